From an optimization exercise on the open Yosys and OpenROAD flow, aimed at small area, a short achievable clock period and few clock cycles per item; shortcuts taken in it are not production practice.
RTL that was checked went through simulation tests only; none was proved equivalent to the original.
Runs are listed by start time; runs that overlapped did not see each other's results, and the first one shown may already differ from the original design.
The series may have gaps, and a smaller design here may also do less where the tests do not look.
For runs 2 to 12, only the layout was checked, not whether the RTL still works.
Power figures rest on the tool's default switching activity, not on a simulated workload.

## config.mk

```make
export PLATFORM = sky130hd
export DESIGN_NAME = v_tile
export DESIGN_NICKNAME = v_tile
export VERILOG_FILES = /design/flow/design.v
export SDC_FILE = /design/flow/constraint.sdc
export NUM_CORES = 4
export LEC_CHECK = 0
export CAP_MARGIN = 20
export CORE_MARGIN = 2
export CORE_UTILIZATION = 40
export SLEW_MARGIN = 20
```

## constraint.sdc

```tcl
create_clock -name core_clock -period 4.5 [get_ports {clk}]
set_input_delay 0.9000 -clock core_clock [delete_from_list [all_inputs] [get_ports {clk}]]
set_output_delay 0.9000 -clock core_clock [all_outputs]
set_load 0.01 [all_outputs]
```

## design.v

```verilog
module regfile #(
    parameter width = 16, 
    parameter num_regs = 16, 
    parameter num_inputs = 4,
    parameter total_inputs = num_inputs + num_inputs)(
    input wire clk,
    input wire reset,
    input wire ren,
    output reg [(total_inputs+1)*width-1:0] r_data,
    output reg r_data_vld,
    input wire wen1,
    input wire [num_inputs*width-1:0] w_data1,
    output reg wr_ack1,
    input wire wen2,
    input wire [num_inputs*width-1:0] w_data2,
    output reg wr_ack2,
    input wire wen3,
    input wire [width-1:0] w_data3,
    output reg wr_ack3
);
    reg [width-1:0] registers [0:num_regs-1];
    always @(*) begin
        if (ren) begin
            for (int i = 0; i <= total_inputs; i += 1 ) begin
                r_data[i*width +: width] = registers[i];  
            end
            r_data_vld = 1'b1;
        end else begin
            for (int i = 0; i <= total_inputs; i += 1) begin
                r_data[i*width +: width] = {width{1'b0}};  
            end
            r_data_vld = 1'b0;
        end
    end
    always @(posedge clk) begin
        wr_ack1 <= 1'b0;
        wr_ack2 <= 1'b0;
        wr_ack3 <= 1'b0;
        if (reset) begin
            for (int i = 0; i < num_regs; i = i + 1) begin
                registers[i] <= {width{1'b0}};
            end
        end else if (!ren) begin
            if (wen1) begin
                for (int i = 0; i < num_inputs; i += 1) begin
                    registers[i] <= w_data1[i*width +: width]; 
                end
                wr_ack1 <= 1'b1;
            end
            if (wen2) begin
                for (int i = 0; i < num_inputs; i += 1) begin
                    registers[i + num_inputs] <= w_data2[i*width +: width]; 
                end
                wr_ack2 <= 1'b1;
            end
            if (wen3) begin
                registers[total_inputs] <= w_data3;
                wr_ack3 <= 1'b1;
            end
        end
    end
endmodule
`timescale 1ns/1ps
module mem #(
    parameter width = 16,
    parameter num_regs = 16,
    parameter num_inputs = 4,
    parameter total_inputs = num_inputs + num_inputs
) (
    input wire clk,
    input wire reset,
    input wire on_off,  
    input wire write_en1,  
    output reg write_rdy1,
    input wire [num_inputs*width-1:0] w_data_in1,
    output wire write_ack1,
    input wire write_en2,  
    output reg write_rdy2,
    input wire [num_inputs*width-1:0] w_data_in2,
    output wire write_ack2,
    input wire write_en3,  
    output reg write_rdy3,
    input wire [width-1:0] w_data_in3,
    output wire write_ack3,
    output wire [width-1:0] config_in,
    output wire [total_inputs*width-1:0] adder_inputs,
    output wire on_off_vector_fu,  
    output wire r_data_vld
);
    reg write_reg_en1, write_reg_en2, write_reg_en3;
    wire [(total_inputs+1)*width-1:0] r_data_out;
    wire read_reg_en, writing;
    wire write_ack_wire1, write_ack_wire2, write_ack_wire3;
    always @(posedge clk) begin
        if (reset) begin
            write_reg_en1 <= 0;
            write_reg_en2 <= 0;
            write_reg_en3 <= 0;
            write_rdy1 <= 1'b1;
            write_rdy2 <= 1'b1;
            write_rdy3 <= 1'b1;
        end else begin
            write_reg_en1 <= 0;
            write_reg_en2 <= 0;
            write_reg_en3 <= 0;
            if (!on_off) begin
                write_rdy1 <= (!write_en1) ? 1'b1 : 1'b0;
                write_rdy2 <= (!write_en2) ? 1'b1 : 1'b0;
                write_rdy3 <= (!write_en3) ? 1'b1 : 1'b0;
                if (write_en1 && !write_ack1) 
                    write_reg_en1 <= 1;
                if (write_en2 && !write_ack2) 
                    write_reg_en2 <= 1;
                if (write_en3 && !write_ack3) 
                    write_reg_en3 <= 1;
            end else begin
                write_rdy1 <= 1'b0;
                write_rdy2 <= 1'b0;
                write_rdy3 <= 1'b0;
            end
        end
    end
    assign writing = (write_en1 || write_en2 || write_en3);
    assign write_ack1 = write_ack_wire1;
    assign write_ack2 = write_ack_wire2;
    assign write_ack3 = write_ack_wire3;
    assign on_off_vector_fu = on_off && !writing;
    assign read_reg_en = on_off_vector_fu;
    assign config_in = r_data_out[total_inputs*width +: width];
    genvar i;
    generate
        for (i = 0; i < total_inputs; i = i + 1) begin
            assign adder_inputs[i*width +: width] = r_data_out[i*width +: width];
        end
    endgenerate
    regfile #(
        .width(width),
        .num_regs(num_regs),
        .num_inputs(num_inputs)
    ) regfile1 (
        .clk(clk),
        .reset(reset),
        .ren(read_reg_en),
        .r_data(r_data_out),
        .r_data_vld(r_data_vld),
        .wen1(write_reg_en1),
        .w_data1(w_data_in1),
        .wr_ack1(write_ack_wire1),
        .wen2(write_reg_en2),
        .w_data2(w_data_in2),
        .wr_ack2(write_ack_wire2),
        .wen3(write_reg_en3),
        .w_data3(w_data_in3),
        .wr_ack3(write_ack_wire3)
    );
endmodule
module half_adder #(parameter width = 16) (
    input wire clk,
    input wire reset,
    input wire [width-1:0] a,
    input wire [width-1:0] b,
    output reg [width-1:0] c,
    output reg carry_out,
    output reg ack,
    input wire on_off
);
    always @(posedge clk) begin
        if (reset || !on_off) begin
            c <= {width{1'b0}};
            carry_out <= 1'b0;
            ack <= 1'b0;
        end else begin
            {carry_out, c} = a + b;
            ack <= 1'b1;
        end
    end
endmodule
module full_adder #(parameter width = 16) (
    input wire clk,
    input wire reset,
    input wire [width-1:0] a,
    input wire [width-1:0] b,
    input wire carry_in,
    output reg [width-1:0] c,
    output reg carry_out,
    output reg ack,
    input wire carry_listen,
    input wire on_off
);
    always @(posedge clk) begin
        if (reset || !on_off) begin
            c <= {width{1'b0}};
            carry_out <= 1'b0;
            ack <= 1'b0;
        end else begin
            if (carry_listen) begin
                {carry_out, c} = a + b + carry_in;
                ack <= 1'b1;
            end else begin
                {carry_out, c} = a + b;
                ack <= 1'b1;
            end
        end
    end
endmodule
`timescale 1ns/1ps
module adder_fu #(
    parameter width = 16,
    parameter num_inputs = 4,
    parameter total_inputs = num_inputs + num_inputs
) (
    input wire clk,
    input wire reset,
    input wire [total_inputs*width-1:0] inputs,
    input wire on_off,
    input wire [15:0] config_in,
    output wire [num_inputs*width-1:0] outputs,
    output wire [3:0] dest_info,
    output wire ack
);
    wire carry1, carry2, carry3, carry4;
    wire ack1, ack2, ack3, ack4;
    reg a1_on_off, a2_on_off, a3_on_off, a4_on_off;
    wire [1:0] adder_config;
    assign adder_config = config_in[1:0];
    assign dest_info = config_in[5:2];
    always @(posedge clk) begin
        if (reset) begin
            a1_on_off <= 1'b0;
            a2_on_off <= 1'b0;
            a3_on_off <= 1'b0;
            a4_on_off <= 1'b0;
        end else if (on_off) begin
            case (adder_config)
                2'd0: begin  
                    a1_on_off <= 1'b1;
                    a2_on_off <= 1'b1;
                    a3_on_off <= 1'b1;
                    a4_on_off <= 1'b1;
                end
                2'd1: begin  
                    a1_on_off <= 1'b1;
                    a2_on_off <= a1_on_off;
                    a3_on_off <= 1'b1;
                    a4_on_off <= a3_on_off;
                end
                2'd3: begin  
                    a1_on_off <= 1'b1;
                    a2_on_off <= a1_on_off;
                    a3_on_off <= a2_on_off;
                    a4_on_off <= a3_on_off;
                end
                default: begin
                    a1_on_off <= 1'b0;
                    a2_on_off <= 1'b0;
                    a3_on_off <= 1'b0;
                    a4_on_off <= 1'b0;
                end
            endcase
        end else begin
                a1_on_off <= 1'b0;
                a2_on_off <= 1'b0;
                a3_on_off <= 1'b0;
                a4_on_off <= 1'b0;
        end
    end
    assign ack = ack4;
    half_adder #( .width(width) ) adder1 (
        .clk(clk),
        .reset(reset),
        .a(inputs[0*width +: width]),
        .b(inputs[4*width +: width]),
        .c(outputs[0*width +: width]),
        .carry_out(carry1),
        .ack(ack1),
        .on_off(a1_on_off)
    );
    full_adder #( .width(width) ) adder2 (
        .clk(clk),
        .reset(reset),
        .a(inputs[1*width +: width]),
        .b(inputs[5*width +: width]),
        .c(outputs[1*width +: width]),
        .carry_in(carry1),
        .carry_out(carry2),
        .carry_listen(config_in[0]),
        .on_off(a2_on_off),
        .ack(ack2)
    );
    full_adder #( .width(width) ) adder3 (
        .clk(clk),    
        .reset(reset),
        .a(inputs[2*width +: width]),
        .b(inputs[6*width +: width]),
        .c(outputs[2*width +: width]),
        .carry_in(carry2),
        .carry_out(carry3),
        .carry_listen(config_in[1]),
        .on_off(a3_on_off),
        .ack(ack3)
    );
    full_adder #( .width(width) ) adder4 (
        .clk(clk),
        .reset(reset),
        .a(inputs[3*width +: width]),
        .b(inputs[7*width +: width]),
        .c(outputs[3*width +: width]),
        .carry_in(carry3),
        .carry_out(carry4),
        .carry_listen(config_in[0]),
        .on_off(a4_on_off),
        .ack(ack4)
    );
endmodule
`timescale 1ns/1ps
module v_tile #(
    parameter width = 16,  
    parameter num_inputs = 4,  
    parameter num_regs = 16,  
    parameter total_inputs = num_inputs + num_inputs  
) (
    input wire clk,
    input wire reset,
    input wire on_off,  
    input wire write_en1,  
    output wire write_rdy1,
    input wire [num_inputs*width-1:0] w_data_in1,  
    output wire write_ack1,
    input wire write_en2,  
    output wire write_rdy2,
    input wire [num_inputs*width-1:0] w_data_in2,  
    output wire write_ack2,
    input wire write_en3,  
    output wire write_rdy3,
    input wire [width-1:0] w_data_in3,
    output wire write_ack3,
    output wire [num_inputs*width-1:0] adder_outputs,  
    output wire [3:0] dest_info,
    output wire adder_ack
);
    wire [total_inputs*width-1:0] adder_inputs;
    wire on_off_vector_fu;
    wire [15:0] config_in;
    mem #(
        .width(width),
        .num_regs(num_regs),
        .num_inputs(num_inputs)
    ) mem_inst (
        .clk(clk),
        .reset(reset),
        .on_off(on_off),
        .write_en1(write_en1),
        .write_rdy1(write_rdy1),
        .w_data_in1(w_data_in1),
        .write_ack1(write_ack1),
        .write_en2(write_en2),
        .write_rdy2(write_rdy2),
        .w_data_in2(w_data_in2),
        .write_ack2(write_ack2),
        .write_en3(write_en3),
        .write_rdy3(write_rdy3),
        .w_data_in3(w_data_in3),
        .write_ack3(write_ack3),
        .config_in(config_in),
        .adder_inputs(adder_inputs),
        .on_off_vector_fu(on_off_vector_fu)
    );
    adder_fu #(
        .width(width),
        .num_inputs(num_inputs)
    ) adder_fu_inst (
        .clk(clk),
        .reset(reset),
        .inputs(adder_inputs),  
        .on_off(on_off_vector_fu),  
        .config_in(config_in),
        .outputs(adder_outputs),
        .dest_info(dest_info),
        .ack(adder_ack)
    );
endmodule
```

## run.sh

```bash
#!/bin/bash
# synth_recipe.tcl (not shown) runs the flow's synth.tcl, then flattens the netlist and writes it again
# the make line also repeats each setting of config.mk as NAME=value (left out here)
make -C /OpenROAD-flow-scripts/flow DESIGN_CONFIG=/design/flow/config.mk WORK_HOME=/design/flow/orfs CLKGATE_MAP_FILE= SYNTH_SCRIPT=/design/flow/synth_recipe.tcl finish
```

==> results of run 1 <==
## what timing repair did
item	CTS	global route
hold buffers	0	0
resized for setup	0	2
setup endpoints to repair	0	2
## path summary, 6_finish.rpt
check	start	endpoint	slack, ns	depth (start not counted)
worst max-delay path	write_en2	adder_fu_inst.adder4.c[15]$_SDFF_PN0_	0.24	15
worst max register to register	mem_inst.regfile1.registers[2][0]$_SDFFE_PP0P_	adder_fu_inst.adder3.carry_out$_SDFF_PP0_	1.12	12
worst min register to register	mem_inst.regfile1.wr_ack2$_SDFF_PP0_	mem_inst.write_reg_en2$_SDFF_PP0_	0.44	1
worst min-delay path	mem_inst.regfile1.wr_ack2$_SDFF_PP0_	mem_inst.write_reg_en2$_SDFF_PP0_	0.44	1
## synthesized netlist by cell type (all sizes together) (4+ instances only)
cell type	n	area, sq um
a31oi	9	71.3
and3	8	50.1
a21oi	186	935
clkbuf	69	259
nor2b	11	68.8
a21o	25	188
nor3b	5	42.5
and2	140	876
xnor2	31	272
o21bai	5	37.5
nor3	34	175
xor2	32	280
a2111oi	5	45.0
inv	23	86.3
a211o	5	43.8
or3	8	50.1
fa	4	80.1
a211oi	14	115
nor4b	7	82.6
o21ai	34	174
dfxtp	215	4300
nand4	9	62.6
a21boi	4	30.0
o211ai	10	75.1
o21a	14	105
nor2	88	330
ha	69	863
buf	5	23.8
nand2b	8	50.1
nand3	33	175
nand2	316	1190
nor4	7	56.3
## area by class of cell
class / instances / area share
inverter: 23 / 0.00531
sequential: 215 / 0.265
timing repair buffer: 379 / 0.211
tap: 384 / 0.0296
clock inverter: 12 / 0.0167
antenna: 1 / 0.000154
clock buffer: 32 / 0.0421
multi-input combinational: 1171 / 0.430
## metrics by stage
| stage | utilization | instances |
|---|---|---|
| after floorplan | - | 1483 |
| after global placement | 0.532 | 2172 |
| after detailed placement | 0.532 | 2172 |
| after CTS | 0.566 | 2216 |
| after global routing | 0.566 | 2217 |
| final | 0.566 | 2217 |
## sequential cells by signal, indices dropped and copies added, names as in the netlist, 16 cells and up
name and count:
adder_fu_inst.adder1.c 16, adder_fu_inst.adder2.c 16, adder_fu_inst.adder3.c 16, adder_fu_inst.adder4.c 16, mem_inst.regfile1.registers 134
## metal layers
layer	routed length, microns	vias up	share of wire
li1	-	5745	-
met1	15000	5216	0.45
met2	15600	231	0.47
met3	1690	45	0.051
met4	751	0	0.023
met5	0	-	0
## cell families after synthesis
logic type,count (synthesis),synth area share
adders and majority gates,73,0.0810
AOI/OAI and AO/OA,347,0.184
muxes,2,0.00193
DFF,215,0.370
buffers and inverters,97,0.0317
and+or+nand+nor,686,0.284
xor gates and xnor gates,63,0.0474
## power groups by stage
stage	sequential, mW	clock (mW)	combinational [mW]
global placement	2.01	0	0.300
floorplan	2.00	0	0.117
CTS	1.97	2.39	0.305
finish	1.97	2.34	0.302
global route	1.97	2.47	0.331
detailed placement	2.01	0	0.302
==> notes.md, run 1 <==
Hold Path Class flop to flop; # Post-CTS Setup Buffers 0; Starting Density 0.406; status complete, no violations; Post-Route Setup TNS 0 ns; dpl ws -0.338 ns; Async SR Flop Fraction 0; fraction of layout cells with a size suffix above 1 0.126; Distinct cells, synth 75; Worst Tran Pin Value 0.864 ns; Area Overhead vs Synth 39.6%; part of the power in registers 0.427; First-pass DRT Iterations 5; Crit path largest cell delay 0.53 ns; met2 usage 0.375; clk sinks 215; crit share post-route 0.948; worst hold-check slack 0.440 ns; #FFs+latches synth 215; commonest non-fill, non-tap cell in the layout nand2_1; Fin. Hold Viols 0; dpl cell area 15300 sq um; dpl hpwl 24300 microns; CTS H-tree lvls 1; worst-path cell with the longest stage delay clkdlybuf4s50_1; CP cell instances clkdlybuf4s50_1 > nor4b_4 > buf_12 > buf_4 > and2_1 > ha_1 > fa_1 > a211oi_2 > o211ai_1 > a31oi_1 > o21ai_1 > a2111oi_0 > a311oi_1 > buf_4 > o41ai_1; layer with the highest usage met2; port buffer count 214; Die Ht 175 microns; first-pass GRT wire length 53600 microns; required time worst endpoint 4.91 ns; Switching Fraction 0.211; Final Critical Period 4.26 ns; vias in the first global route 11000; met3 usage 0.0394; Rows 62; max cap viols 0; synthesized area per cell 7.85 sq um; sequential share of the synthesized area 0.370; root buffer cell clkbuf_16; Nets 2039; core box area 28700 sq um; TritonCTS Buffers 26; Critical Path Sink Type flop; global placement routability congestion 0.878; Critical path buffers and inverters 4; Post-synth EDFFs 0; cell internal pwr 3.64 mW; mapped cell area 11600 sq um; relative slew slack 0.424; Fillers 2723; PnR Total Power 4.61 mW; Synth Flop Type dfxtp_1; DRC Markers 0; io pins 225; clk buf depth 3; FMAX 0.235 GHz; DR vias 11200; GRT Overall Usage 0.213; Worst VDD drop 0.293 mV; Worst path top cell family by delay compound AO/OA/AOI/OAI gates; P per Cell Area 284 nW/um^2; final setup violation count 0; Post-Syn Nets 1706; DR WL/cell 14.9 microns; Multi-input gate area 6990 sq um; Die ar. 30500 sq um; FF/Latch Area 4300 sq um; largest net degree at the start of global routing 79; CTS clock-pin slew for the worst setup and hold paths 0.06 ns; Most common cell on crit path buf_4; LEAKAGE 6.60 nW; DRT Wirelength 33000 microns; design area 16200 sq um; drt initial violations 512; antenna violations before repair 1; Comb pwr share 0.066; yosys warns 6; crit path max fanout 15; clock insertion delay at the later pin of the skew report 0.55 ns; post-route antenna net violation count 0; Gate Count Post-Synth 1483; commonest non-fill, non-tap cells in the layout nand2_1, dfxtp_1, clkdlybuf4s50_1; GRT Residual Overflow 0; CP arrival 4.67 ns; CTS tree yes; critical path launch point type primary input; met1 Usage GRT 0.270; Clock Skews 0.0184 ns; clock power share 0.508; fin worst setup slack 0.236 ns; Slew Limit Fails 0; Vias/cell 5.07; Net Sw Power 974 uW; Die X 175 microns; WS Path Type primary input to flop
Testbench counts, summed over its fixed seeds: cycles 24,588, ops 3,200.
==> run 2: changes to the inputs <==
==> design.v (replaced) <==
`timescale 1ns/1ps
module v_tile #(
    parameter width = 16,
    parameter num_inputs = 4,
    parameter num_regs = 16,
    parameter total_inputs = num_inputs + num_inputs
) (
    input wire clk,
    input wire reset,
    input wire on_off,
    input wire write_en1,
    output wire write_rdy1,
    input wire [num_inputs*width-1:0] w_data_in1,
    output wire write_ack1,
    input wire write_en2,
    output wire write_rdy2,
    input wire [num_inputs*width-1:0] w_data_in2,
    output wire write_ack2,
    input wire write_en3,
    output wire write_rdy3,
    input wire [width-1:0] w_data_in3,
    output wire write_ack3,
    output wire [num_inputs*width-1:0] adder_outputs,
    output wire [3:0] dest_info,
    output wire adder_ack
);
    reg [63:0] op_a, op_b;
    reg [5:0]  cfg;
    reg        rdy1, rdy2, rdy3;
    reg [15:1] blk_carry;    
    wire we1 = write_en1 & ~on_off;
    wire we2 = write_en2 & ~on_off;
    wire we3 = write_en3 & ~on_off;
    always @(posedge clk) begin
        if (reset) begin
            op_a <= 64'd0;
            op_b <= 64'd0;
            cfg  <= 6'd0;
        end else begin
            if (we1) op_a <= w_data_in1;
            if (we2) op_b <= w_data_in2;
            if (we3) cfg  <= w_data_in3[5:0];
        end
    end
    always @(posedge clk) begin
        rdy1 <= reset | (~on_off & ~write_en1);
        rdy2 <= reset | (~on_off & ~write_en2);
        rdy3 <= reset | (~on_off & ~write_en3);
    end
    assign write_rdy1 = rdy1;
    assign write_rdy2 = rdy2;
    assign write_rdy3 = rdy3;
    assign write_ack1 = write_en1 & ~rdy1;
    assign write_ack2 = write_en2 & ~rdy2;
    assign write_ack3 = write_en3 & ~rdy3;
    wire [66:0] sx = {op_a[63:48], cfg[0], op_a[47:32], cfg[1], op_a[31:16], cfg[0], op_a[15:0]};
    wire [66:0] sy = {op_b[63:48], 1'b0,   op_b[47:32], 1'b0,   op_b[31:16], 1'b0,   op_b[15:0]};
    wire [66:0] ss = sx + sy;
    wire [66:0] sc = ss ^ sx ^ sy;   
    integer i;
    always @(posedge clk) begin
        for (i = 1; i < 16; i = i + 1)
            blk_carry[i] <= ~reset & sc[4*i + i/4];
    end
    wire [15:0] cin = {blk_carry, 1'b0};
    genvar g;
    generate
        for (g = 0; g < 16; g = g + 1) begin : blk
            assign adder_outputs[4*g +: 4] = op_a[4*g +: 4] + op_b[4*g +: 4] + {3'b000, cin[g]};
        end
    endgenerate
    wire fu_on = on_off & ~(write_en1 | write_en2 | write_en3);
    assign dest_info = {4{fu_on}} & cfg[5:2];
    assign adder_ack = fu_on & ~(cfg[1] & ~cfg[0]);
endmodule
==> run 2 against run 1 <==
Effect of this change: combinational power rose to 2.5 times the previous value; global-route usage fell by 0.38 points; clock-buffer cell count fell by 13; register-to-register slack improved by 0.40 ns; still clean on timing, DRC and antenna.
==> notes.md, run 2 <==
critical path launch point type primary input; fin worst setup slack 0.722 ns; FMAX 0.265 GHz; DR vias 8006; dpl hpwl 17500 microns; clk buf depth 2; yosys warns 1; CTS clock-pin slew for the worst setup and hold paths 0.06 ns; unrepaired setup endpoints after global routing no; Starting Density 0.408; synthesized area per cell 7.97 sq um; design area 11900 sq um; PnR Total Power 3.67 mW; Hold Path Class flop to flop; final setup violation count 0; worst-path cell with the longest stage delay clkdlybuf4s50_1; Slew Limit Fails 0; Die Ht 153 microns; Gate Count Post-Synth 1116; dpl cell area 11300 sq um; Worst VDD drop 0.198 mV; R2R Path End blk_carry[10]$_DFF_P_; Final Critical Period 3.78 ns; Area Overhead vs Synth 33.8%; Worst R2R Path Depth 11; Crit path largest cell delay 0.72 ns; GRT Residual Overflow 0; max cap viols 0; DRT Wirelength 24200 microns; WHS Endpoint op_b[51]$_SDFFE_PP0P_; biggest regs op_a: 64 flops, op_b: 64 flops, blk_carry: 15 flops; global placement routability congestion 0.796; area leader, netlist dfxtp_1; FF-to-FF Start op_a[0]$_SDFFE_PP0P_; core box area 21800 sq um; crit path max fanout 9; WS Path Type primary input to output pin; P per Cell Area 309 nW/um^2; commonest non-fill, non-tap cells in the layout nand2_1, clkdlybuf4s50_1, a21oi_1; CTS tree yes; # Post-CTS Setup Buffers 0; Multi-input gate area 5370 sq um; clock insertion delay at the later pin of the skew report 0.43 ns; required time worst endpoint 3.60 ns; Critical Path Sink Type output pin; Distinct cells, synth 54; post-route insts no fill 1600; GRT Overall Usage 0.209; Nets 1550; Rows 54; dpl ws 0.715 ns; Post-synth EDFFs 0; dpl cells 1567; port buffer count 214; Post-Syn Nets 1360; largest net degree at the start of global routing 89; Worst Tran Pin Value 0.996 ns; io pins 225; #FFs+latches synth 152; CTS H-tree lvls 4; sequential share of the synthesized area 0.342; LEAKAGE 5.06 nW; commonest non-fill, non-tap cell in the layout nand2_1; worst hold start op_b[51]$_SDFFE_PP0P_; Die X 153 microns; hold depth 2; most common cell in the netlist nand2_1; # hold bufs at CTS 0; Most common cell on crit path clkdlybuf4s50_1; Fillers 2128; Commonest cells post-synth nand2_1, a21oi_1, dfxtp_1, inv_1, ha_1; DR WL/cell 15.1 microns; relative slew slack 0.335; mapped cell area 8900 sq um; Finished Core Util 0.545; First-pass DRT Iterations 5; Vias/cell 5.00; post-route antenna net violation count 0; drt initial violations 309; Synth Flop Type dfxtp_1; DRC Markers 0; TritonCTS Buffers 17; antenna violations before repair 1; CP arrival 2.88 ns; Fin. Hold Viols 0; FF/Latch Area 3040 sq um; status complete, no violations; Post-Route Setup TNS 0 ns; post-synth top area share 0.342; cts repair resizes 0; setup slack, reg-to-reg 1.52 ns; worst hold-check slack 0.459 ns; fraction of layout cells with a size suffix above 1 0.0402; Synth area leaders dfxtp_1, nand2_1, a21oi_1, ha_1, fa_1; clk sinks 152; root buffer cell clkbuf_16; crit share post-route 0.840; Async SR Flop Fraction 0; Die ar. 23400 sq um; vias in the first global route 7886; Clock Skews 0.0103 ns; first-pass GRT wire length 39900 microns; CP cell instances clkdlybuf4s50_1 > nor4b_2 > buf_4 > a21boi_0 > clkdlybuf4s50_1
run 2: layout make-up:
type / instances / share of cell area
inverters: 87 / 0.0274
repair buffers: 220 / 0.187
multi-input cells: 828 / 0.451
clock buffers: 19 / 0.0372
flip-flops and latches: 152 / 0.256
clock inverters: 13 / 0.0121
diodes: 1 / 0.000210
well taps: 280 / 0.0294
run 2: worst max path at each step:
stage | end | startpoint | slack [ns]
2_1_floorplan | adder_ack | write_en2 | 1.90
3_3_place_gp | adder_ack | on_off | 0.77
3_5_place_dp | adder_ack | on_off | 0.71
4_1_cts | adder_ack | on_off | 0.71
5_1_grt | adder_ack | on_off | 0.59
6_report | adder_ack | on_off | 0.72
run 2: cells by family (layout without fill, tap and decap cells):
logic type	Yosys count	count (layout)	share of synthesized area
fa+ha+maj	94	94	0.158
compound gates	277	277	0.181
xor+xnor	71	71	0.0699
simple gates	380	380	0.184
mux	6	6	0.00675
other cells	0	1	0
buf+inv	136	339	0.0575
flops	152	152	0.342
run 2: layer usage:
metal,global-route usage,wire length (microns)
met1,0.277,11300
met2,0.350,11500
met3,0.0451,1150
met4,0.0525,271
met5,0,0
run 2: critical path: cells and delay by family:
family,cells,cell delay [ns]
simple gates,1,0.28
compound gates,1,0.19
buf+inv,3,1.50
run 2: where the power goes:
part           switching [mW]  total, mW  internal (mW)  leakage, nW
Combinational           0.361      0.770          0.410         3.54
Clock                   0.596       1.43          0.837        0.277
Sequential             0.0499       1.47           1.42         1.24
==> run 3: changes to the inputs <==
==> design.v (replaced) <==
`timescale 1ns/1ps
module v_tile #(
    parameter width = 16,
    parameter num_inputs = 4,
    parameter num_regs = 16,
    parameter total_inputs = num_inputs + num_inputs
) (
    input wire clk,
    input wire reset,
    input wire on_off,
    input wire write_en1,
    output wire write_rdy1,
    input wire [num_inputs*width-1:0] w_data_in1,
    output wire write_ack1,
    input wire write_en2,
    output wire write_rdy2,
    input wire [num_inputs*width-1:0] w_data_in2,
    output wire write_ack2,
    input wire write_en3,
    output wire write_rdy3,
    input wire [width-1:0] w_data_in3,
    output wire write_ack3,
    output wire [num_inputs*width-1:0] adder_outputs,
    output wire [3:0] dest_info,
    output wire adder_ack
);
    reg        val1, val2, val3;   
    reg        rdy1, rdy2, rdy3;
    reg [15:1] blk_carry;          
    wire val1_nx = ~reset & (val1 | (write_en1 & ~on_off));
    wire val2_nx = ~reset & (val2 | (write_en2 & ~on_off));
    wire val3_nx = ~reset & (val3 | (write_en3 & ~on_off));
    always @(posedge clk) begin
        val1 <= val1_nx;
        val2 <= val2_nx;
        val3 <= val3_nx;
        rdy1 <= reset | (~on_off & ~write_en1);
        rdy2 <= reset | (~on_off & ~write_en2);
        rdy3 <= reset | (~on_off & ~write_en3);
    end
    assign write_rdy1 = rdy1;
    assign write_rdy2 = rdy2;
    assign write_rdy3 = rdy3;
    assign write_ack1 = write_en1 & ~rdy1;
    assign write_ack2 = write_en2 & ~rdy2;
    assign write_ack3 = write_en3 & ~rdy3;
    wire [63:0] na = w_data_in1 & {64{val1_nx}};
    wire [63:0] nb = w_data_in2 & {64{val2_nx}};
    wire [1:0]  nm = w_data_in3[1:0] & {2{val3_nx}};
    wire [66:0] sx = {na[63:48], nm[0], na[47:32], nm[1], na[31:16], nm[0], na[15:0]};
    wire [66:0] sy = {nb[63:48], 1'b0,  nb[47:32], 1'b0,  nb[31:16], 1'b0,  nb[15:0]};
    wire [66:0] ss = sx + sy;
    wire [66:0] sc = ss ^ sx ^ sy;   
    integer i;
    always @(posedge clk) begin
        for (i = 1; i < 16; i = i + 1)
            blk_carry[i] <= sc[4*i + i/4];
    end
    wire [63:0] ca = w_data_in1 & {64{val1}};
    wire [63:0] cb = w_data_in2 & {64{val2}};
    wire [5:0]  cc = w_data_in3[5:0] & {6{val3}};
    wire [15:0] cin = {blk_carry, 1'b0};
    genvar g;
    generate
        for (g = 0; g < 16; g = g + 1) begin : blk
            assign adder_outputs[4*g +: 4] = ca[4*g +: 4] + cb[4*g +: 4] + {3'b000, cin[g]};
        end
    endgenerate
    wire fu_on = on_off & ~(write_en1 | write_en2 | write_en3);
    assign dest_info = {4{fu_on}} & cc[5:2];
    assign adder_ack = fu_on & ~(cc[1] & ~cc[0]);
endmodule
==> run 3 against run 2 <==
Effect of this change: non-clock buffer count increased by 21; highest routed layer unchanged; clock power is 85% lower; largest cell class unchanged; synthesized cell count is 32% lower; via count decreased by 25%; worst hold slack better by 0.12 ns.
==> notes.md, run 3 <==
CP cell instances clkdlybuf4s50_1 > nand2b_4 > a21o_1 > inv_1 > buf_12 > and2_1 > ha_1 > nand3_1 > or3_1 > nor4_1 > nand2_1 > o41ai_1 > nor2_1 > xor2_1; crit path max fanout 29; Starting Density 0.405; crit share post-route 0.934; critical path launch point type primary input; First-pass DRT Iterations 4; Synth area leaders and2_1, ha_1, fa_1, dfxtp_1, xor2_1; post-route insts no fill 1161; DRC Markers 0; CTS tree yes; relative slew slack 0.667; max cap viols 0; commonest non-fill, non-tap cells in the layout clkdlybuf4s50_1, and2_1, ha_1; clk sinks 21; dpl ws 0.0189 ns; Vias/cell 5.15; area leader, netlist and2_1; post-route antenna net violation count 0; Fillers 1426; clock insertion delay at the later pin of the skew report 0.27 ns; most flop-heavy register blk_carry; dpl cell area 8610 sq um; antenna violations before repair 1; Gate Count Post-Synth 755; GRT Overall Usage 0.222; most common cell in the netlist and2_1; dpl hpwl 15300 microns; DR vias 5976; max reg flops 15; Critical path buffers and inverters 3; Die X 127 microns; Crit path largest cell delay 0.50 ns; unrepaired setup endpoints after global routing no; dpl cells 1157; Rows 45; LEAKAGE 4.14 nW; CP arrival 4.35 ns; Commonest cells post-synth and2_1, ha_1, nand2_1, xor2_1, a21oi_1; WS Path Type primary input to flop; P per Cell Area 137 nW/um^2; core box area 15000 sq um; fin worst setup slack 0.299 ns; Worst VDD drop 0.124 mV; TritonCTS Buffers 3; worst hold-check slack 0.583 ns; Worst Tran Pin Value 0.495 ns; Multi-input gate area 5500 sq um; port buffer count 214; Clock Skews 0.00366 ns; Post-Syn Nets 1025; Critical Path Sink Type flop; required time worst endpoint 4.65 ns; Die Ht 127 microns; Fin. Hold Viols 0; drt initial violations 177; #FFs+latches synth 21; design area 8690 sq um; Nets 1244; FF/Latch Area 423 sq um; mapped cell area 6090 sq um; largest net degree at the start of global routing 33; status complete, no violations; Worst path top cell family by delay simple AND/OR/NAND/NOR gates; fraction of layout cells with a size suffix above 1 0.0576; Final Critical Period 4.20 ns; # hold bufs at CTS 0; sequential share of the synthesized area 0.0690; CTS H-tree lvls 1; clk buf depth 2; DR WL/cell 15.7 microns; commonest non-fill, non-tap cell in the layout clkdlybuf4s50_1; Area Overhead vs Synth 42.7%; yosys warns 1; GRT Residual Overflow 0; root buffer cell clkbuf_16; synthesized area per cell 8.07 sq um; post-synth top area share 0.213; Slew Limit Fails 0; # Post-CTS Setup Buffers 0; io pins 225; global placement routability congestion 0.872; Die ar. 16200 sq um; Post-Route Setup TNS 0 ns; first-pass GRT wire length 30000 microns; cts repair resizes 0; worst-path cell with the longest stage delay nor4_1; final setup violation count 0; Post-synth EDFFs 0; Distinct cells, synth 70; CTS clock-pin slew for the worst setup and hold paths 0.07 ns; Hold Path Class flop to flop; Async SR Flop Fraction 0; number of diodes 0; vias in the first global route 6327; FMAX 0.238 GHz; DRT Wirelength 18200 microns; Synth Flop Type dfxtp_1
==> run 3: cell types whose count changed in the layout (fill, tap and decap cells not counted), moves of 6 or more <==
cell	before	now
nand3_1	16	7
xnor2_1	55	33
ha_1	63	89
inv_1	87	17
buf_4	4	24
xor2_1	16	48
mux2i_1	6	0
dfxtp_1	152	19
and2_1	6	207
clkbuf_16	17	3
nor2_1	30	17
a21oi_1	185	46
nand2_1	273	53
==> run 3: cells by family (layout without fill, tap and decap cells) <==
family          after synthesis  in the layout  synth area share
xor+xnor                     81             81             0.116
buf+inv                      46            264            0.0298
fa+ha+maj                   121            121             0.287
flops                        21             21            0.0690
compound gates              152            152             0.177
simple gates                334            334             0.321
==> run 3: report_power, final <==
group          internal (mW)  switching (mW)
clock network          0.122          0.0889
registers              0.209          0.0173
logic                  0.425           0.328
total                  0.756           0.434
==> run 3: stage by stage <==
step / utilization / total power, mW
after floorplan: - / 0.604
after global placement: 0.573 / 0.975
after detailed placement: 0.573 / 0.987
after CTS: 0.578 / 1.21
after global routing: 0.578 / 1.28
final: 0.578 / 1.19
==> run 3: per-layer routing <==
layer  up-vias  wire length [microns]  GRT usage
met5         -                      0          0
met4         0                    320     0.0556
met3        25                   1030     0.0297
met2       175                   8600      0.399
met1      2764                   8260      0.282
li1       3012                      -          -
==> run 3: tightest hold or removal path: stages, from the launching register on <==
cell and delay, ns:
dfxtp_1 0.31, clkinv_1 0.12, a21oi_1 0.10
==> run 3: path summary, 6_finish.rpt <==
kind	slack (ns)	cells past startpoint	to	start
hold reg to reg	0.58	2	val3$_DFF_P_	val3$_DFF_P_
setup reg to reg	1.07	13	blk_carry[14]$_DFF_P_	val2$_DFF_P_
setup / recovery	0.30	14	blk_carry[14]$_DFF_P_	on_off
hold / removal	0.58	2	val3$_DFF_P_	val3$_DFF_P_
==> run 3: cell type report <==
| cell class | count | share of cell area |
|---|---|---|
| clock buffers | 4 | 0.00907 |
| inverters | 19 | 0.00821 |
| multi-input cells | 688 | 0.633 |
| flip-flops and latches | 21 | 0.0487 |
| well taps | 188 | 0.0271 |
| repair buffers | 241 | 0.274 |
==> run 4: changes to the inputs <==
--- a/design.v
+++ b/design.v
@@ -44,21 +44,18 @@
     assign write_ack1 = write_en1 & ~rdy1;
     assign write_ack2 = write_en2 & ~rdy2;
     assign write_ack3 = write_en3 & ~rdy3;
-    wire [63:0] na = w_data_in1 & {64{val1_nx}};
-    wire [63:0] nb = w_data_in2 & {64{val2_nx}};
-    wire [1:0]  nm = w_data_in3[1:0] & {2{val3_nx}};
-    wire [66:0] sx = {na[63:48], nm[0], na[47:32], nm[1], na[31:16], nm[0], na[15:0]};
-    wire [66:0] sy = {nb[63:48], 1'b0,  nb[47:32], 1'b0,  nb[31:16], 1'b0,  nb[15:0]};
+    wire [63:0] ca = w_data_in1 & {64{val1}};
+    wire [63:0] cb = w_data_in2 & {64{val2}};
+    wire [5:0]  cc = w_data_in3[5:0] & {6{val3}};
+    wire [66:0] sx = {ca[63:48], cc[0], ca[47:32], cc[1], ca[31:16], cc[0], ca[15:0]};
+    wire [66:0] sy = {cb[63:48], 1'b0,  cb[47:32], 1'b0,  cb[31:16], 1'b0,  cb[15:0]};
     wire [66:0] ss = sx + sy;
     wire [66:0] sc = ss ^ sx ^ sy;   
     integer i;
     always @(posedge clk) begin
         for (i = 1; i < 16; i = i + 1)
-            blk_carry[i] <= sc[4*i + i/4];
+            blk_carry[i] <= ~reset & sc[4*i + i/4];
     end
-    wire [63:0] ca = w_data_in1 & {64{val1}};
-    wire [63:0] cb = w_data_in2 & {64{val2}};
-    wire [5:0]  cc = w_data_in3[5:0] & {6{val3}};
     wire [15:0] cin = {blk_carry, 1'b0};
     genvar g;
     generate
--- a/config.mk
+++ b/config.mk
@@ -8,4 +8,5 @@
 export CAP_MARGIN = 20
 export CORE_MARGIN = 2
 export CORE_UTILIZATION = 40
+export SETUP_SLACK_MARGIN = 2.0
 export SLEW_MARGIN = 20
==> run 4 against run 3 <==
Effect of this change: total power grew 19%; cell count grew 1.6%; sequential power shrank 4%; utilization is 30 points higher; still clean; critical path type unchanged; wire length increased by 29%; area after synthesis down 18%; critical endpoint is now blk_carry[11]$_DFF_P_; clock-buffer cell count decreased by 1; die area fell by 18%; first-iteration DRC count up 85%; clock skew up 0.0026 ns; combinational power rose by 33%; largest cell class unchanged.
==> notes.md, run 4 <==
post-route antenna net violation count 0; Nets 1255; sequential share of the synthesized area 0.0843; Hold Path Class flop to flop; Starting Density 0.412; DR vias 6496; required time worst endpoint 4.65 ns; Fillers 591; critical path launch point type primary input; antenna violations before repair 1; root buffer cell clkbuf_16; #FFs+latches synth 21; max cap viols 0; GRT Overall Usage 0.302; max reg flops 15; met1 WL 8130 microns; Post-synth EDFFs 0; vias in the first global route 6458; first-pass GRT wire length 31800 microns; DR WL/cell 19.9 microns; WS Path Type primary input to flop; Synth Flop Type dfxtp_1; crit share post-route 0.719; port buffer count 214; final setup violation count 0; design area 10600 sq um; Vias/cell 5.51; synthesized area per cell 7.64 sq um; Clock Skews 0.00622 ns; dpl ws 0.629 ns; P per Cell Area 134 nW/um^2; Gate Count Post-Synth 653; yosys warns 1; most flop-heavy register blk_carry; TritonCTS Buffers 3; Worst Tran Pin Value 0.471 ns; global placement routability congestion 0.938; First-pass DRT Iterations 9; core box area 12100 sq um; Slew Limit Fails 0; DRC Markers 0; Fin. Hold Viols 0; Synth area leaders ha_1, fa_1, and2_1, dfxtp_1, xnor2_1; fraction of layout cells with a size suffix above 1 0.668; Die ar. 13400 sq um; Post-Syn Nets 897; LEAKAGE 5.22 nW; commonest non-fill, non-tap cells in the layout buf_6, buf_4, and2_4; clk buf depth 2; drt initial violations 328; CTS H-tree lvls 1; Commonest cells post-synth and2_1, inv_1, ha_1, a21oi_1, nand2_1; GRT Residual Overflow 0; Die X 116 microns; most common cell in the netlist and2_1; dpl hpwl 13700 microns; commonest non-fill, non-tap cell in the layout buf_6; CP arrival 3.38 ns; area leader, netlist ha_1; clk sinks 21; Rows 40; Worst VDD drop 0.172 mV; Final Critical Period 3.24 ns; met3 routed WL 1520 microns; CTS clock-pin slew for the worst setup and hold paths 0.07 ns; post-synth top area share 0.158; Critical Path Sink Type flop; mapped cell area 4990 sq um; Top Layer Used met4; routed wl met2 12500 microns; relative slew slack 0.686; Post-Route Setup TNS 0 ns; largest net degree at the start of global routing 29; status complete, no violations; Async SR Flop Fraction 0; FMAX 0.309 GHz; crit path max fanout 4; fin worst setup slack 1.26 ns; DRT Wirelength 23500 microns; Die Ht 116 microns; CTS tree yes; Area Overhead vs Synth 113%; unrepaired setup endpoints after global routing yes; clock insertion delay at the later pin of the skew report 0.26 ns; Distinct cells, synth 53; io pins 225; dpl cell area 8030 sq um
## run 4: cell types whose count changed in the layout (fill, tap and decap cells not counted), moves of 51 or more
cell	previous run	this run
and2_1	207	7
and2_4	0	93
buf_2	0	61
buf_4	24	99
buf_6	0	119
clkdlybuf4s50_1	214	18
ha_1	89	10
ha_4	0	51
## run 4: where the power goes
part | total, mW | switching [mW] | internal [mW] | leakage [nW]
sequential | 0.218 | 0.0135 | 0.204 | 0.175
clock | 0.203 | 0.0833 | 0.120 | 0.0409
combinational | 1.00 | 0.443 | 0.558 | 5.01
total | 1.42 | 0.540 | 0.882 | 5.22
## run 4: logic make-up (layout without fill, tap and decap cells)
group | after synthesis | after routing | synth area share
xor gates and xnor gates | 73 | 73 | 0.128
buffers and inverters | 94 | 451 | 0.0740
adders and majority gates | 94 | 94 | 0.282
and+or+nand+nor | 231 | 231 | 0.251
AOI/OAI and AO/OA | 140 | 140 | 0.180
other | 0 | 1 | 0
DFF | 21 | 21 | 0.0843
## run 4: stage by stage
step           power [mW]  hold slack [ns]   util  cells
2_1_floorplan       0.621            0.573      -    653
3_3_place_gp        0.937            0.670  0.663   1020
3_5_place_dp        0.950            0.677  0.663   1020
4_1_cts              1.31            0.694  0.818   1146
5_1_grt              1.49            0.837  0.879   1179
6_report             1.42            0.796  0.879   1179
## run 4: layout make-up
class                      count  area [sq um]  area share
inverter                      74           288      0.0270
clock inverter                 1          5.00    0.000470
tap                          168           210      0.0198
timing repair buffer         373          3450       0.324
clock buffer                   3          75.1     0.00706
multi-input combinational    538          6180       0.581
sequential                    21           428      0.0402
antenna                        1          2.50    0.000235
## run 4: worst paths after layout
kind                  start                     to  slack (ns)  depth (start not counted)
max          w_data_in1[20]  blk_carry[11]$_DFF_P_        1.26                         11
min            val3$_DFF_P_           val3$_DFF_P_        0.80                          2
max reg2reg    val1$_DFF_P_  blk_carry[11]$_DFF_P_        1.28                         12
min reg2reg    val3$_DFF_P_           val3$_DFF_P_        0.80                          2
## run 4: routing by layer
layer,GRT usage,up-vias
li1,-,2892
met1,0.335,3134
met2,0.570,363
met3,0.0434,107
met4,0.134,0
met5,0,-
## run 4: timing repair
action                     CTS  global route
resized for setup          922           104
setup endpoints to repair   87            81
hold buffers                 0             0
pin swaps                  230           107
setup buffers              122            30
gates cloned                 0             2
## run 4: worst max-delay path: stages
cell and delay (ns):
buf_8 0.10, nand2_4 0.06, buf_4 0.12, inv_1 0.06, ha_4 0.28, nand4_1 0.22, or4_4 0.65, o31ai_4 0.41
nand4_1 0.22, a21oi_1 0.30, nor3_2 0.06
==> run 5: changes to the inputs <==
==> flow/run.sh (new file) <==
#!/bin/bash
# The standard layout, with the ports buffered by the smallest buffer instead
# of the delay cell buffer_ports picks on its own.
bash standard.sh "BUFFER_PORTS_ARGS=-buffer_cell sky130_fd_sc_hd__buf_1" finish > standard.log 2>&1
==> standard.sh (new file) <==
#!/bin/bash
# synth_recipe.tcl (not shown) runs the flow's synth.tcl, then flattens the netlist and writes it again
# the make line also repeats each setting of config.mk as NAME=value (left out here)
make -C /OpenROAD-flow-scripts/flow DESIGN_CONFIG=/design/flow/config.mk WORK_HOME=/design/flow/orfs CLKGATE_MAP_FILE= SYNTH_SCRIPT=/design/flow/synth_recipe.tcl "${@:-finish}"
--- a/config.mk
+++ b/config.mk
@@ -8,5 +8,4 @@
 export CAP_MARGIN = 20
 export CORE_MARGIN = 2
 export CORE_UTILIZATION = 40
-export SETUP_SLACK_MARGIN = 2.0
 export SLEW_MARGIN = 20
removed: run.sh
==> run 5 against run 4 <==
Effect of this change: global-route usage decreased by 11 points; critical path depth decreased by 5; total power decreased by 37%; cell count decreased by 13%; sequential power about the same; worst hold slack got worse by 0.13 ns; critical endpoint is now adder_outputs[13]; non-clock buffer count decreased by 155; first-iteration DRC count decreased by 59%; sequential share of layout area increased by 3.0 points; clock power increased by 2%; highest routed layer unchanged; clock skew about the same; still clean on timing, DRC and antenna.
==> notes.md, run 5 <==
CTS H-tree lvls 1; Async SR Flop Fraction 0; crit share post-route 0.778; core box area 12100 sq um; First-pass DRT Iterations 4; dpl ws 0.906 ns; max reg flops 15; Final Critical Period 3.50 ns; Net Sw Power 368 uW; Worst VDD drop 0.102 mV; critical path launch point type flop; drt initial violations 136; TritonCTS Buffers 3; Switching Fraction 0.413; GRT Overall Usage 0.193; Synth area leaders ha_1, fa_1, and2_1, dfxtp_1, xnor2_1; P per Cell Area 147 nW/um^2; unrepaired setup endpoints after global routing no; setup slack, reg-to-reg 1.07 ns; Area Overhead vs Synth 21.0%; cell internal pwr 523 uW; DRT Wirelength 13200 microns; # Post-CTS Setup Buffers 0; most common cell in the netlist and2_1; Die Ht 116 microns; Commonest cells post-synth and2_1, inv_1, ha_1, a21oi_1, nand2_1; fin worst setup slack 1.00 ns; Slew Limit Fails 0; Critical Path Sink Type output pin; vias in the first global route 4593; final setup violation count 0; DRC Markers 0; Gate Count Post-Synth 653; Hold Path Class flop to flop; first-pass GRT wire length 21100 microns; # hold bufs at CTS 0; post-synth top area share 0.158; most flop-heavy register blk_carry; Die ar. 13400 sq um; Post-synth EDFFs 0; Synth Flop Type dfxtp_1; FMAX 0.286 GHz; Clock Skews 0.00593 ns; LEAKAGE 3.13 nW; root buffer cell clkbuf_16; #FFs+latches synth 21; Vias/cell 4.82; yosys warns 1; Fin. Hold Viols 0; post-route insts no fill 1023; crit path max fanout 32; largest net degree at the start of global routing 41; number of diodes 0; clk buf depth 2; status complete, no violations; max cap viols 0; clock power share 0.233; Starting Density 0.412; CTS clock-pin slew for the worst setup and hold paths 0.07 ns; mapped cell area 4990 sq um; CP arrival 2.60 ns; io pins 225; Post-Syn Nets 897; global placement routability congestion 0.799; sequential share of the synthesized area 0.0843; area leader, netlist ha_1; GRT Residual Overflow 0; Comb pwr share 0.519; commonest non-fill, non-tap cells in the layout buf_1, and2_1, inv_1; part of the power in registers 0.248; required time worst endpoint 3.60 ns; Worst Tran Pin Value 0.883 ns; CTS tree yes; WS Path Type flop to output pin; DR vias 4934; DR WL/cell 12.9 microns; clock insertion delay at the later pin of the skew report 0.26 ns; synthesized area per cell 7.64 sq um; Die X 116 microns; dpl cells 1019; cts repair resizes 0; Rows 40; Distinct cells, synth 53; Nets 1100; dpl hpwl 11300 microns; fraction of layout cells with a size suffix above 1 0.0257; commonest non-fill, non-tap cell in the layout buf_1; post-route antenna net violation count 0; Post-Route Setup TNS 0 ns; worst hold-check slack 0.669 ns; port buffer count 214; antenna violations before repair 0; clk sinks 21; relative slew slack 0.406
-- run 5: worst max-delay path, cell delays in order, from the launching register on --
cell	delay, ns
dfxtp_2	0.70
buf_4	0.33
nand2_1	0.15
fa_1	0.43
inv_1	0.11
fa_1	0.46
buf_1	0.16
-- run 5: per-stage QoR --
stage               cell area, sq um   util  power [mW]
detailed placement              5960  0.492       0.690
global route                    6040  0.499       0.973
global placement                5960  0.492       0.691
floorplan                       4990      -       0.543
CTS                             6040  0.499       0.910
finish                          6040  0.499       0.890
-- run 5: area by class of cell --
type / instances / area [sq um]
Multi-Input combinational cell: 538 / 4200
Clock buffer: 3 / 75.1
Fill cell: 1299 / 6070
Sequential cell: 21 / 423
Timing Repair Buffer: 218 / 846
Tap cell: 168 / 210
Clock inverter: 1 / 7.51
Inverter: 74 / 278
-- run 5: path summary, 6_finish.rpt --
kind / endpoint / cells past startpoint / start
max: adder_outputs[13] / 6 / val1$_DFF_P_
min: val3$_DFF_P_ / 2 / val3$_DFF_P_
min reg2reg: val3$_DFF_P_ / 2 / val3$_DFF_P_
max reg2reg: blk_carry[11]$_DFF_P_ / 13 / val1$_DFF_P_
-- run 5: routing by layer --
metal  up-vias  share of wire  track usage
met5         -              0            0
met4         0         0.0040       0.0238
met3         4          0.045       0.0209
met2       131           0.48        0.350
met1      2212           0.47        0.254
li1       2587              -            -
-- run 5: kinds of logic after synthesis --
family | Yosys count | share of synthesized area
XOR/XNOR | 73 | 0.128
adder cells (fa/ha/maj) | 94 | 0.282
AND/OR/NAND/NOR | 231 | 0.251
AO/OA/AOI/OAI | 140 | 0.180
flip-flops | 21 | 0.0843
buffers and inverters | 94 | 0.0740
-- run 5: power groups by stage --
stage / clock, mW / combinational (mW) / sequential (mW)
3_5_place_dp: 0 / 0.464 / 0.226
4_1_cts: 0.220 / 0.469 / 0.221
2_1_floorplan: 0 / 0.329 / 0.214
5_1_grt: 0.223 / 0.526 / 0.224
3_3_place_gp: 0 / 0.465 / 0.226
6_report: 0.207 / 0.462 / 0.221
==> run 6: changes to the inputs <==
==> flow/run.sh (replaced) <==
#!/bin/bash
# The standard layout, with the ports buffered by the smallest buffer instead
# of the delay cell buffer_ports picks on its own, and timing repair aiming
# for setup slack beyond the clock period's.
bash standard.sh "BUFFER_PORTS_ARGS=-buffer_cell sky130_fd_sc_hd__buf_1" SETUP_SLACK_MARGIN=2.0 finish > standard.log 2>&1
==> run 6 against run 5 <==
Effect of this change: still clean on timing, DRC and antenna; final area rose by 44%; register-to-register slack improved by 0.48 ns; clock-buffer cell count did not move; wire length rose by 34%; critical path depth did not move; cell count rose by 8.8%; critical path type is now primary input to output pin.
==> notes.md, run 6 <==
commonest non-fill, non-tap cell in the layout buf_1; CTS H-tree lvls 1; vias in the first global route 5780; required time worst endpoint 3.60 ns; post-route antenna net violation count 0; Die X 116 microns; core box area 12100 sq um; Post-synth EDFFs 0; WS Path Type primary input to output pin; Synth Flop Type dfxtp_1; #FFs+latches synth 21; met1 WL 6790 microns; DRC Markers 0; fin worst setup slack 1.39 ns; Distinct cells, synth 53; root buffer cell clkbuf_16; First-pass DRT Iterations 4; most flop-heavy register blk_carry; Top Layer Used met4; DRT Wirelength 17700 microns; post-synth top area share 0.158; unrepaired setup endpoints after global routing yes; LEAKAGE 4.16 nW; critical path launch point type primary input; Nets 1190; Fillers 966; Post-Syn Nets 897; io pins 225; yosys warns 1; DR WL/cell 15.9 microns; Adder-Cell Fraction of Synth Area 0.282; post-synthesis xor/xnor area fraction 0.128; clk buf depth 2; GRT Residual Overflow 0; clock insertion delay at the later pin of the skew report 0.26 ns; crit path max fanout 2; fraction of layout cells with a size suffix above 1 0.496; antenna violations before repair 0; Hold Path Class flop to flop; port buffer count 214; Vias/cell 5.08; met3 routed WL 903 microns; TritonCTS Buffers 3; CP arrival 2.21 ns; drt initial violations 188; # hold bufs at CTS 0; clk sinks 21; Synth Area in Compound Gates 0.180; number of diodes 0; Starting Density 0.412; Commonest cells post-synth and2_1, inv_1, ha_1, a21oi_1, nand2_1; crit share post-route 0.691; status complete, no violations; largest net degree at the start of global routing 32; GRT Overall Usage 0.248; first-pass GRT wire length 26600 microns; CTS tree yes; max reg flops 15; global placement routability congestion 0.909; Slew Limit Fails 0; Critical Path Sink Type output pin; Area Overhead vs Synth 73.7%; Rows 40; dpl hpwl 12400 microns; Fin. Hold Viols 0; most common cell in the netlist and2_1; Finished Core Util 0.716; DR vias 5656; Die Ht 116 microns; routed wl met2 9630 microns; main combinational cell family by area after synthesis adder cells; Final Critical Period 3.11 ns; Synth Area in Simple Gates 0.251; dpl ws 1.04 ns; CTS clock-pin slew for the worst setup and hold paths 0.06 ns; Async SR Flop Fraction 0; commonest non-fill, non-tap cells in the layout buf_1, buf_4, buf_6; relative slew slack 0.640; max cap viols 0; mux contribution to synthesized area 0; area leader, netlist ha_1; Post-Route Setup TNS 0 ns; synthesized area per cell 7.64 sq um; Worst Tran Pin Value 0.540 ns; P per Cell Area 136 nW/um^2; Die ar. 13400 sq um; Worst VDD drop 0.180 mV; FMAX 0.322 GHz; mapped cell area 4990 sq um; sequential share of the synthesized area 0.0843; Clock Skews 0.00401 ns; Synth area leaders ha_1, fa_1, and2_1, dfxtp_1, xnor2_1; final setup violation count 0; Gate Count Post-Synth 653
## run 6: what timing repair did
item	CTS	global route
setup endpoints to repair	83	81
pin swaps	93	78
gates resized for setup	187	130
setup buffers	63	27
gates cloned	1	0
## run 6: routing by layer
metal | track usage | up-vias
met4 | 0.0643 | 0
met3 | 0.0324 | 28
met1 | 0.273 | 2694
li1 | - | 2757
met2 | 0.494 | 177
met5 | 0 | -
## run 6: worst max-delay path: stages
cell	delay, ns
buf_1	0.08
and2_4	0.16
fa_2	0.38
fa_2	0.36
xor2_2	0.16
buf_2	0.16
## run 6: path summary, 6_finish.rpt
check                       from                     to  slack [ns]  depth (start not counted)
setup / recovery  w_data_in2[48]      adder_outputs[50]        1.39                          6
hold / removal      val1$_DFF_P_           val1$_DFF_P_        0.74                          3
setup reg to reg    val2$_DFF_P_  blk_carry[11]$_DFF_P_        1.55                         14
hold reg to reg     val1$_DFF_P_           val1$_DFF_P_        0.74                          3
## run 6: power breakdown
part	internal (mW)	switching (mW)	leakage, nW
registers	0.204	0.0120	0.175
clock network	0.120	0.0825	0.0409
logic	0.394	0.367	3.94
total	0.718	0.461	4.16
## run 6: per-stage QoR
stage | cells | hold WS (ns) | area [sq um] | power (mW)
after floorplan | 653 | 0.573 | 5800 | 0.621
after global placement | 1018 | 0.668 | 6690 | 0.765
after detailed placement | 1018 | 0.684 | 6690 | 0.773
after CTS | 1086 | 0.702 | 7940 | 1.11
after global routing | 1113 | 0.760 | 8670 | 1.26
final | 1113 | 0.738 | 8670 | 1.18
## run 6: area by class of cell
class,instances,area [sq um],area share
clock buffer,3,75.1,0.00866
clock inverter,1,5.00,0.000577
inverter,74,283,0.0326
multi-input combinational,538,5590,0.645
sequential,21,428,0.0494
tap,168,210,0.0243
timing repair buffer,308,2070,0.239
## run 6: kinds of logic after synthesis
logic type | Yosys count
AND/OR/NAND/NOR | 231
adder cells (fa/ha/maj) | 94
flip-flops | 21
AO/OA/AOI/OAI | 140
buffers and inverters | 94
XOR/XNOR | 73
==> run 7: changes to the inputs <==
--- a/design.v
+++ b/design.v
@@ -26,14 +26,11 @@
 );
     reg        val1, val2, val3;   
     reg        rdy1, rdy2, rdy3;
-    reg [15:1] blk_carry;          
-    wire val1_nx = ~reset & (val1 | (write_en1 & ~on_off));
-    wire val2_nx = ~reset & (val2 | (write_en2 & ~on_off));
-    wire val3_nx = ~reset & (val3 | (write_en3 & ~on_off));
+    reg [31:1] blk_carry;          
     always @(posedge clk) begin
-        val1 <= val1_nx;
-        val2 <= val2_nx;
-        val3 <= val3_nx;
+        val1 <= ~reset & (val1 | (write_en1 & ~on_off));
+        val2 <= ~reset & (val2 | (write_en2 & ~on_off));
+        val3 <= ~reset & (val3 | (write_en3 & ~on_off));
         rdy1 <= reset | (~on_off & ~write_en1);
         rdy2 <= reset | (~on_off & ~write_en2);
         rdy3 <= reset | (~on_off & ~write_en3);
@@ -53,14 +50,17 @@
     wire [66:0] sc = ss ^ sx ^ sy;   
     integer i;
     always @(posedge clk) begin
-        for (i = 1; i < 16; i = i + 1)
-            blk_carry[i] <= ~reset & sc[4*i + i/4];
+        for (i = 1; i < 32; i = i + 1)
+            blk_carry[i] <= ~reset & sc[2*i + i/8];
     end
-    wire [15:0] cin = {blk_carry, 1'b0};
-    genvar g;
+    wire [31:0] cin = {blk_carry, 1'b0};
+    wire [63:0] p = ca ^ cb;
+    wire [63:0] g = ca & cb;
+    genvar k;
     generate
-        for (g = 0; g < 16; g = g + 1) begin : blk
-            assign adder_outputs[4*g +: 4] = ca[4*g +: 4] + cb[4*g +: 4] + {3'b000, cin[g]};
+        for (k = 0; k < 32; k = k + 1) begin : blk
+            assign adder_outputs[2*k]     = p[2*k] ^ cin[k];
+            assign adder_outputs[2*k + 1] = p[2*k + 1] ^ (g[2*k] | (p[2*k] & cin[k]));
         end
     endgenerate
     wire fu_on = on_off & ~(write_en1 | write_en2 | write_en3);
==> flow/run.sh (replaced) <==
#!/bin/bash
# The standard layout, with the ports buffered by the smallest buffer instead
# of the delay cell buffer_ports picks on its own, and without the full and
# half adder cells (ABC maps the adders to plain gates).
bash standard.sh "BUFFER_PORTS_ARGS=-buffer_cell sky130_fd_sc_hd__buf_1" ADDER_MAP_FILE= finish > standard.log 2>&1
==> run 7 against run 6 <==
Effect of this change: critical path depth decreased by 1; critical path type is now flop to output pin; largest power group unchanged; synthesized cell count is 87% higher; highest routed layer unchanged; sequential share of layout area up 3.6 points; utilization down 26 points; wire length is 41% higher; clock skew up 0.0045 ns; critical endpoint is now adder_outputs[31]; first-iteration DRC count increased to 3.6 times the previous value; still clean on timing, DRC and antenna.
==> notes.md, run 7 <==
Die Ht 145 microns; post-synthesis xor/xnor area fraction 0.141; Die ar. 21000 sq um; critical path launch point type flop; mapped cell area 7930 sq um; #FFs+latches synth 37; mux contribution to synthesized area 0; Area Overhead vs Synth 10.9%; PnR Total Power 1.33 mW; worst-path cell with the longest stage delay dfxtp_4; Worst Setup SP val1$_DFF_P_; FF/Latch Area 748 sq um; DRC Markers 0; FF-to-FF Start val1$_DFF_P_; post-route antenna net violation count 0; Synth Area in Simple Gates 0.348; TritonCTS Buffers 5; cell internal pwr 752 uW; Worst Tran Pin Value 0.737 ns; port buffer count 214; Vias/cell 5.78; met3 routed WL 1500 microns; sequential share of the synthesized area 0.0934; Distinct cells, synth 74; P per Cell Area 151 nW/um^2; vias in the first global route 7478; area leader, netlist nand2_1; CTS tree yes; CTS clock-pin slew for the worst setup and hold paths 0.06 ns; number of diodes 0; Top Layer Used met4; Fillers 2106; Worst VDD drop 0.118 mV; global placement routability congestion 0.867; First-pass DRT Iterations 6; routed wl met2 10600 microns; Multi-input gate area 6530 sq um; fin worst setup slack 1.05 ns; yosys warns 1; fraction of layout cells with a size suffix above 1 0.0297; Commonest cells post-synth nand2_1, o21ai_0, xnor2_1, nor4bb_1, a21oi_1; Comb pwr share 0.453; part of the power in registers 0.264; unrepaired setup endpoints after global routing no; CP arrival 2.55 ns; commonest non-fill, non-tap cells in the layout buf_1, nand2_1, o21ai_0; WS Path Type flop to output pin; DRT Wirelength 25000 microns; commonest non-fill, non-tap cell in the layout buf_1; clk sinks 37; FMAX 0.290 GHz; cts repair resizes 0; Crit path largest cell delay 0.64 ns; Synth area leaders nand2_1, nor4bb_1, o21ai_0, dfxtp_1, xnor2_1; LEAKAGE 2.65 nW; Most common cell on crit path xor2_1; Gate Count Post-Synth 1218; max cap viols 0; Critical Path Sink Type output pin; most flop-heavy register blk_carry; # hold bufs at CTS 0; core box area 19500 sq um; Post-Syn Nets 1368; Net Sw Power 576 uW; most common cell in the netlist nand2_1; Nets 1494; Synth Area in Compound Gates 0.295; worst hold start val3$_DFF_P_; final setup violation count 0; Switching Fraction 0.434; io pins 225; root buffer cell clkbuf_16; Adder-Cell Fraction of Synth Area 0.0404; CP cell instances buf_4 > nand2_1 > xor2_1 > xor2_1 > buf_1; dpl cells 1602; status complete, no violations; Rows 51; Starting Density 0.407; drt initial violations 679; Synth Flop Type dfxtp_1; crit share post-route 0.766; Final Critical Period 3.45 ns; Die X 145 microns; dpl hpwl 18400 microns; Async SR Flop Fraction 0; post-synth top area share 0.0994; dpl ws 0.932 ns; Hold Path Class flop to flop; clock insertion delay at the later pin of the skew report 0.31 ns; dpl cell area 8650 sq um; main combinational cell family by area after synthesis simple AND/OR/NAND/NOR gates; design area 8790 sq um; antenna violations before repair 0; relative slew slack 0.506; Post-synth EDFFs 0; Clock Skews 0.00848 ns; GRT Overall Usage 0.227; first-pass GRT wire length 38800 microns; clock power share 0.283; GRT Residual Overflow 0; synthesized area per cell 6.51 sq um; Fin. Hold Viols 0; post-route insts no fill 1610; required time worst endpoint 3.60 ns; clk buf depth 2; CTS H-tree lvls 2; largest net degree at the start of global routing 85; max reg flops 31; DR WL/cell 15.5 microns; crit path max fanout 64; met1 WL 12500 microns; # Post-CTS Setup Buffers 0; Post-Route Setup TNS 0 ns; DR vias 9306; Slew Limit Fails 0
run 7: worst paths after layout:
path	to	slack (ns)	cells after the start
setup reg to reg	blk_carry[30]$_DFF_P_	1.10	10
setup / recovery	adder_outputs[31]	1.05	5
hold / removal	val3$_DFF_P_	0.64	2
hold reg to reg	val3$_DFF_P_	0.64	2
run 7: per-stage QoR:
step / hold slack (ns) / util
after floorplan: 0.530 / -
after global placement: 0.623 / 0.445
after detailed placement: 0.632 / 0.445
after CTS: 0.647 / 0.452
after global routing: 0.682 / 0.452
final: 0.644 / 0.452
run 7: per-layer routing:
metal	track usage	vias up
met1	0.348	4296
met2	0.337	297
met3	0.0276	23
met4	0.0480	0
met5	0	-
li1	-	4690
run 7: final cells by class:
type / instances / area share
Sequential cell: 37 / 0.0851
Clock buffer: 6 / 0.0147
Multi-Input combinational cell: 1038 / 0.743
Inverter: 37 / 0.0158
Clock inverter: 2 / 0.00114
Tap cell: 265 / 0.0377
Timing Repair Buffer: 225 / 0.102
run 7: cell families (layout without fill, tap and decap cells):
family	Yosys count	count (layout)
adders and majority gates	32	32
xor gates and xnor gates	128	128
AOI/OAI and AO/OA	375	375
DFF	37	37
and+or+nand+nor	503	503
buffers and inverters	143	270
run 7: power by group through the flow:
| stage | Clock [mW] | Sequential, mW | Combinational [mW] |
|---|---|---|---|
| 3_5_place_dp | 0 | 0.358 | 0.597 |
| 4_1_cts | 0.379 | 0.350 | 0.599 |
| 2_1_floorplan | 0 | 0.344 | 0.425 |
| 6_report | 0.375 | 0.351 | 0.602 |
| 5_1_grt | 0.394 | 0.353 | 0.672 |
| 3_3_place_gp | 0 | 0.358 | 0.587 |
run 7: critical path, delay by kind of cell (launching register included):
family	cells	cell delay, ns
buf+inv	2	0.76
simple gates	1	0.17
xor+xnor	2	0.62
flops	1	0.64
==> run 8: changes to the inputs <==
==> flow/run.sh (replaced) <==
#!/bin/bash
# The standard layout, with the ports buffered by the smallest buffer instead
# of the delay cell buffer_ports picks on its own.
bash standard.sh "BUFFER_PORTS_ARGS=-buffer_cell sky130_fd_sc_hd__buf_1" finish > standard.log 2>&1
==> run 8 against run 7 <==
Effect of this change: die area decreased by 18%; still clean; non-clock buffer count fell by 7; register-to-register slack worse by 0.48 ns; flip-flop and latch count did not move; global-route usage fell by 2.7 points; area after synthesis fell by 19%; clock skew fell by 0.0022 ns; sequential power rose by 12%; total power increased by 13%; clock-buffer cell count shrank 1; synthesized cell count fell by 29%; combinational power is 1% higher.
==> notes.md, run 8 <==
status complete, no violations; crit path max fanout 52; most flop-heavy register blk_carry; Synth Flop Type dfxtp_1; Crit path largest cell delay 0.97 ns; LEAKAGE 3.45 nW; drt initial violations 241; global placement routability congestion 0.866; dpl cells 1269; WHS Endpoint val3$_DFF_P_; required time worst endpoint 4.66 ns; fin worst setup slack 0.621 ns; Hold Path Class flop to flop; Post-synth EDFFs 0; CP arrival 4.04 ns; post-synth top area share 0.127; Slew Limit Fails 0; #FFs+latches synth 37; dpl ws 0.564 ns; sequential share of the synthesized area 0.115; Critical Path Sink Type flop; largest net degree at the start of global routing 52; Commonest cells post-synth inv_1, nand2_1, xnor2_1, and2_1, ha_1; max cap viols 0; met1 Usage GRT 0.267; P per Cell Area 198 nW/um^2; R2R Path End blk_carry[30]$_DFF_P_; Nets 1305; Worst VDD drop 0.141 mV; GRT Residual Overflow 0; DR vias 6206; worst hold-check slack 0.739 ns; met3 usage 0.0289; Vias/cell 4.86; Starting Density 0.406; Distinct cells, synth 61; fraction of layout cells with a size suffix above 1 0.0330; FMAX 0.258 GHz; unrepaired setup endpoints after global routing no; antenna violations before repair 0; Die ar. 17100 sq um; root buffer cell clkbuf_16; Worst R2R Path Depth 12; yosys warns 1; area leader, netlist xnor2_1; DR WL/cell 13.3 microns; post-route insts no fill 1278; crit share post-route 0.862; clk buf depth 2; setup slack, reg-to-reg 0.62 ns; mapped cell area 6430 sq um; Async SR Flop Fraction 0; TritonCTS Buffers 5; port buffer count 214; CTS tree yes; cts repair resizes 0; FF-to-FF Start val1$_DFF_P_; synthesized area per cell 7.45 sq um; max reg flops 31; CP cell instances nand2_1 > inv_1 > ha_1 > and4_4 > a221o_2 > a311oi_1 > a311oi_2 > a211oi_2 > o41ai_4 > a31oi_2 > xnor2_1 > nor2_1; Die X 131 microns; CTS H-tree lvls 2; PnR Total Power 1.51 mW; Worst Setup SP val1$_DFF_P_; post-route antenna net violation count 0; critical path launch point type flop; hold depth 2; CTS clock-pin slew for the worst setup and hold paths 0.07 ns; # Post-CTS Setup Buffers 0; layer with the highest usage met2; Fin. Hold Viols 0; # hold bufs at CTS 0; vias in the first global route 5696; Worst path top cell family by delay compound AO/OA/AOI/OAI gates; Die Ht 131 microns; DRC Markers 0; GRT Overall Usage 0.200; Post-Route Setup TNS 0 ns; Post-Syn Nets 1109; io pins 225; most common cell in the netlist inv_1; relative slew slack 0.357; clock insertion delay at the later pin of the skew report 0.31 ns; worst-path cell with the longest stage delay dfxtp_2; Final Critical Period 3.88 ns; commonest non-fill, non-tap cells in the layout buf_1, inv_1, nand2_1; First-pass DRT Iterations 4; met2 usage 0.335; first-pass GRT wire length 27400 microns; DRT Wirelength 17000 microns; Rows 46; Clock Skews 0.00632 ns; final setup violation count 0; worst hold start val3$_DFF_P_; clk sinks 37; Gate Count Post-Synth 864; core box area 15800 sq um; WS Path Type flop to flop; Critical path buffers and inverters 1; Synth area leaders xnor2_1, ha_1, dfxtp_1, fa_1, and2_1; commonest non-fill, non-tap cell in the layout buf_1; Area Overhead vs Synth 18.1%; dpl hpwl 13700 microns; Worst Tran Pin Value 0.964 ns
## run 8: changes by cell type in the layout (fill, tap and decap cells not counted), moves of 32 or more
cell	change
fa_1	+32
o21ai_0	-125
and2_1	+58
maj3_1	-32
nand2_1	-113
nor4bb_1	-76
ha_1	+63
inv_1	+69
## run 8: layer usage
| metal | part of all wire | vias to the layer above |
|---|---|---|
| met1 | 0.47 | 2761 |
| met4 | 0.022 | 0 |
| li1 | - | 3257 |
| met5 | 0 | - |
| met2 | 0.45 | 164 |
| met3 | 0.049 | 24 |
## run 8: worst reg2reg max path: cells and delay by family, from the launching register on
kind,cells,cell delay [ns]
adder cells (fa/ha/maj),1,0.27
XOR/XNOR,1,0.14
buffers and inverters,1,0.13
flip-flops,1,0.97
AO/OA/AOI/OAI,6,1.67
AND/OR/NAND/NOR,3,0.58
## run 8: kinds of logic (layout without fill, tap and decap cells)
logic type | after synthesis | after routing | share of synthesized area
AOI/OAI and AO/OA | 165 | 165 | 0.172
and+or+nand+nor | 310 | 310 | 0.241
adders and majority gates | 95 | 95 | 0.222
xor gates and xnor gates | 122 | 122 | 0.166
buffers and inverters | 135 | 332 | 0.0836
other | 0 | 1 | 0
DFF | 37 | 37 | 0.115
## run 8: power by group
group / switching (mW) / internal (mW) / total (mW)
clock network: 0.183 / 0.321 / 0.503
registers: 0.0298 / 0.362 / 0.392
logic: 0.350 / 0.260 / 0.610
## run 8: worst max path at each step
stage | end | slack [ns] | depth (start not counted)
floorplan | blk_carry[21]$_DFF_P_ | 1.19 | 12
global placement | blk_carry[21]$_DFF_P_ | 0.59 | 13
detailed placement | blk_carry[21]$_DFF_P_ | 0.56 | 13
CTS | blk_carry[30]$_DFF_P_ | 0.55 | 12
global route | blk_carry[30]$_DFF_P_ | 0.21 | 12
finish | blk_carry[30]$_DFF_P_ | 0.62 | 12
## run 8: cell type report
class	count	area, sq um
clock buffers	5	125
flip-flops and latches	37	743
clock inverters	3	68.8
repair buffers	218	835
multi-input cells	692	5150
fillers	1696	8230
well taps	216	270
diodes	1	2.50
inverters	106	398
## run 8: per-stage QoR
| step | instance area, sq um | util |
|---|---|---|
| floorplan | 6430 | - |
| global placement | 7400 | 0.468 |
| detailed placement | 7400 | 0.468 |
| CTS | 7590 | 0.480 |
| global route | 7590 | 0.480 |
| finish | 7600 | 0.480 |
==> run 9: changes to the inputs <==
--- a/design.v
+++ b/design.v
@@ -24,9 +24,12 @@
     output wire [3:0] dest_info,
     output wire adder_ack
 );
+    localparam BLK = 4;            
+    localparam NB  = 64 / BLK;     
+    localparam BPL = 16 / BLK;     
     reg        val1, val2, val3;   
     reg        rdy1, rdy2, rdy3;
-    reg [31:1] blk_carry;          
+    reg [NB-1:1] blk_carry;        
     always @(posedge clk) begin
         val1 <= ~reset & (val1 | (write_en1 & ~on_off));
         val2 <= ~reset & (val2 | (write_en2 & ~on_off));
@@ -44,25 +47,50 @@
     wire [63:0] ca = w_data_in1 & {64{val1}};
     wire [63:0] cb = w_data_in2 & {64{val2}};
     wire [5:0]  cc = w_data_in3[5:0] & {6{val3}};
-    wire [66:0] sx = {ca[63:48], cc[0], ca[47:32], cc[1], ca[31:16], cc[0], ca[15:0]};
-    wire [66:0] sy = {cb[63:48], 1'b0,  cb[47:32], 1'b0,  cb[31:16], 1'b0,  cb[15:0]};
-    wire [66:0] ss = sx + sy;
-    wire [66:0] sc = ss ^ sx ^ sy;   
-    integer i;
-    always @(posedge clk) begin
-        for (i = 1; i < 32; i = i + 1)
-            blk_carry[i] <= ~reset & sc[2*i + i/8];
+    wire [63:0] p = ca ^ cb;       
+    wire [63:0] g = ca & cb;       
+    reg [NB-1:0] bg, bp;
+    integer b, j;
+    always @* begin
+        for (b = 0; b < NB; b = b + 1) begin
+            bg[b] = 1'b0;
+            bp[b] = 1'b1;
+            for (j = 0; j < BLK; j = j + 1) begin
+                bg[b] = g[BLK*b + j] | (p[BLK*b + j] & bg[b]);
+                bp[b] = bp[b] & p[BLK*b + j];
+            end
+        end
+        bg[1*BPL - 1] = bg[1*BPL - 1] & cc[0];
+        bp[1*BPL - 1] = bp[1*BPL - 1] & cc[0];
+        bg[2*BPL - 1] = bg[2*BPL - 1] & cc[1];
+        bp[2*BPL - 1] = bp[2*BPL - 1] & cc[1];
+        bg[3*BPL - 1] = bg[3*BPL - 1] & cc[0];
+        bp[3*BPL - 1] = bp[3*BPL - 1] & cc[0];
     end
-    wire [31:0] cin = {blk_carry, 1'b0};
-    wire [63:0] p = ca ^ cb;
-    wire [63:0] g = ca & cb;
-    genvar k;
-    generate
-        for (k = 0; k < 32; k = k + 1) begin : blk
-            assign adder_outputs[2*k]     = p[2*k] ^ cin[k];
-            assign adder_outputs[2*k + 1] = p[2*k + 1] ^ (g[2*k] | (p[2*k] & cin[k]));
+    reg [NB-1:0] pg, pp;
+    integer lv, k;
+    always @* begin
+        pg = bg;
+        pp = bp;
+        for (lv = 1; lv < NB; lv = lv * 2)
+            for (k = 0; k < NB; k = k + 1)
+                if (k & lv) begin
+                    pg[k] = pg[k] | (pp[k] & pg[(k & ~(lv - 1)) - 1]);
+                    pp[k] = pp[k] & pp[(k & ~(lv - 1)) - 1];
+                end
+    end
+    always @(posedge clk)
+        blk_carry <= {NB-1{~reset}} & pg[NB-2:0];
+    wire [NB-1:0] cin = {blk_carry, 1'b0};
+    reg  [63:0] c;
+    always @* begin
+        for (b = 0; b < NB; b = b + 1) begin
+            c[BLK*b] = cin[b];
+            for (j = 1; j < BLK; j = j + 1)
+                c[BLK*b + j] = g[BLK*b + j - 1] | (p[BLK*b + j - 1] & c[BLK*b + j - 1]);
         end
-    endgenerate
+    end
+    assign adder_outputs = p ^ c;
     wire fu_on = on_off & ~(write_en1 | write_en2 | write_en3);
     assign dest_info = {4{fu_on}} & cc[5:2];
     assign adder_ack = fu_on & ~(cc[1] & ~cc[0]);
==> run 9 against run 8 <==
Effect of this change: final area fell by 33%; via count fell by 37%; wire length fell by 36%; clock skew fell by 0.0041 ns; total power fell by 59%; combinational power fell by about 50%; critical path depth did not move; maximum frequency fell by 2.9%; synthesized cell count fell by 46%; clock power fell by 75%; critical endpoint is now blk_carry[10]$_DFF_P_; worst hold slack got worse by 0.031 ns; largest cell class unchanged; flip-flop and latch count fell by 16.
==> notes.md, run 9 <==
status complete, no violations; GRT Residual Overflow 0; GRT Overall Usage 0.201; critical path launch point type primary input; first-pass GRT wire length 18400 microns; max cap viols 0; Final Critical Period 3.99 ns; Distinct cells, synth 46; cts repair resizes 0; Gate Count Post-Synth 465; unrepaired setup endpoints after global routing no; core box area 9860 sq um; port buffer count 214; First-pass DRT Iterations 4; clk buf depth 2; main combinational cell family by area after synthesis adder cells; clock insertion delay at the later pin of the skew report 0.26 ns; vias in the first global route 4075; LEAKAGE 2.49 nW; Die ar. 11100 sq um; Nets 926; dpl cell area 5030 sq um; CP arrival 4.12 ns; max reg flops 15; Synth Area in Compound Gates 0.112; Worst Tran Pin Value 0.842 ns; design area 5080 sq um; #FFs+latches synth 21; Vias/cell 4.85; Die X 105 microns; synthesized area per cell 8.80 sq um; dpl cells 799; Slew Limit Fails 0; largest net degree at the start of global routing 65; Synth area leaders fa_1, and2_1, ha_1, dfxtp_1, inv_1; FMAX 0.250 GHz; worst-path cell with the longest stage delay fa_1; Post-Route Setup TNS 0 ns; most common cell in the netlist and2_1; Starting Density 0.415; post-route insts no fill 803; CP cell instances buf_1 > and2_1 > ha_1 > fa_1 > fa_1 > fa_1 > a211oi_2 > o21ai_1 > a21oi_2 > a21oi_2 > a31oi_1 > o21ai_0; Clock Skews 0.00219 ns; WS Path Type primary input to flop; Async SR Flop Fraction 0; clk sinks 21; Hold Path Class flop to flop; Fin. Hold Viols 0; Critical Path Sink Type flop; # Post-CTS Setup Buffers 0; dpl hpwl 9530 microns; number of diodes 0; drt initial violations 81; fraction of layout cells with a size suffix above 1 0.0358; crit share post-route 0.888; final setup violation count 0; Adder-Cell Fraction of Synth Area 0.409; Crit path largest cell delay 0.49 ns; commonest non-fill, non-tap cell in the layout buf_1; Rows 36; Commonest cells post-synth and2_1, ha_1, fa_1, inv_1, a21oi_1; root buffer cell clkbuf_8; DRC Markers 0; post-synth top area share 0.235; Synth Area in Simple Gates 0.289; required time worst endpoint 4.63 ns; DRT Wirelength 10900 microns; mapped cell area 4090 sq um; post-synthesis xor/xnor area fraction 0.0342; Synth Flop Type dfxtp_1; Die Ht 105 microns; DR WL/cell 13.6 microns; area leader, netlist fa_1; io pins 225; Most common cell on crit path fa_1; antenna violations before repair 0; sequential share of the synthesized area 0.103; yosys warns 1; Worst VDD drop 0.0730 mV; most flop-heavy register blk_carry; TritonCTS Buffers 3; CTS tree yes; relative slew slack 0.433; crit path max fanout 5; # hold bufs at CTS 0; Area Overhead vs Synth 24.1%; mux contribution to synthesized area 0; DR vias 3891; P per Cell Area 123 nW/um^2; global placement routability congestion 0.819; Post-synth EDFFs 0; CTS clock-pin slew for the worst setup and hold paths 0.08 ns; commonest non-fill, non-tap cells in the layout buf_1, and2_1, ha_1; Post-Syn Nets 720; post-route antenna net violation count 0; CTS H-tree lvls 1
-- run 9: cell types whose count changed after synthesis, moves of 15 or more --
cell,change
xnor2_1,-91
nand2_1,-78
inv_1,-68
and2_1,+45
nor2_1,-44
a21oi_1,-29
dfxtp_1,-16
fa_1,+16
xor2_1,-15
-- run 9: through the flow --
step                      hold WS (ns)  total power, mW  utilization  setup slack (ns)
final                            0.709            0.623        0.515             0.506
after global routing             0.760            0.679        0.515             0.286
after CTS                        0.712            0.634        0.515             0.507
after detailed placement         0.700            0.506        0.510             0.240
after global placement           0.683            0.503        0.510             0.289
after floorplan                  0.555            0.395            -             0.712
-- run 9: logic make-up after synthesis --
family                   after synthesis
AO/OA/AOI/OAI                         73
XOR/XNOR                              16
adder cells (fa/ha/maj)              105
buffers and inverters                 55
flip-flops                            21
AND/OR/NAND/NOR                      195
-- run 9: area by class of cell --
cell class | instances | area (sq um)
fillers | 1000 | 4780
multi-input cells | 389 | 3460
repair buffers | 218 | 846
flip-flops and latches | 21 | 420
well taps | 133 | 166
inverters | 38 | 143
clock buffers | 3 | 41.3
clock inverters | 1 | 5.00
-- run 9: worst paths after layout --
check | startpoint | end | slack, ns | cells after the start
max | w_data_in2[0] | blk_carry[10]$_DFF_P_ | 0.51 | 12
min | val3$_DFF_P_ | val3$_DFF_P_ | 0.71 | 2
max reg2reg | val2$_DFF_P_ | blk_carry[10]$_DFF_P_ | 0.83 | 11
min reg2reg | val3$_DFF_P_ | val3$_DFF_P_ | 0.71 | 2
-- run 9: critical path, delay by kind of cell --
family | cells | cell delay (ns)
simple gates | 1 | 0.15
fa+ha+maj | 4 | 1.69
compound gates | 6 | 1.32
buf+inv | 1 | 0.07
-- run 9: power by group --
group | total (mW) | leakage, nW | internal [mW] | switching (mW)
Combinational | 0.303 | 2.30 | 0.126 | 0.177
Clock | 0.125 | 0.0255 | 0.0617 | 0.0632
Sequential | 0.195 | 0.171 | 0.190 | 0.00521
Total | 0.623 | 2.49 | 0.377 | 0.245
-- run 9: metal layers --
layer	share of wire	track usage	wire, microns	up-vias
li1	-	-	-	1956
met1	0.42	0.257	4630	1773
met2	0.49	0.359	5410	151
met3	0.070	0.0243	764	11
met4	0.013	0.0457	143	0
met5	0	0	0	-
==> run 10: changes to the inputs <==
==> flow/run.sh (replaced) <==
#!/bin/bash
# The standard layout, with the ports buffered by the smallest buffer instead
# of the delay cell buffer_ports picks on its own, the adders mapped by ABC
# to plain gates (no full/half adder cells), and ABC's area script.
bash standard.sh "BUFFER_PORTS_ARGS=-buffer_cell sky130_fd_sc_hd__buf_1" ADDER_MAP_FILE= ABC_AREA=1 finish > standard.log 2>&1
==> run 10 against run 9 <==
Effect of this change: still clean; critical path depth is 3 lower; clock skew hardly changed; setup slack better by 0.52 ns; clock power is 9.6% higher; largest power group unchanged.
==> notes.md, run 10 <==
DR vias 4923; Area Overhead vs Synth 23.4%; #FFs+latches synth 21; global placement routability congestion 0.786; mapped cell area 3900 sq um; crit share post-route 0.773; FMAX 0.288 GHz; port buffer count 214; Critical Path Sink Type output pin; WS Path Type flop to output pin; Synth area leaders nand2_1, xor2_1, dfxtp_1, inv_1, nor2_1; largest net degree at the start of global routing 49; Worst Tran Pin Value 0.625 ns; CTS clock-pin slew for the worst setup and hold paths 0.09 ns; core box area 9640 sq um; Worst VDD drop 0.0961 mV; root buffer cell clkbuf_8; antenna violations before repair 0; Synth Flop Type dfxtp_1; clk sinks 21; # hold bufs at CTS 0; cts repair resizes 0; commonest non-fill, non-tap cell in the layout nand2_1; post-route antenna net violation count 0; CTS tree yes; FF/Latch Area 425 sq um; Fillers 1117; met2 usage 0.362; Die X 103 microns; LEAKAGE 2.24 nW; commonest non-fill, non-tap cells in the layout nand2_1, buf_1, inv_1; DR WL/cell 11.0 microns; met1 Usage GRT 0.275; Multi-input gate area 2970 sq um; GRT Overall Usage 0.211; Post-Syn Nets 879; Die ar. 10600 sq um; clock insertion delay at the later pin of the skew report 0.27 ns; dpl hpwl 9720 microns; most flop-heavy register blk_carry; Final Critical Period 3.48 ns; unrepaired setup endpoints after global routing no; number of diodes 0; met3 usage 0.0481; max cap viols 0; io pins 225; Vias/cell 4.63; Async SR Flop Fraction 0; GRT Residual Overflow 0; required time worst endpoint 3.60 ns; Hold Path Class flop to flop; Nets 1081; crit path max fanout 48; Slew Limit Fails 0; Distinct cells, synth 36; synthesized area per cell 5.35 sq um; DRC Markers 0; fraction of layout cells with a size suffix above 1 0.0312; max reg flops 15; first-pass GRT wire length 18100 microns; drt initial violations 135; yosys warns 1; critical path launch point type flop; DRT Wirelength 11700 microns; relative slew slack 0.581; clk buf depth 2; most common cell in the netlist nand2_1; Die Ht 103 microns; layer with the highest usage met2; CTS H-tree lvls 1; sequential share of the synthesized area 0.108; Gate Count Post-Synth 729; Post-Route Setup TNS 0 ns; post-synth top area share 0.257; status complete, no violations; Clock Skews 0.00196 ns; Starting Density 0.405; area leader, netlist nand2_1; P per Cell Area 140 nW/um^2; First-pass DRT Iterations 5; vias in the first global route 4146; Post-synth EDFFs 0; Fin. Hold Viols 0; Rows 36; PnR Total Power 675 uW; Commonest cells post-synth nand2_1, inv_1, nor2_1, xor2_1; # Post-CTS Setup Buffers 0; TritonCTS Buffers 3; CP arrival 2.58 ns; final setup violation count 0
==> run 10: cell count changes after synthesis, sizes merged, moves of 18 or more <==
cell / previous run / this run
nand2: 22 / 270
and2: 126 / 1
nor2: 14 / 78
ha: 57 / 0
inv: 38 / 93
fa: 48 / 0
xor2: 14 / 51
nand3: 4 / 29
nand4: 9 / 32
xnor2: 2 / 22
buf: 2 / 20
==> run 10: power breakdown <==
| part | leakage [nW] | total (mW) | internal [mW] | switching (mW) |
|---|---|---|---|---|
| clock network | 0.0255 | 0.137 | 0.0619 | 0.0747 |
| registers | 0.172 | 0.205 | 0.190 | 0.0149 |
| logic | 2.04 | 0.333 | 0.121 | 0.212 |
| total | 2.24 | 0.675 | 0.373 | 0.302 |
==> run 10: cell families after synthesis <==
group,Yosys count,synth area share
buffers and inverters,116,0.130
xor gates and xnor gates,73,0.166
DFF,21,0.108
AOI/OAI and AO/OA,89,0.132
and+or+nand+nor,430,0.464
==> run 10: routing by layer <==
layer,vias up,share of wire
met1,2053,0.47
met2,154,0.44
li1,2708,-
met5,-,0
met3,8,0.085
met4,0,0.011
==> run 10: final cells by class <==
type | count | share of cell area
clock inverter | 1 | 0.00104
inverter | 95 | 0.0741
sequential | 21 | 0.0884
multi-input combinational | 592 | 0.618
clock buffer | 3 | 0.00858
tap | 133 | 0.0346
timing repair buffer | 218 | 0.176
==> run 10: per-stage QoR <==
step | util | area [sq um] | hold slack, ns | std cells | setup slack, ns
after detailed placement | 0.494 | 4770 | 0.585 | 1059 | 1.31
final | 0.499 | 4810 | 0.606 | 1063 | 1.02
after global routing | 0.499 | 4810 | 0.637 | 1063 | 0.794
after global placement | 0.494 | 4770 | 0.577 | 1059 | 1.33
after CTS | 0.499 | 4810 | 0.599 | 1063 | 1.00
after floorplan | - | 3900 | 0.533 | 729 | 1.71
==> run 10: critical path, cell delays in order, from the launching register on <==
cell and delay [ns]:
dfxtp_2 0.67, buf_12 0.28, nand2_1 0.09, nor3_1 0.29, a21oi_1 0.14, o21ai_0 0.29
nand2_1 0.08, nand2_1 0.08, xor2_1 0.16, buf_1 0.19
==> run 10: path summary, 6_finish.rpt <==
path	slack (ns)	endpoint	cells past startpoint	start
worst max register to register	1.93	blk_carry[13]$_DFF_P_	15	val1$_DFF_P_
worst max-delay path	1.02	adder_outputs[15]	9	val1$_DFF_P_
worst min-delay path	0.61	val3$_DFF_P_	2	val3$_DFF_P_
worst min register to register	0.61	val3$_DFF_P_	2	val3$_DFF_P_
==> run 11: changes to the inputs <==
==> flow/run.sh (replaced) <==
#!/bin/bash
# The standard layout, with the ports buffered by the smallest buffer instead
# of the delay cell buffer_ports picks on its own, the adders mapped by ABC
# to plain gates (no full/half adder cells), and ABC's area script.
bash standard.sh "BUFFER_PORTS_ARGS=-buffer_cell sky130_fd_sc_hd__buf_1" ADDER_MAP_FILE= ABC_AREA=1 SETUP_SLACK_MARGIN=1.5 finish > standard.log 2>&1
==> run 11 against run 10 <==
Effect of this change: worst hold slack worse by 0.0050 ns; total power is 5.4% higher; first-iteration DRC count is 8.1% lower; non-clock buffer count is 18 higher; flip-flop and latch count stayed put; largest power group unchanged; critical path type is now primary input to output pin; via count is 2.6% higher; setup slack better by 0.49 ns; die area stayed put; synthesized cell count stayed put.
==> notes.md, run 11 <==
LEAKAGE 2.41 nW; Final Critical Period 2.99 ns; Die X 103 microns; Die ar. 10600 sq um; DRC Markers 0; max cap viols 0; # hold bufs at CTS 0; root buffer cell clkbuf_8; area leader, netlist nand2_1; Starting Density 0.405; Synth Flop Type dfxtp_1; largest net degree at the start of global routing 28; sequential share of the synthesized area 0.108; Comb pwr share 0.530; DR vias 5051; fraction of layout cells with a size suffix above 1 0.0886; max reg flops 15; post-synth top area share 0.257; final setup violation count 0; met3 usage 0.0481; Switching Fraction 0.449; unrepaired setup endpoints after global routing yes; met2 usage 0.390; Gate Count Post-Synth 729; Distinct cells, synth 36; Hold Path Class flop to flop; commonest non-fill, non-tap cell in the layout nand2_1; Fin. Hold Viols 0; Finished Core Util 0.531; most common cell in the netlist nand2_1; GRT Overall Usage 0.223; First-pass DRT Iterations 4; PnR Total Power 711 uW; P per Cell Area 139 nW/um^2; Worst VDD drop 0.0976 mV; required time worst endpoint 3.60 ns; Area Overhead vs Synth 31.3%; relative slew slack 0.592; status complete, no violations; global placement routability congestion 0.786; drt initial violations 124; clock insertion delay at the later pin of the skew report 0.27 ns; Worst Tran Pin Value 0.608 ns; core box area 9640 sq um; worst hold start val3$_DFF_P_; met1 Usage GRT 0.287; number of diodes 0; Post-Syn Nets 879; synthesized area per cell 5.35 sq um; FF-to-FF Start val1$_DFF_P_; CTS clock-pin slew for the worst setup and hold paths 0.09 ns; Commonest cells post-synth nand2_1, inv_1, nor2_1, xor2_1; Vias/cell 4.67; WS Path Type primary input to output pin; first-pass GRT wire length 18800 microns; #FFs+latches synth 21; vias in the first global route 4225; Worst Setup SP w_data_in1[44]; Async SR Flop Fraction 0; CTS H-tree lvls 1; clock power share 0.195; Rows 36; mapped cell area 3900 sq um; commonest non-fill, non-tap cells in the layout nand2_1, buf_1, inv_1; crit path max fanout 3; DR WL/cell 11.8 microns; most flop-heavy register blk_carry; layer with the highest usage met2; io pins 225; critical path launch point type primary input; DRT Wirelength 12800 microns; part of the power in registers 0.275; antenna violations before repair 0; Slew Limit Fails 0; Die Ht 103 microns; post-route antenna net violation count 0; cell internal pwr 392 uW; TritonCTS Buffers 3; Clock Skews 0.00172 ns; port buffer count 214; dpl hpwl 9720 microns; yosys warns 1; Post-Route Setup TNS 0 ns; FMAX 0.335 GHz; crit share post-route 0.664; dpl cell area 4770 sq um; Post-synth EDFFs 0; CP arrival 2.09 ns; design area 5120 sq um; Nets 1099; Net Sw Power 319 uW; Synth area leaders nand2_1, xor2_1, dfxtp_1, inv_1, nor2_1; GRT Residual Overflow 0; clk sinks 21; Critical Path Sink Type output pin; CTS tree yes; clk buf depth 2
-- run 11: changes by cell type in the layout (fill, tap and decap cells not counted), sizes merged --
| cell | previous run | this run |
|---|---|---|
| buf | 218 | 230 |
| bufbuf | 0 | 1 |
| clkbuf | 3 | 8 |
| clkinvlp | 0 | 1 |
| inv | 93 | 92 |
-- run 11: stage by stage --
stage                     hold slack (ns)  setup slack [ns]  cells
after global routing                0.636              1.43   1081
final                               0.601              1.51   1081
after floorplan                     0.533              1.71    729
after detailed placement            0.585              1.31   1059
after global placement              0.577              1.33   1059
after CTS                           0.599              1.42   1069
-- run 11: worst paths after layout --
path	endpoint	slack, ns	cells past startpoint
setup reg to reg	blk_carry[14]$_DFF_P_	2.24	13
hold / removal	val3$_DFF_P_	0.60	2
setup / recovery	adder_outputs[47]	1.51	11
hold reg to reg	val3$_DFF_P_	0.60	2
-- run 11: per-layer routing --
metal / vias up / part of all wire
met5: - / 0
met4: 0 / 0.0080
met3: 6 / 0.070
met2: 151 / 0.46
met1: 2148 / 0.46
li1: 2746 / -
-- run 11: worst max-delay path, cell delays in order --
cell     delay, ns
buf_1         0.11
nand4_1       0.14
nand2_1       0.13
inv_1         0.06
nand2_1       0.05
nand2_1       0.07
nand2_1       0.06
nand2_1       0.08
a21oi_2       0.15
xnor2_1       0.15
buf_2         0.17
-- run 11: final cells by class --
| cell class | instances | area (sq um) |
|---|---|---|
| Clock buffer | 3 | 41.3 |
| Clock inverter | 1 | 5.00 |
| Fill cell | 1091 | 4520 |
| Inverter | 95 | 363 |
| Multi-Input combinational cell | 592 | 3070 |
| Sequential cell | 21 | 428 |
| Tap cell | 133 | 166 |
| Timing Repair Buffer | 236 | 1040 |
-- run 11: cell families after synthesis --
| logic type | Yosys count | synth area share |
|---|---|---|
| simple gates | 430 | 0.464 |
| buf+inv | 116 | 0.130 |
| compound gates | 89 | 0.132 |
| xor+xnor | 73 | 0.166 |
| flops | 21 | 0.108 |
-- run 11: what timing repair did --
| action | 4_1_cts | 5_1_grt |
|---|---|---|
| gates resized for setup | 9 | 54 |
| pin swaps | 0 | 16 |
| cloned | 1 | 0 |
| setup buffers | 5 | 12 |
| endpoints found under the setup margin | 42 | 23 |
-- run 11: power groups by stage --
stage / logic (mW) / clock network (mW) / registers, mW
floorplan: 0.227 / 0 / 0.198
global placement: 0.334 / 0 / 0.209
detailed placement: 0.335 / 0 / 0.209
CTS: 0.361 / 0.145 / 0.196
global route: 0.422 / 0.149 / 0.196
finish: 0.377 / 0.139 / 0.196
==> run 12: changes to the inputs <==
==> flow/run.sh (replaced) <==
#!/bin/bash
# The standard layout, with the ports buffered by the smallest buffer instead
# of the delay cell buffer_ports picks on its own, the adders mapped by ABC
# to plain gates (no full/half adder cells), and ABC's area script.
bash standard.sh "BUFFER_PORTS_ARGS=-buffer_cell sky130_fd_sc_hd__buf_1" ADDER_MAP_FILE= ABC_AREA=1 SETUP_SLACK_MARGIN=2.0 finish > standard.log 2>&1
==> run 12 against run 11 <==
Effect of this change: die area unchanged; wire length grew 43%; worst hold slack better by 0.037 ns; flip-flop and latch count did not move; global-route usage rose by 5.2 points; clock power about the same; setup slack better by 0.065 ns; area after synthesis is the same; register-to-register slack got worse by 0.56 ns; synthesized cell count unchanged; maximum frequency up 2.2%; critical path depth stayed put; largest cell class unchanged; highest routed layer unchanged.
==> notes.md, run 12 <==
Gate Count Post-Synth 729; first-pass GRT wire length 23400 microns; relative slew slack 0.567; Most common cell on crit path nand2_2; Distinct cells, synth 36; number of diodes 0; most flop-heavy register blk_carry; Die X 103 microns; Final Critical Period 2.92 ns; Post-synth EDFFs 0; worst-path cell with the longest stage delay buf_2; Post-Syn Nets 879; DR WL/cell 15.1 microns; Vias/cell 5.14; status complete, no violations; dpl cells 1059; sequential share of the synthesized area 0.108; # hold bufs at CTS 0; Finished Core Util 0.805; post-route insts no fill 1212; post-synth top area share 0.257; Clock Skews 0.00517 ns; LEAKAGE 3.83 nW; Fin. Hold Viols 0; io pins 225; FF/Latch Area 428 sq um; Area Overhead vs Synth 99.0%; FMAX 0.342 GHz; max cap viols 0; DR vias 6225; TritonCTS Buffers 3; Synth area leaders nand2_1, xor2_1, dfxtp_1, inv_1, nor2_1; Async SR Flop Fraction 0; Worst path top cell family by delay simple AND/OR/NAND/NOR gates; Post-Route Setup TNS 0 ns; GRT Overall Usage 0.274; fraction of layout cells with a size suffix above 1 0.446; Slew Limit Fails 0; CTS tree yes; First-pass DRT Iterations 5; critical path launch point type primary input; Multi-input gate area 4030 sq um; synthesized area per cell 5.35 sq um; clk sinks 21; DRT Wirelength 18300 microns; global placement routability congestion 0.846; Starting Density 0.405; clk buf depth 2; Hold Path Class flop to flop; DRC Markers 0; Rows 36; P per Cell Area 123 nW/um^2; CP cell instances buf_6 > nand4_1 > buf_4 > nand2_4 > o21ai_2 > nand3_1 > nand2_2 > nand2_2 > nand2_2 > xnor2_2 > buf_2; crit share post-route 0.649; dpl ws 1.39 ns; commonest non-fill, non-tap cell in the layout nand2_1; Critical path buffers and inverters 3; Nets 1230; vias in the first global route 5417; Critical Path Sink Type output pin; fin worst setup slack 1.58 ns; yosys warns 1; GRT Residual Overflow 0; dpl hpwl 10500 microns; mapped cell area 3900 sq um; CP arrival 2.02 ns; Worst Tran Pin Value 0.645 ns; CTS clock-pin slew for the worst setup and hold paths 0.09 ns; Die Ht 103 microns; Crit path largest cell delay 0.15 ns; required time worst endpoint 3.60 ns; Commonest cells post-synth nand2_1, inv_1, nor2_1, xor2_1; crit path max fanout 2; Fillers 733; root buffer cell clkbuf_8; Die ar. 10600 sq um; Worst VDD drop 0.121 mV; clock insertion delay at the later pin of the skew report 0.27 ns; largest net degree at the start of global routing 34; WS Path Type primary input to output pin; unrepaired setup endpoints after global routing yes; post-route antenna net violation count 0; area leader, netlist nand2_1; port buffer count 214; CTS H-tree lvls 1; drt initial violations 239; most common cell in the netlist nand2_1; antenna violations before repair 0; final setup violation count 0; commonest non-fill, non-tap cells in the layout nand2_1, buf_1, buf_6; Synth Flop Type dfxtp_1; #FFs+latches synth 21; max reg flops 15; core box area 9640 sq um
run 12: cell counts after synthesis:
No cell type changed its count.
run 12: final cells by class:
type                    count  area share
multi-input cells         592       0.520
repair buffers            367       0.350
flip-flops and latches     21      0.0551
inverters                  95      0.0477
well taps                 133      0.0214
clock buffers               4     0.00580
run 12: worst min-delay path: stages (launching register included):
cell and delay (ns):
dfxtp_1 0.40, a21oi_1 0.15, nor2_1 0.05
run 12: where the power goes:
| part | internal, mW | switching, mW | total (mW) |
|---|---|---|---|
| combinational | 0.291 | 0.328 | 0.619 |
| sequential | 0.190 | 0.00856 | 0.198 |
| clock | 0.0633 | 0.0724 | 0.136 |
| total | 0.544 | 0.409 | 0.953 |
run 12: path summary, 6_finish.rpt:
check / cells past startpoint / to / slack [ns] / from
worst max-delay path: 11 / adder_outputs[51] / 1.58 / w_data_in1[48]
worst min-delay path: 2 / val3$_DFF_P_ / 0.64 / val3$_DFF_P_
worst max register to register: 22 / blk_carry[15]$_DFF_P_ / 1.68 / val2$_DFF_P_
worst min register to register: 2 / val3$_DFF_P_ / 0.64 / val3$_DFF_P_
run 12: through the flow:
step / hold slack, ns / power (mW) / instance area, sq um
after global routing: 0.673 / 1.01 / 7760
after detailed placement: 0.580 / 0.571 / 5080
after CTS: 0.592 / 0.819 / 6470
final: 0.638 / 0.953 / 7760
after floorplan: 0.533 / 0.448 / 4220
after global placement: 0.573 / 0.565 / 5080
run 12: metal layers:
metal	vias to the layer above	GRT usage	wire [microns]
met3	48	0.0468	1160
met4	0	0.0617	524
met1	2912	0.318	7180
met2	263	0.523	9420
li1	3002	-	-
met5	-	0	0
run 12: kinds of logic (layout without fill, tap and decap cells):
logic type,count (synthesis),in the layout,synth area share
simple gates,430,430,0.464
buf+inv,116,466,0.130
compound gates,89,89,0.132
xor+xnor,73,73,0.166
flops,21,21,0.108
run 12: repair_timing:
item / 4_1_cts / 5_1_grt
buffers inserted: 101 / 41
gates cloned: 0 / 7
endpoints found under the hold margin: 0 / 0
resized for setup: 193 / 226
setup endpoints to repair: 79 / 82
pin swaps: 94 / 116
==> run 13: changes to the inputs <==
==> design.v (replaced) <==
`timescale 1ns/1ps
module v_tile #(
    parameter width = 16,
    parameter num_inputs = 4,
    parameter num_regs = 16,
    parameter total_inputs = num_inputs + num_inputs
) (
    input wire clk,
    input wire reset,
    input wire on_off,
    input wire write_en1,
    output wire write_rdy1,
    input wire [num_inputs*width-1:0] w_data_in1,
    output wire write_ack1,
    input wire write_en2,
    output wire write_rdy2,
    input wire [num_inputs*width-1:0] w_data_in2,
    output wire write_ack2,
    input wire write_en3,
    output wire write_rdy3,
    input wire [width-1:0] w_data_in3,
    output wire write_ack3,
    output wire [num_inputs*width-1:0] adder_outputs,
    output wire [3:0] dest_info,
    output wire adder_ack
);
    reg        val1, val2, val3;   
    reg        rdy1, rdy2, rdy3;
    reg [7:1]  blk_carry;          
    reg [31:0] grp_carry;          
    wire val3_nx = ~reset & (val3 | (write_en3 & ~on_off));
    always @(posedge clk) begin
        val1 <= ~reset & (val1 | (write_en1 & ~on_off));
        val2 <= ~reset & (val2 | (write_en2 & ~on_off));
        val3 <= val3_nx;
        rdy1 <= reset | (~on_off & ~write_en1);
        rdy2 <= reset | (~on_off & ~write_en2);
        rdy3 <= reset | (~on_off & ~write_en3);
    end
    assign write_rdy1 = rdy1;
    assign write_rdy2 = rdy2;
    assign write_rdy3 = rdy3;
    assign write_ack1 = write_en1 & ~rdy1;
    assign write_ack2 = write_en2 & ~rdy2;
    assign write_ack3 = write_en3 & ~rdy3;
    wire val12 = val1 & val2;
    wire [63:0] rg = w_data_in1 & w_data_in2;
    wire [63:0] rt = w_data_in1 | w_data_in2;
    reg [31:0] g2, t2;
    integer k;
    always @* begin
        for (k = 0; k < 32; k = k + 1) begin
            g2[k] = rg[2*k + 1] | (rt[2*k + 1] & rg[2*k]);
            t2[k] = rt[2*k + 1] & rt[2*k];
        end
    end
    wire [1:0] mode_nx = w_data_in3[1:0] & {2{val3_nx}};
    reg [7:0] g8, t8;
    integer b;
    always @* begin
        for (b = 0; b < 8; b = b + 1) begin
            g8[b] = g2[4*b + 3] | (t2[4*b + 3] & (g2[4*b + 2] | (t2[4*b + 2] & (g2[4*b + 1] | (t2[4*b + 1] & g2[4*b])))));
            t8[b] = &t2[4*b +: 4];
        end
        g8[1] = g8[1] & mode_nx[0];
        t8[1] = t8[1] & mode_nx[0];
        g8[3] = g8[3] & mode_nx[1];
        t8[3] = t8[3] & mode_nx[1];
        g8[5] = g8[5] & mode_nx[0];
        t8[5] = t8[5] & mode_nx[0];
    end
    reg [7:0] pg, pt;
    integer lv;
    always @* begin
        pg = g8;
        pt = t8;
        for (lv = 1; lv < 8; lv = lv * 2)
            for (k = 0; k < 8; k = k + 1)
                if (k & lv) begin
                    pg[k] = pg[k] | (pt[k] & pg[(k & ~(lv - 1)) - 1]);
                    pt[k] = pt[k] & pt[(k & ~(lv - 1)) - 1];
                end
    end
    reg [31:0] gc;
    always @* begin
        for (k = 0; k < 32; k = k + 1)
            if (k % 4 == 0)
                gc[k] = (k == 0) ? 1'b0 : blk_carry[k / 4];
            else
                gc[k] = g2[k - 1] | (t2[k - 1] & gc[k - 1]);
    end
    always @(posedge clk) begin
        blk_carry <= ~{7{reset}} & pg[6:0];
        for (k = 0; k < 32; k = k + 1)
            grp_carry[k] <= (k % 4 != 0) & ~reset & val12 & gc[k];
    end
    wire [63:0] ca = w_data_in1 & {64{val1}};
    wire [63:0] cb = w_data_in2 & {64{val2}};
    wire [5:0]  cc = w_data_in3[5:0] & {6{val3}};
    wire [63:0] p = ca ^ cb;
    wire [63:0] g = ca & cb;
    wire [63:0] t = ca | cb;
    reg [63:0] c;
    always @* begin
        for (k = 0; k < 32; k = k + 1) begin
            if (k % 4 == 0)
                c[2*k] = (k == 0) ? 1'b0 : (val12 & blk_carry[k / 4]);
            else
                c[2*k] = grp_carry[k];
            c[2*k + 1] = g[2*k] | (t[2*k] & c[2*k]);
        end
    end
    assign adder_outputs = p ^ c;
    wire fu_on = on_off & ~(write_en1 | write_en2 | write_en3);
    assign dest_info = {4{fu_on}} & cc[5:2];
    assign adder_ack = fu_on & ~(cc[1] & ~cc[0]);
endmodule
==> flow/run.sh (replaced) <==
#!/bin/bash
# The standard layout, except: the ports are buffered by the smallest buffer
# instead of the delay cell buffer_ports picks on its own; the adders are
# mapped by ABC's area script to plain gates (no full/half adder cells); and
# timing repair aims for setup slack beyond the clock period's.
bash standard.sh "BUFFER_PORTS_ARGS=-buffer_cell sky130_fd_sc_hd__buf_1" ADDER_MAP_FILE= ABC_AREA=1 SETUP_SLACK_MARGIN=1.8 finish > standard.log 2>&1
==> run 13 against run 12 <==
Effect of this change: global-route usage fell by 4.4 points; wire length fell by 24%; utilization fell by 28 points; still clean; highest routed layer unchanged.
==> notes.md, run 13 <==
LEAKAGE 2.63 nW; post-route antenna net violation count 0; Area Overhead vs Synth 28.7%; dpl hpwl 10800 microns; commonest non-fill, non-tap cell in the layout nand2_1; First-pass DRT Iterations 4; core box area 10700 sq um; Critical Path Sink Type output pin; TritonCTS Buffers 5; drt initial violations 243; worst hold-check slack 0.529 ns; clock insertion delay at the later pin of the skew report 0.29 ns; FF-to-FF Start val1$_DFF_P_; Commonest cells post-synth nand2_1, inv_1, nor2_1, xor2_1, xnor2_1; Die ar. 11800 sq um; synthesized area per cell 5.64 sq um; dpl ws 1.38 ns; Worst VDD drop 0.129 mV; #FFs+latches synth 37; worst hold start blk_carry[2]$_DFF_P_; DRT Wirelength 14000 microns; design area 5620 sq um; worst-path cell with the longest stage delay nor4_4; Synth area leaders nand2_1, dfxtp_1, xor2_1, xnor2_1, inv_1; DR vias 5417; Starting Density 0.406; final setup violation count 0; Slew Limit Fails 0; CTS H-tree lvls 2; root buffer cell clkbuf_8; WS Path Type primary input to output pin; first-pass GRT wire length 21500 microns; fin worst setup slack 1.86 ns; CTS tree yes; P per Cell Area 192 nW/um^2; dpl cell area 5270 sq um; Post-Route Setup TNS 0 ns; Async SR Flop Fraction 0; Fillers 1192; mapped cell area 4360 sq um; required time worst endpoint 3.60 ns; Worst Tran Pin Value 0.560 ns; global placement routability congestion 0.813; most common cell in the netlist nand2_1; area leader, netlist nand2_1; CTS clock-pin slew for the worst setup and hold paths 0.08 ns; most flop-heavy register grp_carry; yosys warns 1; crit path max fanout 4; Clock Skews 0.00240 ns; max cap viols 0; port buffer count 214; Worst Setup SP write_en3; DRC Markers 0; status complete, no violations; Die Ht 108 microns; Distinct cells, synth 29; fraction of layout cells with a size suffix above 1 0.0738; post-synth top area share 0.241; clk sinks 37; unrepaired setup endpoints after global routing yes; Hold Path Class flop to flop; GRT Overall Usage 0.231; commonest non-fill, non-tap cells in the layout nand2_1, buf_1, nor2_1, inv_1, xor2_1; DR WL/cell 12.4 microns; Nets 1138; Rows 38; Post-Syn Nets 923; Vias/cell 4.80; Final Critical Period 2.64 ns; FMAX 0.379 GHz; largest net degree at the start of global routing 42; critical path launch point type primary input; sequential share of the synthesized area 0.170; GRT Residual Overflow 0; Crit path largest cell delay 0.27 ns; number of diodes 0; vias in the first global route 4682; antenna violations before repair 0; biggest regs grp_carry: 24 flops, blk_carry: 7 flops; CP arrival 1.74 ns; relative slew slack 0.626; Die X 108 microns; clk buf depth 2; Gate Count Post-Synth 773; R2R Path End grp_carry[7]$_DFF_P_; setup slack, reg-to-reg 2.69 ns; crit path to adder_ack; io pins 225; max reg flops 24; Post-synth EDFFs 0; Fin. Hold Viols 0; crit share post-route 0.587; Worst R2R Path Depth 7; Synth Flop Type dfxtp_1; CP cell instances buf_1 > nor4_4 > inv_2 > a31oi_2 > buf_2
==> run 13: power breakdown <==
part	leakage, nW	total, mW	switching (mW)	internal (mW)
sequential	0.303	0.348	0.00970	0.338
clock	0.0542	0.263	0.124	0.139
combinational	2.28	0.465	0.286	0.179
==> run 13: cells by family (layout without fill, tap and decap cells) <==
group / Yosys count / count (layout) / share of synthesized area
AO/OA/AOI/OAI: 113 / 113 / 0.157
XOR/XNOR: 96 / 96 / 0.193
buffers and inverters: 107 / 323 / 0.0961
flip-flops: 37 / 37 / 0.170
AND/OR/NAND/NOR: 420 / 420 / 0.384
==> run 13: metal layers <==
| layer | routed length (microns) | vias to the layer above | part of all wire | global-route usage |
|---|---|---|---|---|
| li1 | - | 2873 | - | - |
| met1 | 6230 | 2385 | 0.45 | 0.290 |
| met2 | 6760 | 148 | 0.48 | 0.413 |
| met3 | 833 | 11 | 0.060 | 0.0392 |
| met4 | 146 | 0 | 0.010 | 0.0458 |
| met5 | 0 | - | 0 | 0 |
==> run 13: timing repair <==
item / 4_1_cts / 5_1_grt
buffers inserted: 9 / 2
hold buffers: 0 / 0
resized for setup: 20 / 34
pin swaps: 1 / 1
setup endpoints to repair: 69 / 57
==> run 13: worst min-delay path by stage <==
stage	endpoint	slack, ns	cells after the start
3_3_place_gp	grp_carry[9]$_DFF_P_	0.52	2
2_1_floorplan	grp_carry[9]$_DFF_P_	0.47	2
3_5_place_dp	grp_carry[9]$_DFF_P_	0.50	2
6_report	grp_carry[9]$_DFF_P_	0.53	2
4_1_cts	grp_carry[9]$_DFF_P_	0.53	2
5_1_grt	grp_carry[9]$_DFF_P_	0.56	2
==> run 13: layout make-up <==
type | count | area [sq um] | area share
repair buffers | 228 | 956 | 0.170
multi-input cells | 629 | 3290 | 0.586
flip-flops and latches | 37 | 748 | 0.133
inverters | 87 | 344 | 0.0613
well taps | 140 | 175 | 0.0312
clock inverters | 1 | 5.00 | 0.000891
clock buffers | 7 | 96.3 | 0.0172
==> run 13: critical path, delay by kind of cell <==
| family | cells | cell delay [ns] |
|---|---|---|
| AO/OA/AOI/OAI | 1 | 0.18 |
| buffers and inverters | 3 | 0.39 |
| AND/OR/NAND/NOR | 1 | 0.27 |
==> run 13: per-stage QoR <==
step           cells   util  total power [mW]
3_5_place_dp    1110  0.491             0.795
4_1_cts         1127  0.512              1.07
6_report        1129  0.523              1.08
3_3_place_gp    1110  0.491             0.795
2_1_floorplan    773      -             0.629
5_1_grt         1129  0.523              1.16
Testbench counts for the RTL of run 13, summed over its fixed seeds: cycles 9,600, ops 3,200.
==> run 14: changes to the inputs <==
--- a/design.v
+++ b/design.v
@@ -98,8 +98,6 @@
     wire [63:0] cb = w_data_in2 & {64{val2}};
     wire [5:0]  cc = w_data_in3[5:0] & {6{val3}};
     wire [63:0] p = ca ^ cb;
-    wire [63:0] g = ca & cb;
-    wire [63:0] t = ca | cb;
     reg [63:0] c;
     always @* begin
         for (k = 0; k < 32; k = k + 1) begin
@@ -107,7 +105,7 @@
                 c[2*k] = (k == 0) ? 1'b0 : (val12 & blk_carry[k / 4]);
             else
                 c[2*k] = grp_carry[k];
-            c[2*k + 1] = g[2*k] | (t[2*k] & c[2*k]);
+            c[2*k + 1] = (val12 & rg[2*k]) | (rt[2*k] & c[2*k]);
         end
     end
     assign adder_outputs = p ^ c;
==> flow/run.sh (replaced) <==
#!/bin/bash
# The standard layout, except: the ports are buffered by the smallest buffer
# instead of the delay cell buffer_ports picks on its own; the adders are
# mapped by ABC's area script to plain gates (no full/half adder cells); and
# timing repair aims for setup slack beyond the clock period's.
bash standard.sh "BUFFER_PORTS_ARGS=-buffer_cell sky130_fd_sc_hd__buf_1" ADDER_MAP_FILE= ABC_AREA=1 SETUP_SLACK_MARGIN=1.95 finish > standard.log 2>&1
==> run 14 against run 13 <==
Effect of this change: still clean; area after synthesis barely moved; via count is 1.9% higher; flip-flop and latch count did not move; clock skew is 0.0026 ns higher; sequential power about the same; clock-buffer cell count stayed put; first-iteration DRC count up 35%; synthesized cell count shrank 2.8%; non-clock buffer count rose by 13; sequential share of layout area is 1.6 points lower; register-to-register slack got worse by 0.31 ns; total power is 7.1% higher.
==> notes.md, run 14 <==
part of the power in registers 0.303; relative slew slack 0.444; max cap viols 0; fin worst setup slack 1.95 ns; CTS H-tree lvls 2; dpl hpwl 10000 microns; dpl ws 1.77 ns; global placement routability congestion 0.832; Die ar. 11800 sq um; required time worst endpoint 3.60 ns; sequential share of the synthesized area 0.170; CTS clock-pin slew for the worst setup and hold paths 0.08 ns; Area Overhead vs Synth 45.6%; GRT Residual Overflow 0; DRT Wirelength 15300 microns; Slew Limit Fails 0; First-pass DRT Iterations 5; status complete, no violations; most common cell in the netlist nand2_1; yosys warns 1; Fin. Hold Viols 0; Net Sw Power 454 uW; GRT Overall Usage 0.235; Final Critical Period 2.55 ns; post-route insts no fill 1118; biggest regs grp_carry: 24 flops, blk_carry: 7 flops; vias in the first global route 4675; io pins 225; clk buf depth 2; root buffer cell clkbuf_8; Synth area leaders nand2_1, dfxtp_1, xor2_1, nor2_1, o21ai_0; # hold bufs at CTS 0; WS Path Type flop to output pin; setup slack, reg-to-reg 2.38 ns; #FFs+latches synth 37; Worst R2R Path Depth 9; PnR Total Power 1.15 mW; clock insertion delay at the later pin of the skew report 0.29 ns; Fillers 1137; clk sinks 37; core box area 10700 sq um; hold depth 2; first-pass GRT wire length 21900 microns; largest net degree at the start of global routing 32; FMAX 0.392 GHz; Die X 108 microns; Nets 1128; FF/Latch Area 748 sq um; area leader, netlist nand2_1; CP arrival 1.65 ns; cell internal pwr 698 uW; Worst VDD drop 0.109 mV; Multi-input gate area 3570 sq um; post-route antenna net violation count 0; Async SR Flop Fraction 0; critical path launch point type flop; Critical Path Sink Type output pin; Switching Fraction 0.394; commonest non-fill, non-tap cell in the layout nand2_1; Comb pwr share 0.484; Post-Route Setup TNS 0 ns; clock power share 0.213; Gate Count Post-Synth 751; final setup violation count 0; unrepaired setup endpoints after global routing yes; port buffer count 214; Die Ht 108 microns; synthesized area per cell 5.81 sq um; Commonest cells post-synth nand2_1, nor2_1, inv_1, xor2_1, o21ai_0; worst hold-check slack 0.532 ns; Starting Density 0.406; LEAKAGE 2.93 nW; dpl cells 1087; Post-Syn Nets 901; Synth Flop Type dfxtp_1; Hold Path Class flop to flop; number of diodes 0; max reg flops 24; CTS tree yes; Worst Tran Pin Value 0.833 ns; Rows 38; Vias/cell 4.94; crit path max fanout 11; mapped cell area 4370 sq um; Post-synth EDFFs 0; most flop-heavy register grp_carry; TritonCTS Buffers 5; DR WL/cell 13.7 microns; Clock Skews 0.00502 ns; DRC Markers 0; P per Cell Area 181 nW/um^2; post-synth top area share 0.183; commonest non-fill, non-tap cells in the layout nand2_1, nor2_1, buf_1; drt initial violations 328; fraction of layout cells with a size suffix above 1 0.264; crit share post-route 0.567; DR vias 5518; Distinct cells, synth 31; antenna violations before repair 0
-- run 14: critical path, cell delays in order (launching register included) --
cell	delay, ns
dfxtp_4	0.48
nand2_8	0.14
buf_4	0.19
o31ai_4	0.23
xor2_1	0.17
buf_2	0.16
-- run 14: routing by layer --
metal / part of all wire / global-route usage
met2: 0.49 / 0.417
met1: 0.44 / 0.303
met3: 0.059 / 0.0344
met4: 0.012 / 0.0412
met5: 0 / 0
-- run 14: timing repair --
item                       CTS  global route
pin swaps                    8            66
setup endpoints to repair   69            68
gates resized for setup     63           239
buffers inserted             2            14
hold endpoints to repair     0             0
gates cloned                 5             3
-- run 14: cells by family after synthesis --
logic type,Yosys count,share of synthesized area
compound gates,156,0.214
xor+xnor,97,0.195
flops,37,0.170
buf+inv,101,0.0923
simple gates,360,0.330
-- run 14: final cells by class --
| class | count | share of cell area |
|---|---|---|
| clock buffer | 7 | 0.0136 |
| inverter | 79 | 0.0478 |
| multi-input combinational | 614 | 0.562 |
| sequential | 37 | 0.118 |
| tap | 140 | 0.0276 |
| timing repair buffer | 241 | 0.232 |
-- run 14: worst paths after layout --
path | startpoint | end
worst max-delay path | val2$_DFF_P_ | adder_outputs[33]
worst min-delay path | blk_carry[4]$_DFF_P_ | grp_carry[17]$_DFF_P_
worst min register to register | blk_carry[4]$_DFF_P_ | grp_carry[17]$_DFF_P_
worst max register to register | val1$_DFF_P_ | grp_carry[11]$_DFF_P_
-- run 14: power groups by stage --
stage / Sequential [mW] / Clock (mW) / Combinational (mW)
after floorplan: 0.350 / 0 / 0.282
after global placement: 0.351 / 0 / 0.442
after detailed placement: 0.351 / 0 / 0.442
after CTS: 0.347 / 0.254 / 0.488
after global routing: 0.350 / 0.266 / 0.616
final: 0.349 / 0.245 / 0.558
-- run 14: stage by stage --
| stage | instance area [sq um] | util |
|---|---|---|
| floorplan | 4370 | - |
| global placement | 5270 | 0.491 |
| detailed placement | 5270 | 0.491 |
| CTS | 5660 | 0.527 |
| global route | 6350 | 0.591 |
| finish | 6350 | 0.591 |
==> run 15: changes to the inputs <==
==> flow/run.sh (replaced) <==
#!/bin/bash
# The standard layout, except: the ports are buffered by the smallest buffer
# instead of the delay cell buffer_ports picks on its own; the adders are
# mapped by ABC's area script to plain gates (no full/half adder cells); and
# timing repair aims for setup slack beyond the clock period's.
bash standard.sh "BUFFER_PORTS_ARGS=-buffer_cell sky130_fd_sc_hd__buf_1" ADDER_MAP_FILE= ABC_AREA=1 SETUP_SLACK_MARGIN=1.8 finish > standard.log 2>&1
==> run 15 against run 14 <==
Effect of this change: still clean on timing, DRC and antenna; combinational power is 16% lower; cell count is 1.5% lower; clock power about the same; non-clock buffer count decreased by 17; die area did not move; global-route usage down 2.4 points; clock-buffer cell count unchanged; first-iteration DRC count stayed put; sequential power about the same; largest cell class unchanged; largest power group unchanged.
==> notes.md, run 15 <==
CP arrival 1.72 ns; post-route antenna net violation count 0; first-pass GRT wire length 20200 microns; Final Critical Period 2.62 ns; yosys warns 1; final setup violation count 0; number of diodes 0; commonest non-fill, non-tap cells in the layout nand2_1, buf_1, nor2_1; mux contribution to synthesized area 0; # hold bufs at CTS 0; drt initial violations 328; port buffer count 214; dpl hpwl 10000 microns; post-synthesis xor/xnor area fraction 0.195; FMAX 0.382 GHz; Hold Path Class flop to flop; R2R Path End grp_carry[11]$_DFF_P_; routed wl met2 6810 microns; Die Ht 108 microns; CTS H-tree lvls 2; Worst Tran Pin Value 0.840 ns; global placement routability congestion 0.832; Post-Syn Nets 901; GRT Residual Overflow 0; unrepaired setup endpoints after global routing yes; P per Cell Area 191 nW/um^2; Post-synth EDFFs 0; dpl cell area 5270 sq um; biggest regs grp_carry: 24 flops, blk_carry: 7 flops; #FFs+latches synth 37; DRT Wirelength 14300 microns; CTS tree yes; Synth area leaders nand2_1, dfxtp_1, xor2_1, nor2_1, o21ai_0; post-synth top area share 0.183; Adder-Cell Fraction of Synth Area 0; Nets 1111; core box area 10700 sq um; most flop-heavy register grp_carry; Die X 108 microns; main combinational cell family by area after synthesis simple AND/OR/NAND/NOR gates; status complete, no violations; Multi-input gate area 3270 sq um; required time worst endpoint 3.60 ns; most common cell in the netlist nand2_1; Fillers 1228; Commonest cells post-synth nand2_1, nor2_1, inv_1, xor2_1, o21ai_0; met3 routed WL 830 microns; Worst VDD drop 0.104 mV; Synth Area in Compound Gates 0.214; antenna violations before repair 0; Fin. Hold Viols 0; Worst R2R Path Depth 9; max cap viols 0; crit share post-route 0.582; FF-to-FF Start val1$_DFF_P_; Synth Flop Type dfxtp_1; clk buf depth 2; hold depth 2; vias in the first global route 4545; PnR Total Power 1.06 mW; First-pass DRT Iterations 5; crit path max fanout 4; setup slack, reg-to-reg 2.33 ns; WHS Endpoint grp_carry[13]$_DFF_P_; DRC Markers 0; clock insertion delay at the later pin of the skew report 0.29 ns; TritonCTS Buffers 5; io pins 225; relative slew slack 0.439; area leader, netlist nand2_1; design area 5560 sq um; Area Overhead vs Synth 27.5%; fraction of layout cells with a size suffix above 1 0.0552; Critical Path Sink Type output pin; Distinct cells, synth 31; CTS clock-pin slew for the worst setup and hold paths 0.07 ns; Rows 38; critical path launch point type primary input; Post-Route Setup TNS 0 ns; Clock Skews 0.00507 ns; Async SR Flop Fraction 0; synthesized area per cell 5.81 sq um; root buffer cell clkbuf_8; commonest non-fill, non-tap cell in the layout nand2_1; WS Path Type primary input to output pin; Die ar. 11800 sq um; GRT Overall Usage 0.210; Vias/cell 4.82; mapped cell area 4370 sq um; max reg flops 24; sequential share of the synthesized area 0.170; Top Layer Used met4; largest net degree at the start of global routing 63; met1 WL 6610 microns; LEAKAGE 2.35 nW; worst hold start blk_carry[3]$_DFF_P_; Starting Density 0.406; Slew Limit Fails 0; FF/Latch Area 748 sq um; Gate Count Post-Synth 751; Synth Area in Simple Gates 0.330; DR WL/cell 13.0 microns; clk sinks 37; DR vias 5304
[run 15: cell counts after synthesis]
Identical to the previous run, type by type.
[run 15: final cells by class]
cell class                      instances  area share
Multi-Input combinational cell        614       0.588
Sequential cell                        37       0.134
Tap cell                              140      0.0315
Timing Repair Buffer                  224       0.177
Inverter                               79      0.0537
Clock buffer                            7      0.0155
[run 15: worst max-delay path, stage by stage]
cell and delay, ns:
buf_1 0.16, nor2_1 0.10, o31ai_2 0.24, xor2_1 0.16, buf_1 0.16
[run 15: worst max-delay path by stage]
stage,start,end,slack (ns),depth (start not counted)
finish,w_data_in1[16],adder_outputs[17],1.88,5
global route,w_data_in1[52],adder_outputs[52],1.78,5
CTS,val1$_DFF_P_,adder_outputs[2],1.77,6
detailed placement,val1$_DFF_P_,adder_outputs[2],1.77,6
global placement,val1$_DFF_P_,adder_outputs[36],1.74,6
floorplan,write_en3,adder_ack,2.12,3
[run 15: where the power goes]
group	leakage (nW)	switching, mW	internal [mW]	total [mW]
clock	0.0443	0.123	0.122	0.245
sequential	0.303	0.00908	0.338	0.347
combinational	2.01	0.293	0.178	0.471
total	2.35	0.425	0.638	1.06
[run 15: routing by layer]
metal,GRT usage,up-vias
met4,0.0421,0
met5,0,-
met3,0.0344,6
met1,0.265,2311
met2,0.376,168
li1,-,2819
[run 15: cells by family (layout without fill, tap and decap cells)]
| family | count (synthesis) | in the layout |
|---|---|---|
| DFF | 37 | 37 |
| xor gates and xnor gates | 97 | 97 |
| buffers and inverters | 101 | 310 |
| AOI/OAI and AO/OA | 156 | 156 |
| and+or+nand+nor | 360 | 361 |
[run 15: timing repair]
action / in CTS / in global routing
endpoints found under the hold margin: 0 / 0
cloned: 0 / 5
buffers inserted: 0 / 2
pin swaps: 0 / 1
gates resized for setup: 9 / 16
endpoints found under the setup margin: 63 / 40
[run 15: per-stage QoR]
| step | cells | setup slack (ns) | hold WS (ns) | util |
|---|---|---|---|---|
| after global routing | 1101 | 1.78 | 0.557 | 0.518 |
| after floorplan | 751 | 2.12 | 0.471 | - |
| after global placement | 1087 | 1.74 | 0.508 | 0.491 |
| after CTS | 1094 | 1.77 | 0.530 | 0.503 |
| final | 1101 | 1.88 | 0.533 | 0.518 |
| after detailed placement | 1087 | 1.77 | 0.511 | 0.491 |
==> run 16: changes to the inputs <==
==> flow/run.sh (replaced) <==
#!/bin/bash
# The standard layout, except: the ports are buffered by the smallest buffer
# instead of the delay cell buffer_ports picks on its own; the adders are
# mapped by ABC's area script to plain gates (no full/half adder cells);
# timing repair aims for setup slack beyond the clock period's; the clock
# tree uses small buffers; and the core is packed denser.
bash standard.sh "BUFFER_PORTS_ARGS=-buffer_cell sky130_fd_sc_hd__buf_1" ADDER_MAP_FILE= ABC_AREA=1 SETUP_SLACK_MARGIN=1.8 \
  "CTS_BUF_LIST=sky130_fd_sc_hd__clkbuf_2 sky130_fd_sc_hd__clkbuf_4" CORE_UTILIZATION=60 finish > standard.log 2>&1
==> run 16 against run 15 <==
Effect of this change: first-iteration DRC count fell by 3.4%; total power down 4.7%; worst hold slack improved by 0.016 ns; critical path depth increased by 1; cell count is 3.6% lower; sequential power about the same; global-route usage increased by 11 points; register-to-register slack improved by 0.05 ns; combinational power grew 3%; still clean; synthesized cell count unchanged; die area fell by 32%; largest power group unchanged.
==> notes.md, run 16 <==
Critical Path Sink Type output pin; worst hold start blk_carry[3]$_DFF_P_; most flop-heavy register grp_carry; unrepaired setup endpoints after global routing yes; core box area 7140 sq um; io pins 225; R2R Path End grp_carry[11]$_DFF_P_; P per Cell Area 183 nW/um^2; Final Critical Period 2.72 ns; Die X 89.3 microns; GRT Overall Usage 0.315; Starting Density 0.612; Die Ht 89.3 microns; worst-path cell with the longest stage delay dfxtp_4; crit path max fanout 31; Post-synth EDFFs 0; required time worst endpoint 3.60 ns; number of diodes 0; # hold bufs at CTS 0; clock power share 0.177; port buffer count 214; synthesized area per cell 5.81 sq um; clk buf depth 2; final setup violation count 0; DRC Markers 0; mapped cell area 4370 sq um; dpl cells 1045; Synth Flop Type dfxtp_1; commonest non-fill, non-tap cell in the layout nand2_1; Worst Setup SP val2$_DFF_P_; most common cell in the netlist nand2_1; post-route insts no fill 1061; commonest non-fill, non-tap cells in the layout nand2_1, buf_1, nor2_1; clk sinks 37; FMAX 0.368 GHz; first-pass GRT wire length 19900 microns; fin worst setup slack 1.78 ns; global placement routability congestion 0.809; biggest regs grp_carry: 24 flops, blk_carry: 7 flops; Gate Count Post-Synth 751; fraction of layout cells with a size suffix above 1 0.0665; #FFs+latches synth 37; Fin. Hold Viols 0; Post-Syn Nets 901; Synth area leaders nand2_1, dfxtp_1, xor2_1, nor2_1, o21ai_0; TritonCTS Buffers 5; area leader, netlist nand2_1; drt initial violations 317; status complete, no violations; dpl ws 1.82 ns; Comb pwr share 0.479; Die ar. 7970 sq um; root buffer cell clkbuf_4; Commonest cells post-synth nand2_1, nor2_1, inv_1, xor2_1, o21ai_0; FF-to-FF Start val1$_DFF_P_; Worst R2R Path Depth 9; setup slack, reg-to-reg 2.38 ns; post-synth top area share 0.183; crit share post-route 0.605; Nets 1111; dpl hpwl 10100 microns; Hold Path Class flop to flop; Clock Skews 0.0123 ns; Slew Limit Fails 0; cell internal pwr 577 uW; sequential share of the synthesized area 0.170; Vias/cell 5.44; CTS clock-pin slew for the worst setup and hold paths 0.11 ns; largest net degree at the start of global routing 32; GRT Residual Overflow 0; LEAKAGE 2.37 nW; Net Sw Power 435 uW; Worst VDD drop 0.115 mV; First-pass DRT Iterations 5; Async SR Flop Fraction 0; WS Path Type flop to output pin; CP arrival 1.82 ns; Area Overhead vs Synth 26.8%; vias in the first global route 4788; CTS H-tree lvls 2; CP cell instances buf_12 > inv_1 > o22ai_1 > o21ai_0 > xor2_1 > buf_1; DR vias 5768; Distinct cells, synth 31; CTS tree yes; max cap viols 0; critical path launch point type flop; part of the power in registers 0.343; antenna violations before repair 0; Crit path largest cell delay 0.44 ns; Post-Route Setup TNS 0 ns; yosys warns 1; DR WL/cell 13.6 microns; relative slew slack 0.468; Worst Tran Pin Value 0.797 ns; Switching Fraction 0.430; crit path to adder_outputs[36]; DRT Wirelength 14500 microns; post-route antenna net violation count 0; Rows 31; max reg flops 24; clock insertion delay at the later pin of the skew report 0.37 ns
## run 16: cell types whose count changed in the layout (fill, tap and decap cells not counted), moves of 5 or more
cell / delta
o21ai_1: +6
clkbuf_4: +5
o21ai_0: -6
clkbuf_8: -6
clkbuf_2: +5
buf_1: -5
## run 16: critical path, delay by kind of cell (launching register included)
family                 cells  cell delay, ns
flip-flops                 1            0.44
XOR/XNOR                   1            0.17
buffers and inverters      3            0.52
AO/OA/AOI/OAI              2            0.32
## run 16: area by class of cell
| type | instances | area [sq um] |
|---|---|---|
| Inverter | 79 | 299 |
| Clock buffer | 5 | 37.5 |
| Timing Repair Buffer | 224 | 1000 |
| Clock inverter | 3 | 12.5 |
| Tap cell | 99 | 124 |
| Sequential cell | 37 | 748 |
| Multi-Input combinational cell | 614 | 3310 |
| Fill cell | 617 | 1600 |
## run 16: worst min-delay path by stage
| stage | cells past startpoint | endpoint | slack [ns] |
|---|---|---|---|
| global placement | 2 | grp_carry[13]$_DFF_P_ | 0.51 |
| floorplan | 2 | grp_carry[13]$_DFF_P_ | 0.47 |
| CTS | 2 | grp_carry[17]$_DFF_P_ | 0.54 |
| global route | 2 | grp_carry[17]$_DFF_P_ | 0.57 |
| finish | 2 | grp_carry[13]$_DFF_P_ | 0.55 |
| detailed placement | 2 | grp_carry[17]$_DFF_P_ | 0.51 |
## run 16: power by group through the flow
stage | clock [mW] | combinational (mW) | sequential [mW]
3_5_place_dp | 0 | 0.442 | 0.351
5_1_grt | 0.188 | 0.538 | 0.349
3_3_place_gp | 0 | 0.427 | 0.351
4_1_cts | 0.180 | 0.462 | 0.346
2_1_floorplan | 0 | 0.282 | 0.350
6_report | 0.179 | 0.485 | 0.348
## run 16: what timing repair did
| action | in CTS | in global routing |
|---|---|---|
| pin swaps | 1 | 1 |
| gates cloned | 2 | 2 |
| endpoints found under the setup margin | 63 | 41 |
| buffers inserted | 0 | 4 |
| gates resized for setup | 14 | 33 |
## run 16: layer usage
layer | GRT usage | part of all wire | vias to the layer above
met2 | 0.591 | 0.50 | 297
met1 | 0.337 | 0.38 | 2599
li1 | - | - | 2831
met4 | 0.137 | 0.027 | 0
met5 | 0 | 0 | -
met3 | 0.0683 | 0.089 | 41
## run 16: cell families after synthesis
kind of cell / Yosys count / synth area share
buf+inv: 101 / 0.0923
compound gates: 156 / 0.214
simple gates: 360 / 0.330
xor+xnor: 97 / 0.195
flops: 37 / 0.170
## run 16: metrics by stage
step	hold WS (ns)	total power [mW]	area, sq um	utilization
finish	0.549	1.01	5530	0.775
floorplan	0.471	0.632	4370	-
global route	0.574	1.07	5530	0.775
detailed placement	0.506	0.794	5210	0.731
CTS	0.542	0.988	5390	0.755
global placement	0.507	0.777	5210	0.731
==> run 17: changes to the inputs <==
==> flow/run.sh (replaced) <==
#!/bin/bash
# The standard layout, except: the ports are buffered by the smallest buffer
# instead of the delay cell buffer_ports picks on its own; the adders are
# mapped by ABC's area script to plain gates (no full/half adder cells); and
# timing repair aims for setup slack beyond the clock period's.
bash standard.sh "BUFFER_PORTS_ARGS=-buffer_cell sky130_fd_sc_hd__buf_1" ADDER_MAP_FILE= ABC_AREA=1 SETUP_SLACK_MARGIN=1.88 finish > standard.log 2>&1
==> run 17 against run 16 <==
Effect of this change: still clean on timing, DRC and antenna; sequential power hardly changed; die area up 48%; worst hold slack got worse by 0.017 ns; clock power increased by 36%; combinational power increased by 2%.
==> notes.md, run 17 <==
status complete, no violations; setup slack, reg-to-reg 2.36 ns; Comb pwr share 0.457; Synth Flop Type dfxtp_1; layer with the highest usage met2; GRT Overall Usage 0.225; worst hold start blk_carry[4]$_DFF_P_; Gate Count Post-Synth 751; #FFs+latches synth 37; max cap viols 0; mapped cell area 4370 sq um; main combinational cell family by area after synthesis simple AND/OR/NAND/NOR gates; TritonCTS Buffers 5; Worst R2R Path Depth 9; WHS Endpoint grp_carry[17]$_DFF_P_; Synth Area in Compound Gates 0.214; Rows 38; Area Overhead vs Synth 31.4%; DR vias 5403; Critical Path Sink Type output pin; design area 5740 sq um; Net Sw Power 432 uW; DRC Markers 0; Synth Area in Simple Gates 0.330; # hold bufs at CTS 0; yosys warns 1; drt initial violations 320; CTS tree yes; Worst VDD drop 0.106 mV; cell internal pwr 656 uW; met3 usage 0.0344; post-route antenna net violation count 0; part of the power in registers 0.319; CTS H-tree lvls 2; root buffer cell clkbuf_8; R2R Path End grp_carry[11]$_DFF_P_; met2 usage 0.401; sequential share of the synthesized area 0.170; Hold Path Class flop to flop; Die X 108 microns; Final Critical Period 2.61 ns; Synth area leaders nand2_1, dfxtp_1, xor2_1, nor2_1, o21ai_0; crit path max fanout 5; Slew Limit Fails 0; max reg flops 24; final setup violation count 0; relative slew slack 0.443; most common cell in the netlist nand2_1; most flop-heavy register grp_carry; core box area 10700 sq um; post-synth top area share 0.183; Fin. Hold Viols 0; Vias/cell 4.89; P per Cell Area 190 nW/um^2; largest net degree at the start of global routing 32; Die ar. 11800 sq um; fraction of layout cells with a size suffix above 1 0.102; area leader, netlist nand2_1; commonest non-fill, non-tap cell in the layout nand2_1; Async SR Flop Fraction 0; CP arrival 1.71 ns; global placement routability congestion 0.832; commonest non-fill, non-tap cells in the layout nand2_1, buf_1, nor2_1; number of diodes 0; met1 Usage GRT 0.289; worst hold-check slack 0.532 ns; crit share post-route 0.581; Post-Route Setup TNS 0 ns; required time worst endpoint 3.60 ns; First-pass DRT Iterations 5; post-synthesis xor/xnor area fraction 0.195; biggest regs grp_carry: 24 flops, blk_carry: 7 flops; Adder-Cell Fraction of Synth Area 0; first-pass GRT wire length 21300 microns; Switching Fraction 0.397; CTS clock-pin slew for the worst setup and hold paths 0.08 ns; Distinct cells, synth 31; Commonest cells post-synth nand2_1, nor2_1, inv_1, xor2_1, o21ai_0; clk buf depth 2; clock power share 0.224; fin worst setup slack 1.89 ns; FMAX 0.382 GHz; dpl hpwl 10000 microns; DRT Wirelength 14700 microns; clk sinks 37; critical path launch point type primary input; Nets 1116; antenna violations before repair 0; DR WL/cell 13.3 microns; Post-synth EDFFs 0; vias in the first global route 4615; Fillers 1212; Clock Skews 0.00245 ns; Worst Tran Pin Value 0.835 ns; mux contribution to synthesized area 0; io pins 225; LEAKAGE 2.52 nW; FF-to-FF Start val1$_DFF_P_; port buffer count 214; Post-Syn Nets 901; Die Ht 108 microns; hold depth 2; synthesized area per cell 5.81 sq um; dpl ws 1.77 ns; Starting Density 0.406; WS Path Type primary input to output pin; GRT Residual Overflow 0; dpl cell area 5270 sq um; unrepaired setup endpoints after global routing yes; clock insertion delay at the later pin of the skew report 0.29 ns
[run 17: cell counts after synthesis]
No cell type changed its count.
[run 17: repair_timing]
item                                   4_1_cts  5_1_grt
setup endpoints to repair                   69       59
endpoints found under the hold margin        0        0
gates resized for setup                     16       86
cloned                                       3        3
setup buffers                                0        6
pin swaps                                    1       10
[run 17: cell type report]
| type | instances | area (sq um) | area share |
|---|---|---|---|
| multi-input combinational | 614 | 3310 | 0.576 |
| timing repair buffer | 229 | 1120 | 0.195 |
| sequential | 37 | 748 | 0.130 |
| inverter | 79 | 304 | 0.0530 |
| tap | 140 | 175 | 0.0305 |
| clock buffer | 7 | 86.3 | 0.0151 |
[run 17: critical path, stage by stage]
cell and delay, ns:
buf_1 0.15, nor4_4 0.31, inv_2 0.10, a21oi_1 0.11, buf_2 0.14
[run 17: routing by layer]
layer / routed length, microns / up-vias
li1: - / 2835
met1: 6660 / 2385
met2: 7010 / 179
met3: 925 / 4
met4: 69 / 0
met5: 0 / -
[run 17: power groups by stage]
stage	registers, mW	logic (mW)	clock network (mW)
2_1_floorplan	0.350	0.282	0
3_3_place_gp	0.351	0.442	0
6_report	0.347	0.497	0.244
5_1_grt	0.348	0.555	0.266
3_5_place_dp	0.351	0.442	0
4_1_cts	0.347	0.463	0.254
[run 17: worst max-delay path by stage]
stage                  startpoint           endpoint  slack [ns]  cells past startpoint
floorplan               write_en3          adder_ack        2.12                      3
global placement     val1$_DFF_P_  adder_outputs[36]        1.74                      6
detailed placement   val1$_DFF_P_   adder_outputs[2]        1.77                      6
CTS                 w_data_in1[8]   adder_outputs[9]        1.88                      5
global route            write_en1       dest_info[2]        1.81                      5
finish                  write_en1          adder_ack        1.89                      5
[run 17: kinds of logic after synthesis]
kind of cell / count (synthesis)
buffers and inverters: 101
AND/OR/NAND/NOR: 360
flip-flops: 37
XOR/XNOR: 97
AO/OA/AOI/OAI: 156
[run 17: stage by stage]
step	instances	util	total power, mW
2_1_floorplan	751	-	0.632
3_3_place_gp	1087	0.491	0.793
3_5_place_dp	1087	0.491	0.794
4_1_cts	1097	0.512	1.06
5_1_grt	1106	0.534	1.17
6_report	1106	0.534	1.09

[re-timing with driven ports]
The flow's constraints put no driver on any port. The routed layouts listed below were extracted and timed again, unchanged, in two steps. Step 1: set_driving_cell puts a clkbuf_16 on clk and a buf_2 on each other input, an assumption about the parent block. Step 2 moves the port delays by t, midway between the first and last clock arrival at a register: inputs arrive t later, outputs are due t later. That takes back most of the time a late clock gives input paths. a / b / c = ideal / step 1 / step 2; a / b = the first two.
| run | t, ns | setup slack, ns | worst setup path at the end | worst data-port slew with drivers (ns) | cell pins on the clock port's net |
|---|---|---|---|---|---|
| run 1 | 0.586 | 0.236 / 0.227 / -0.327 | input to register | 0.09 | 1 |
| run 2 | 0.469 | 0.722 / 0.693 / 0.693 | input to output | 0.07 | 1 |
| run 3 | 0.302 | 0.299 / 0.305 / 0.003 | input to register | 0.07 | 1 |
| run 4 | 0.295 | 1.263 / 1.258 / 0.962 | input to register | 0.08 | 1 |
| run 5 | 0.296 | 1.001 / 0.964 / 0.919 | input to register | 0.05 | 1 |
| run 6 | 0.296 | 1.391 / 1.363 / 1.204 | input to register | 0.07 | 1 |
| run 7 | 0.343 | 1.055 / 1.012 / 0.789 | input to register | 0.06 | 1 |
| run 8 | 0.344 | 0.621 / 0.621 / 0.528 | input to register | 0.07 | 1 |
| run 9 | 0.286 | 0.506 / 0.514 / 0.228 | input to register | 0.05 | 1 |
| run 10 | 0.296 | 1.023 / 0.992 / 1.288 | register to output | 0.06 | 1 |
| run 11 | 0.297 | 1.513 / 1.485 / 1.485 | input to output | 0.06 | 1 |
| run 12 | 0.298 | 1.578 / 1.525 / 1.330 | input to register | 0.07 | 1 |
| run 13 | 0.323 | 1.859 / 1.822 / 1.822 | input to output | 0.05 | 1 |
| run 14 | 0.319 | 1.948 / 1.916 / 1.922 | input to output | 0.06 | 1 |
| run 15 | 0.321 | 1.881 / 1.842 / 1.842 | input to output | 0.06 | 1 |
| run 16 | 0.387 | 1.779 / 1.752 / 1.780 | input to register | 0.05 | 1 |
| run 17 | 0.319 | 1.885 / 1.865 / 1.865 | input to output | 0.06 | 1 |
Met with ideal ports but missed after step 2: setup timing in run 1. For run 1, which loses most, drivers alone change the setup slack by -0.009 ns; drivers and shift together by -0.563 ns.
